From an optimization exercise on the open Yosys and OpenROAD flow, aimed at small area; shortcuts taken in it are not production practice.
RTL that was checked went through simulation tests only; none was proved equivalent to the original.
Runs are listed by start time; runs that overlapped did not see each other's results, and the first one shown may already differ from the original design.
Not every run is shown, and edits may drop behaviour that the tests do not exercise.
For runs 1 to 4, only the layout was checked, not whether the RTL still works.
The clock cells of runs 9 to 12 come from the design's own scripts or RTL, not from TritonCTS.
The clock input has no modelled driver; a real chip could not lean on it and would need a root buffer or a full tree.
Power and IR drop assume default switching activity.

==> design/flow/design.v <==
module CSRFile (
    input             clk,
    input             rst,
    input      [11:0] csr_addr,        
    input      [11:0] csr_raddr,       
    input      [31:0] csr_wdata,       
    input             csr_write,       
    input      [31:0] csr_set,         
    input             csr_set_valid,   
    input      [31:0] csr_clear,       
    input             csr_clear_valid, 
    output reg [31:0] csr_rdata,       
    output reg [31:0] mstatus,   
    output reg [31:0] mie,       
    output reg [31:0] mtvec,     
    output reg [31:0] mepc,      
    output reg [31:0] mcause,    
    output reg [31:0] mip        
);
    always @(posedge clk or negedge rst) begin
        if (!rst) begin
            mstatus <= 32'h0;
            mie     <= 32'h0;
            mtvec   <= 32'h0;
            mepc    <= 32'h0;
            mcause  <= 32'h0;
            mip     <= 32'h0;
        end else begin
            if (csr_write) begin
                case (csr_addr)
                    12'h300: mstatus <= csr_wdata;
                    12'h304: mie     <= csr_wdata;
                    12'h305: mtvec   <= csr_wdata;
                    12'h341: mepc    <= csr_wdata;
                    12'h342: mcause  <= csr_wdata;
                    12'h344: mip     <= csr_wdata;
                    default: ;
                endcase
            end
            else if (csr_set_valid) begin
                case (csr_addr)
                    12'h300: mstatus <= mstatus | csr_set;
                    12'h304: mie     <= mie     | csr_set;
                    12'h344: mip     <= mip     | csr_set;
                    default: ;
                endcase
            end
            else if (csr_clear_valid) begin
                case (csr_addr)
                    12'h300: mstatus <= mstatus & ~csr_clear;
                    12'h304: mie     <= mie     & ~csr_clear;
                    12'h344: mip     <= mip     & ~csr_clear;
                    default: ;
                endcase
            end
        end
    end
    always @(*) begin
        case (csr_raddr)
            12'h300: csr_rdata = mstatus;
            12'h304: csr_rdata = mie;
            12'h305: csr_rdata = mtvec;
            12'h341: csr_rdata = mepc;
            12'h342: csr_rdata = mcause;
            12'h344: csr_rdata = mip;
            default: csr_rdata = 32'h0;
        endcase
    end
endmodule
module ExceptionHandler
#(  parameter CSR_ADDR_MSTATUS = 12'h300, 
    parameter CSR_ADDR_MIE     = 12'h304, 
    parameter CSR_ADDR_MTVEC   = 12'h305, 
    parameter CSR_ADDR_MEPC    = 12'h341, 
    parameter CSR_ADDR_MCAUSE  = 12'h342, 
    parameter CSR_ADDR_MIP     = 12'h344 )
(
    input  wire        clk,
    input  wire        rst,
    input  wire        exception,         
    input  wire        mret,              
    input  wire [31:0] mcause_in,         
    input  wire [31:0] pc_actual,         
    input  wire        csr_op_valid,      
    input  wire [2:0]  csr_op_type,       
    input  wire [11:0] csr_op_addr,       
    input  wire [31:0] csr_op_wdata,      
    output wire [31:0] csr_op_rdata,      
    output wire        csr_op_done,       
	 output reg [31:0] mtvec_vect_out,   
	 output reg [31:0] mepc_out,          
    output reg         exception_handling_flag  
);
    reg  [11:0] csr_addr;        
    reg  [31:0] csr_wdata;       
    reg         csr_write;       
    reg  [31:0] csr_set;         
    reg         csr_set_valid;   
    reg  [31:0] csr_clear;       
    reg         csr_clear_valid; 
    wire [31:0] csr_rdata;       
    wire [31:0] mstatus, mie, mtvec, mepc, mcause, mip;
    reg [31:0] csr_op_rdata_reg;    
    reg        csr_op_done_reg;
    assign csr_op_rdata = csr_op_rdata_reg;
    assign csr_op_done  = csr_op_done_reg;
    reg [1:0] prep_step;    
    reg       prep_done;    
    CSRFile u_csrfile (
        .clk            (clk),
        .rst            (rst),
        .csr_addr       (csr_addr),
        .csr_raddr      (csr_op_addr),
        .csr_wdata      (csr_wdata),
        .csr_write      (csr_write),
        .csr_set        (csr_set),
        .csr_set_valid  (csr_set_valid),
        .csr_clear      (csr_clear),
        .csr_clear_valid(csr_clear_valid),
        .csr_rdata      (csr_rdata),
        .mstatus        (mstatus),
        .mie            (mie),
        .mtvec          (mtvec),
        .mepc           (mepc),
        .mcause         (mcause),
        .mip            (mip)
    );
    parameter  IDLE       = 3'b000,
               PREPARE    = 3'b001,
               HANDLE     = 3'b010,
               RESTORE    = 3'b011,
               CSR_ACCESS = 3'b100;
    reg [2:0] current_state, next_state;
    always @(posedge clk or negedge rst) begin
        if (!rst) 
            current_state <= IDLE;
        else     
            current_state <= next_state;
    end
    always @(*) begin
        case (current_state)
            IDLE: begin
                if (exception)
                    next_state = PREPARE;
                else if (csr_op_valid)
                    next_state = CSR_ACCESS;
                else
                    next_state = IDLE;
            end
            PREPARE:    next_state = (prep_step == 2'd2) ? HANDLE : PREPARE;
            HANDLE:     next_state = mret ? RESTORE : HANDLE;
            RESTORE:    next_state = IDLE;
            CSR_ACCESS: next_state = IDLE;
            default:    next_state = IDLE;
        endcase
    end
    always @(posedge clk or negedge rst) begin
        if (!rst) begin
            csr_addr         <= 12'h0;
            csr_wdata        <= 32'h0;
            csr_write        <= 1'b0;
            csr_set          <= 32'h0;
            csr_set_valid    <= 1'b0;
            csr_clear        <= 32'h0;
            csr_clear_valid  <= 1'b0;
            csr_op_rdata_reg <= 32'h0;
            csr_op_done_reg  <= 1'b0;
            exception_handling_flag <= 1'b0;
            prep_step        <= 2'd0;
            prep_done        <= 1'b0;
				mtvec_vect_out  <= 32'h0;    
            mepc_out        <= 32'h0;
        end else begin
            csr_addr         <= 12'h0;
            csr_wdata        <= 32'h0;
            csr_write        <= 1'b0;
            csr_set          <= 32'h0;
            csr_set_valid    <= 1'b0;
            csr_clear        <= 32'h0;
            csr_clear_valid  <= 1'b0;
            csr_op_rdata_reg <= 32'h0;   
            csr_op_done_reg  <= 1'b0;
				mtvec_vect_out  <= 32'h0;    
            mepc_out        <= 32'h0;
            prep_done        <= 1'b0;     
            case (current_state)
                PREPARE: begin
                    case (prep_step)
                        2'd0: begin
                            csr_addr  <= CSR_ADDR_MCAUSE;
                            csr_wdata <= mcause_in;
                            csr_write <= 1'b1;
									 mtvec_vect_out <= (mtvec[0])      ?    
                                              ({mtvec[31:2],2'b00} + (mcause_in << 2)) :
                                              {mtvec[31:2],2'b00};   
                            prep_step <= 2'd1;
                        end
                        2'd1: begin
                            csr_addr  <= CSR_ADDR_MEPC;
                            csr_wdata <= pc_actual;
                            csr_write <= 1'b1;
                            prep_step <= 2'd2;
									 mepc_out  <= pc_actual;
                        end
                        2'd2: begin
                            csr_addr  <= CSR_ADDR_MSTATUS;
                            csr_wdata <= { mstatus[31:8],         
                                           mstatus[3],            
                                           mstatus[6:4],          
                                           1'b0,                  
                                           mstatus[2:0] };        
                            csr_write <= 1'b1;
                            prep_step <= 2'd0;    
                            prep_done <= 1'b1;    
                        end
                    endcase
                end
                HANDLE: begin
                    exception_handling_flag <= 1'b1;
                end
                RESTORE: begin
                    exception_handling_flag <= 1'b0;
                    csr_addr  <= CSR_ADDR_MSTATUS;
                    csr_wdata <= { mstatus[31:8],
                                   1'b1,                  
                                   mstatus[6:4],
                                   mstatus[7],            
                                   mstatus[2:0] };
                    csr_write <= 1'b1;
                end
                CSR_ACCESS: begin
                    csr_addr <= csr_op_addr;
                    case (csr_op_type)
                        3'd1: begin                      
                            csr_write <= 1'b1;
                            csr_wdata <= csr_op_wdata;
                        end
                        3'd2: begin                      
                            csr_set_valid <= 1'b1;
                            csr_set       <= csr_op_wdata;
                        end
                        3'd3: begin                      
                            csr_clear_valid <= 1'b1;
                            csr_clear       <= csr_op_wdata;
                        end
                    endcase
                    if (csr_op_type == 3'd0)
                        csr_op_rdata_reg <= csr_rdata;
                    csr_op_done_reg <= 1'b1;  
                end
            endcase
        end
    end
endmodule
==> design/flow/run.sh <==
#!/bin/bash
# synth_recipe.tcl (not shown) runs the flow's synth.tcl, then flattens the netlist and writes it again
# the make line also repeats each setting of config.mk as NAME=value (left out here)
make -C /OpenROAD-flow-scripts/flow DESIGN_CONFIG=/design/flow/config.mk WORK_HOME=/design/flow/orfs CLKGATE_MAP_FILE= SYNTH_SCRIPT=/design/flow/synth_recipe.tcl finish
==> design/flow/config.mk <==
export PLATFORM = sky130hd
export DESIGN_NAME = ExceptionHandler
export DESIGN_NICKNAME = ExceptionHandler
export VERILOG_FILES = /design/flow/design.v
export SDC_FILE = /design/flow/constraint.sdc
export NUM_CORES = 4
export LEC_CHECK = 0
export CAP_MARGIN = 20
export CORE_MARGIN = 2
export CORE_UTILIZATION = 40
export SLEW_MARGIN = 20
==> design/flow/constraint.sdc <==
create_clock -name core_clock -period 10.0 [get_ports {clk}]
set_input_delay 2.0000 -clock core_clock [delete_from_list [all_inputs] [get_ports {clk}]]
set_output_delay 2.0000 -clock core_clock [all_outputs]
set_load 0.01 [all_outputs]
==> results of run 1 <==
## stage by stage
step	instances	cell area, sq um	utilization [%]
3_3_place_gp	2235	20200	46.8
6_report	2308	21600	50.1
2_1_floorplan	1513	17400	-
3_5_place_dp	2235	20200	46.8
4_1_cts	2307	21600	50.1
5_1_grt	2308	21600	50.1
## worst max-delay path, cell delays in order
cell,delay (ps)
clkdlybuf4s50_1,450
ha_1,240
fa_1,430
a211oi_2,310
o21bai_2,140
a31oi_2,280
o2111ai_2,270
a221oi_2,480
o21ai_2,140
a311oi_2,290
xnor2_1,140
mux2i_1,80
nor2_1,100
## worst paths after layout
check	from	endpoint	slack [ps]	depth (start not counted)
worst max-delay path	mcause_in[0]	mtvec_vect_out[30]	5130	13
worst min-delay path	u_csrfile.mepc[22]	u_csrfile.mepc[22]	510	1
worst min register to register	u_csrfile.mepc[22]	u_csrfile.mepc[22]	510	1
worst max register to register	u_csrfile.mtvec[2]	mtvec_vect_out[30]	6570	12
max in group asynchronous	rst	csr_set[23]	7230	2
min in group asynchronous	rst	csr_wdata[4]	1410	1
## power by group
group	switching [uW]	total (uW)	internal [uW]
sequential	202	2070	1870
clock	660	1620	956
combinational	630	969	340
## cell families after synthesis
logic type / synth area share (%)
AO/OA/AOI/OAI: 20.7
XOR/XNOR: 1.31
adder cells (fa/ha/maj): 2.56
buffers and inverters: 2.61
flip-flops: 58.0
multiplexers: 7.48
other: 0.0215
AND/OR/NAND/NOR: 7.33
## cell usage in the layout, fill, tap and decap left out, types with 3 or more instances in the layout
cell type | Yosys | routed
a211oi_1 | 3 | 3
a21o_1 | 15 | 15
a21oi_1 | 65 | 65
a22oi_1 | 188 | 188
a31oi_1 | 34 | 34
and2_1 | 65 | 65
and3_1 | 47 | 46
buf_4 | 2 | 29
bufinv_16 | 0 | 3
clkbuf_1 | 92 | 10
clkbuf_16 | 0 | 45
clkbuf_8 | 0 | 8
clkdlybuf4s50_1 | 0 | 210
clkinv_2 | 0 | 3
dfrtp_1 | 404 | 403
ha_1 | 34 | 33
inv_1 | 13 | 13
mux2_2 | 97 | 97
mux2i_1 | 21 | 21
nand2_1 | 32 | 31
nand2b_1 | 3 | 3
nand3_1 | 12 | 11
nand4_1 | 4 | 4
nor2_1 | 48 | 42
nor2_2 | 0 | 4
nor3_1 | 6 | 4
nor4_1 | 3 | 3
nor4b_2 | 0 | 3
o211ai_1 | 4 | 4
o21ai_0 | 238 | 237
o21bai_1 | 3 | 3
xnor2_1 | 17 | 17
xor2_1 | 9 | 9
## layout make-up
type | count | area [sq um]
Clock buffer | 63 | 1270
Clock inverter | 9 | 130
Fill cell | 3867 | 21500
Inverter | 13 | 48.8
Multi-Input combinational cell | 992 | 6940
Sequential cell | 404 | 10100
Tap cell | 585 | 732
Timing Repair Buffer | 242 | 2360
## routing by layer
layer / GRT usage, % / up-vias / routed length (um)
met5: 0 / - / 0
met4: 8.01 / 0 / 1290
met3: 4.46 / 77 / 3840
met2: 40.4 / 499 / 26500
met1: 34.7 / 6911 / 24100
li1: - / 5954 / -
==> run_results.csv, run 1 <==
group,metric,value,unit
setup_path,start_kind,"input port",
route,drt-pass1-iter-count,5,
clock_tree,clock-root-buffer,"clkbuf_16",
sta,fmax,205,MHz
worst_hold_path,hp-class,"reg2reg",
placed_design,io_buffers,211,
sta,grt_setup_unrepaired,"no",
yosys,yosysMostFrequentCell,"dfrtp_1",
clock_tree,tritoncts,"built",
clock_tree,cts_resized,0,
placed_design,dp_hpwl,33700,um
yosys,yosys_register_bits,404,
sta,max_slew_margin,41.5,%
floorplan,fp.coreArea,43100,sq um
route,drc,0,
yosys,synth.area.top_cells,"dfrtp_1 (58%), a22oi_1 (8.1%), o21ai_0 (6.8%)",
cells_and_area,diodes,0,
power,ir_drop,133,uV
clock_tree,clkLatencyLatePin,580,ps
floorplan,die_h,213,um
grt,grt_pass1_wl,84700,um
clock_tree,cts_sinks,404,
sta,finalWorstSetupSlack,5130,ps
run,maxCapViolCount,0,
run_status,status,"timing/DRC/antenna clean",
sta,hold_violations,0,
grt,grtUsageTotal,25.1,%
yosys,ys_top_cells_by_count,"dfrtp_1 (404), o21ai_0 (238), a22oi_1 (188)",
setup_path,arrival,5370,ps
grt,grt_pass1_vias,13700,
sta,finalSetupTns,0,ps
yosys,async_flop_share,100,%
clock_tree,cts-hold-fix-buffers,0,
yosys,synth_cell_types,63,
yosys,avgSynthCellArea,11.5,sq um
cells_and_area,area_delta_synth_final,23.9,%
route,ant_nets,0,
yosys,synth-seq-area-share,58.0,%
sta,setup_violations,0,
grt,grt-ovfl-total,0,
power,power_density,216,nW/um^2
route,wl_per_cell,24.1,um
setup_path,required,10500,ps
sta,holdWs,507,ps
cells_and_area,layout.nets,1848,
yosys,synth_warnings,2,
yosys,synthFlopType,"dfrtp_1",
clock_tree,clk_pin_slew,60,ps
sta,worst_pin_slew,878,ps
clock_tree,clock_path_buffers,3,
route,via_per_inst,5.82,
cells_and_area,drive_gt1_share,13.0,%
sta,period_needed,4870,ps
floorplan,die_w,213,um
power,power.total,4650,uW
sta,finalClockSkew,19.7,ps
yosys,netlist_instances,1512,
floorplan,die_area,45200,sq um
yosys,synth_area,17400,sq um
setup_path,path_max_fanout,3,
grt,antenna_found_initial,0,
sta,slew_violations,0,
clock_tree,h-tree-depth,2,
route,initialDrtViolationCount,1142,
floorplan,row_count,76,
power,leakage,0.00955,uW
setup_path,endpoint_kind,"flop",
grt,grt_max_degree,81,
clock_tree,post_cts_buffers,0,
yosys,synth-edff-count,0,
clock_tree,cts_buffers,44,
route,routed_wl,55700,um
sta,fin_crit_sh,48.7,%
placed_design,place_ws,4550,ps
yosys,yosysTopAreaCell,"dfrtp_1",
yosys,yosys.area.top_type_share,58.0,%
floorplan,initial_core_util,40.4,%
route,vias,13400,
placed_design,gp_routability_congestion,0.848,
setup_path,crit_type,"in2reg",
floorplan,ios,214,
==> inputs of run 2 (changes only) <==
==> design/flow/design.v (replaced) <==
module CSRFile (
    input             clk,
    input             rst,
    input      [31:0] wdata,
    input             ms_w, ms_s, ms_c,    
    input             ie_w, ie_s, ie_c,    
    input             ip_w, ip_s, ip_c,    
    input             tv_w,                
    input             ep_w,                
    input             ca_w,                
    input             ca_trap,             
    input      [31:0] trap_cause,
    input             ep_trap,             
    input      [31:0] trap_pc,
    input             ms_enter,            
    input             ms_exit,             
    output     [31:0] mstatus,
    output reg [31:0] mie,
    output reg [31:0] mtvec,
    output reg [31:0] mepc,
    output reg [31:0] mcause,
    output reg [31:0] mip,
    output reg        ms_v, ie_v, tv_v, ep_v, ca_v, ip_v
);
    reg [31:0] ms;         
    reg        mie_b, mpie_b;
    assign mstatus = {ms[31:8], mpie_b, ms[6:4], mie_b, ms[2:0]};
    always @(posedge clk or negedge rst) begin
        if (!rst) begin
            ms_v <= 1'b0; ie_v <= 1'b0; ip_v <= 1'b0;
            tv_v <= 1'b0; ep_v <= 1'b0; ca_v <= 1'b0;
            mie_b <= 1'b0; mpie_b <= 1'b0;
        end else begin
            if (ms_w | ms_s) ms_v <= 1'b1;
            if (ie_w | ie_s) ie_v <= 1'b1;
            if (ip_w | ip_s) ip_v <= 1'b1;
            if (tv_w) tv_v <= 1'b1;
            if (ep_w | ep_trap) ep_v <= 1'b1;
            if (ca_w | ca_trap) ca_v <= 1'b1;
            if (ms_w)
                {mpie_b, mie_b} <= {wdata[7], wdata[3]};
            else if (ms_s)
                {mpie_b, mie_b} <= {mpie_b | wdata[7], mie_b | wdata[3]};
            else if (ms_c)
                {mpie_b, mie_b} <= {mpie_b & ~wdata[7], mie_b & ~wdata[3]};
            else if (ms_enter)
                {mpie_b, mie_b} <= {mie_b, 1'b0};
            else if (ms_exit)
                {mpie_b, mie_b} <= {1'b1, mpie_b};
        end
    end
    wire ms_k = ms_w | (ms_s & ~ms_v);
    wire ie_k = ie_w | (ie_s & ~ie_v);
    wire ip_k = ip_w | (ip_s & ~ip_v);
    always @(posedge clk) begin
        ms  <= (wdata & {32{ms_w | ms_s}}) | (ms  & ~{32{ms_k}} & ~(wdata & {32{ms_c}}));
        mie <= (wdata & {32{ie_w | ie_s}}) | (mie & ~{32{ie_k}} & ~(wdata & {32{ie_c}}));
        mip <= (wdata & {32{ip_w | ip_s}}) | (mip & ~{32{ip_k}} & ~(wdata & {32{ip_c}}));
        if (tv_w) mtvec <= wdata;
        if (ep_trap) mepc <= trap_pc;
        else if (ep_w) mepc <= wdata;
        if (ca_trap) mcause <= trap_cause;
        else if (ca_w) mcause <= wdata;
    end
endmodule
module ExceptionHandler (
    input  wire        clk,
    input  wire        rst,
    input  wire        exception,
    input  wire        mret,
    input  wire [31:0] mcause_in,
    input  wire [31:0] pc_actual,
    input  wire        csr_op_valid,
    input  wire [2:0]  csr_op_type,       
    input  wire [11:0] csr_op_addr,
    input  wire [31:0] csr_op_wdata,
    output wire [31:0] csr_op_rdata,
    output wire        csr_op_done,
    output wire [31:0] mtvec_vect_out,
    output wire [31:0] mepc_out,
    output wire        exception_handling_flag
);
    localparam IDLE = 3'd0, CSR = 3'd1, P0 = 3'd2, P1 = 3'd3,
               P2 = 3'd4, H1 = 3'd5, H2 = 3'd6, RST = 3'd7;
    reg [2:0] st;
    reg [2:0] rd;
    wire s_csr = (st == CSR);
    wire a_ms = (csr_op_addr == 12'h300);
    wire a_ie = (csr_op_addr == 12'h304);
    wire a_tv = (csr_op_addr == 12'h305);
    wire a_ep = (csr_op_addr == 12'h341);
    wire a_ca = (csr_op_addr == 12'h342);
    wire a_ip = (csr_op_addr == 12'h344);
    wire t_r = s_csr & (csr_op_type == 3'd0);
    wire t_w = s_csr & (csr_op_type == 3'd1);
    wire t_s = s_csr & (csr_op_type == 3'd2);
    wire t_c = s_csr & (csr_op_type == 3'd3);
    wire [31:0] mstatus, mie, mtvec, mepc, mcause, mip;
    wire ms_v, ie_v, tv_v, ep_v, ca_v, ip_v;
    CSRFile u_csrfile (
        .clk(clk), .rst(rst),
        .wdata(csr_op_wdata),
        .ms_w(t_w & a_ms), .ms_s(t_s & a_ms), .ms_c(t_c & a_ms),
        .ie_w(t_w & a_ie), .ie_s(t_s & a_ie), .ie_c(t_c & a_ie),
        .ip_w(t_w & a_ip), .ip_s(t_s & a_ip), .ip_c(t_c & a_ip),
        .tv_w(t_w & a_tv), .ep_w(t_w & a_ep), .ca_w(t_w & a_ca),
        .ca_trap(st == P0), .trap_cause(mcause_in),
        .ep_trap(st == P1), .trap_pc(pc_actual),
        .ms_enter(st == P2), .ms_exit(st == RST),
        .mstatus(mstatus), .mie(mie), .mtvec(mtvec), .mepc(mepc),
        .mcause(mcause), .mip(mip),
        .ms_v(ms_v), .ie_v(ie_v), .tv_v(tv_v), .ep_v(ep_v), .ca_v(ca_v), .ip_v(ip_v));
    always @(posedge clk or negedge rst) begin
        if (!rst) begin
            st <= IDLE;
            rd <= 3'd0;
        end else begin
            case (st)
                IDLE:    st <= exception ? P0 : csr_op_valid ? CSR : IDLE;
                P0:      st <= P1;
                P1:      st <= P2;
                P2:      st <= H1;
                H1, H2:  st <= mret ? RST : H2;
                default: st <= IDLE;
            endcase
            if (!s_csr)          rd <= 3'd0;
            else if (!t_r)       rd <= 3'd1;
            else if (a_ms)       rd <= 3'd2;
            else if (a_ie)       rd <= ie_v ? 3'd3 : 3'd1;
            else if (a_tv)       rd <= tv_v ? 3'd4 : 3'd1;
            else if (a_ep)       rd <= ep_v ? 3'd5 : 3'd1;
            else if (a_ca)       rd <= ca_v ? 3'd6 : 3'd1;
            else if (a_ip)       rd <= ip_v ? 3'd7 : 3'd1;
            else                 rd <= 3'd1;
        end
    end
    assign csr_op_done = (rd != 3'd0);
    wire [31:0] ms_read = {mstatus[31:8] & {24{ms_v}}, mstatus[7], mstatus[6:4] & {3{ms_v}},
                           mstatus[3], mstatus[2:0] & {3{ms_v}}};
    assign csr_op_rdata = ({32{rd == 3'd2}} & ms_read)
                        | ({32{rd == 3'd3}} & mie)
                        | ({32{rd == 3'd4}} & mtvec)
                        | ({32{rd == 3'd5}} & mepc)
                        | ({32{rd == 3'd6}} & mcause)
                        | ({32{rd == 3'd7}} & mip);
    wire [29:0] vec = mtvec[31:2] + (mcause[29:0] & {30{mtvec[0]}});
    assign mtvec_vect_out = {vec & {30{st == P1 && tv_v}}, 2'b00};
    assign mepc_out = mepc & {32{st == P2}};
    assign exception_handling_flag = (st == H2) | (st == RST);
endmodule
--- a/design/flow/config.mk
+++ b/design/flow/config.mk
@@ -5,6 +5,7 @@
 export SDC_FILE = /design/flow/constraint.sdc
 export NUM_CORES = 4
 export LEC_CHECK = 0
+export ABC_AREA = 1
 export CAP_MARGIN = 20
 export CORE_MARGIN = 2
 export CORE_UTILIZATION = 40
==> run 2 against run 1 <==
Clock power decreased by about 40%. First-iteration DRC count is 10% lower. Combinational power down 23%. Utilization up 1.9 points. Routed wire length down 22%. Setup slack got worse by 1000 ps. Critical endpoint is now mtvec_vect_out[30]. Largest power group unchanged.
==> run_results.csv, run 2 <==
group,metric,value,unit
route,wl_per_cell,19.2,um
setup_path,max_stage_delay,780,ps
clock_tree,cts_sinks,204,
floorplan,ios,214,
setup_path,arrival,3900,ps
yosys,synth_cell_types,46,
cells_and_area,nFillCells,2966,
setup_path,slowest_stage,"edfxtp_1",
setup_path,timing.rr.start,"st[2]",
route,routed_wl,43400,um
placed_design,gp_routability_congestion,0.922,
yosys,synth_warnings,2,
placed_design,dp_hpwl,30100,um
clock_tree,cts-hold-fix-buffers,0,
worst_hold_path,hp-class,"reg2reg",
yosys,synth_area,12100,sq um
run,maxCapViolCount,0,
yosys,yosys.area.top_type_share,23.8,%
route,via_per_inst,5.31,
worst_hold_path,hold_start,"u_csrfile.mie[1]",
placed_design,postPlaceCellArea,14600,sq um
sta,max_slew_margin,21.1,%
cells_and_area,most-common-layout-cells,"nand2_1 (490), inv_1 (214), clkdlybuf4s50_1 (211)",
sta,fmax,169,MHz
cells_and_area,fin_area,15500,sq um
setup_path,endpoint_kind,"output pin",
route,ant_nets,0,
route,drc,0,
sta,period_needed,5900,ps
worst_hold_path,min_path_cells,2,
setup_path,crit_type,"reg2out",
setup_path,r2r_cells,6,
setup_path,critPathLaunch,"u_csrfile.mtvec[0]",
clock_tree,clkLatencyLatePin,540,ps
yosys,avgSynthCellArea,7.32,sq um
yosys,yosysTopAreaCell,"edfxtp_1",
sta,grt_setup_unrepaired,"no",
power,power_density,179,nW/um^2
run_status,status,"timing/DRC/antenna clean",
clock_tree,cts_buffers,25,
floorplan,row_count,63,
grt,antenna_found_initial,3,
clock_tree,h-tree-depth,1,
grt,grt-ovfl-total,0,
floorplan,die_h,178,um
yosys,yosys_register_bits,204,
cells_and_area,layout_commonest_cell,"nand2_1",
sta,hold_violations,0,
setup_path,start_kind,"flop",
sta,slew_violations,0,
route,initialDrtViolationCount,1027,
floorplan,initial_core_util,40.8,%
sta,setup_violations,0,
placed_design,io_buffers,211,
floorplan,die_w,178,um
clock_tree,clk_pin_slew,60,ps
power,leakage,0.00664,uW
floorplan,die_area,31700,sq um
cells_and_area,drive_gt1_share,7.03,%
yosys,synth.area.top_cells,"edfxtp_1 (24%), dfxtp_1 (16%), nand2_1 (15%)",
power,ir_drop,120,uV
grt,grtUsageTotal,27.3,%
sta,fin_crit_sh,59.0,%
clock_tree,cts_resized,0,
grt,grt_pass1_wl,65800,um
clock_tree,tritoncts,"built",
yosys,yosysMostFrequentCell,"nand2_1",
floorplan,fp.coreArea,29700,sq um
route,drt-pass1-iter-count,5,
clock_tree,clock_path_buffers,3,
clock_tree,post_cts_buffers,0,
grt,grt_pass1_vias,11500,
setup_path,path_cells,"buf_4 -> nand2_1 -> inv_1 -> ha_1 -> inv_1 -> fa_1 -> inv_1 -> nand3_1 -> nand3_1 -> nand2_1 -> nand3_1 -> nand2_1 -> nand3_1 -> nand2_1 -> nor2_1 -> clkdlybuf4s50_1",
clock_tree,clock-root-buffer,"clkbuf_16",
setup_path,path_max_fanout,18,
yosys,ys_top_cells_by_count,"nand2_1 (490), inv_1 (214), nor2_1 (168)",
grt,grt_max_degree,67,
cells_and_area,area_delta_synth_final,27.4,%
yosys,synth-seq-area-share,42.2,%
yosys,async_flop_share,6.86,%
sta,worst_pin_slew,1180,ps
yosys,synth-edff-count,96,
yosys,netlist_instances,1657,
sta,finalClockSkew,15.6,ps
route,vias,12000,
yosys,synthFlopType,"edfxtp_1",
cells_and_area,layout.nets,1990,
sta,finalSetupTns,0,ps
setup_path,required,8000,ps
## run 2: cells by family after synthesis
| group | synth area share, % |
|---|---|
| simple gates | 29.4 |
| buf+inv | 10.0 |
| compound gates | 15.1 |
| flops | 42.2 |
| fa+ha+maj | 3.16 |
| xor+xnor | 0.144 |
| other cells | 0.0309 |
## run 2: final cells by class
type	instances	area (sq um)	area share, %
well taps	390	488	3.16
multi-input cells	1164	5890	38.1
repair buffers	227	2250	14.6
clock buffers	27	643	4.16
clock inverters	19	229	1.48
diodes	2	5.00	0.0324
flip-flops and latches	204	5110	33.1
inverters	222	833	5.39
## run 2: final timing paths
kind / to / slack, ps
worst max-delay path: mtvec_vect_out[30] / 4100
worst min-delay path: u_csrfile.mie[1] / 470
worst max register to register: u_csrfile.mcause[31] / 7480
worst min register to register: u_csrfile.mie[1] / 470
max in group asynchronous: u_csrfile.mpie_b / 7660
min in group asynchronous: u_csrfile.ca_v / 1890
## run 2: layer usage
| metal | share of wire (%) | routed length [um] | global-route usage, % | vias up |
|---|---|---|---|---|
| met5 | 0.030 | 13 | 0 | - |
| met4 | 2.2 | 938 | 7.96 | 2 |
| met3 | 7.1 | 3100 | 3.82 | 63 |
| met2 | 45 | 19700 | 43.9 | 477 |
| met1 | 45 | 19700 | 38.1 | 5612 |
| li1 | - | - | - | 5814 |
## run 2: report_power, final
group          switching [uW]  total [uW]  internal, uW  leakage, uW
registers                60.0        1060           997      0.00179
logic                     470         742           272      0.00442
clock network             375         970           595     0.000431
## run 2: critical path: cells and delay by family, from the launching register on
family	cells	cell delay, ps
buf+inv	5	1080
simple gates	9	910
fa+ha+maj	2	590
flops	1	780
## run 2: metrics by stage
stage	total power (uW)	hold WS [ps]	setup slack, ps	utilization, %	std cells
6_report	2770	466	4100	52.0	2255
5_1_grt	2890	482	3780	52.0	2254
4_1_cts	2770	468	4100	52.0	2253
3_5_place_dp	1810	460	4660	49.1	2207
3_3_place_gp	1810	453	4760	49.0	2206
2_1_floorplan	1470	440	4630	-	1658
==> inputs of run 3 (changes only) <==
--- a/design/flow/config.mk
+++ b/design/flow/config.mk
@@ -9,4 +9,5 @@
 export CAP_MARGIN = 20
 export CORE_MARGIN = 2
 export CORE_UTILIZATION = 40
+export CTS_BUF_LIST = sky130_fd_sc_hd__clkbuf_4
 export SLEW_MARGIN = 20
==> run 3 against run 2 <==
Combinational power hardly changed. Clock skew rose by 39 ps. Register-to-register slack worse by 70 ps. Worst hold slack got worse by 0.94 ps. Via count rose by 1.9%. Sequential cell count did not move. Setup slack lost 190 ps. Utilization fell by 0.53 points. Die area unchanged. Synthesized cell count is the same.
==> run_results.csv, run 3 <==
group,metric,value,unit
power,power_density,166,nW/um^2
worst_hold_path,hp-class,"reg2reg",
floorplan,fp.coreArea,29700,sq um
power,ir_drop,118,uV
yosys,synth_warnings,2,
setup_path,reg2reg_setup_slack,7410,ps
sta,finalClockSkew,54.9,ps
route,initialDrtViolationCount,1075,
setup_path,critPathBufInv,5,
placed_design,io_buffers,211,
yosys,yosysMostFrequentCell,"nand2_1",
clock_tree,clk_pin_slew,70,ps
sta,max_slew_margin,22.2,%
clock_tree,cts_sinks,204,
clock_tree,h-tree-depth,2,
setup_path,critPathLaunch,"u_csrfile.mtvec[0]",
setup_path,start_kind,"flop",
cells_and_area,nFillCells,3023,
floorplan,die_h,178,um
sta,setup_violations,0,
sta,slew_violations,0,
floorplan,ios,214,
run,maxCapViolCount,0,
cells_and_area,layout.nets,2019,
setup_path,max_stage_delay,780,ps
yosys,synth.area.top_cells,"edfxtp_1 (24%), dfxtp_1 (16%), nand2_1 (15%)",
cells_and_area,most-common-layout-cells,"nand2_1 (490), inv_1 (214), clkdlybuf4s50_1 (211)",
route,wl_per_cell,18.8,um
sta,period_needed,6090,ps
yosys,synthFlopType,"edfxtp_1",
setup_path,timing.rr.start,"st[2]",
setup_path,path_delay_family,"buffers and inverters",
route,drt-pass1-iter-count,6,
setup_path,required,8000,ps
yosys,synth-seq-area-share,42.2,%
yosys,synth_area,12100,sq um
placed_design,dpl.cell_count,2207,
worst_hold_path,min_path_cells,2,
setup_path,r2r_cells,6,
setup_path,reg2reg_to,"u_csrfile.mcause[20]",
setup_path,arrival,4090,ps
worst_hold_path,hold_start,"u_csrfile.mie[1]",
yosys,synth_cell_types,46,
cells_and_area,drive_gt1_share,9.17,%
setup_path,path_depth,16,
floorplan,die_w,178,um
cells_and_area,final_cells,2311,
clock_tree,cts-hold-fix-buffers,0,
setup_path,path_cells,"buf_4 -> nand2_1 -> inv_1 -> ha_1 -> inv_1 -> fa_1 -> inv_1 -> nand3_1 -> nand3_1 -> nand2_1 -> nand3_1 -> nand2_1 -> nand3_1 -> nand2_1 -> nor2_1 -> clkdlybuf4s50_1",
route,via_per_inst,5.28,
setup_path,slowest_stage,"edfxtp_1",
grt,grt_max_degree,67,
grt,antenna_found_initial,3,
clock_tree,tritoncts,"built",
yosys,yosys.area.top_type_share,23.8,%
route,ant_nets,0,
sta,finalSetupTns,0,ps
cells_and_area,layout_commonest_cell,"nand2_1",
setup_path,path_max_fanout,18,
grt,grt-ovfl-total,0,
yosys,yosysTopAreaCell,"edfxtp_1",
yosys,yosys_register_bits,204,
floorplan,initial_core_util,40.8,%
yosys,async_flop_share,6.86,%
sta,worst_pin_slew,1160,ps
setup_path,endpoint_kind,"output pin",
clock_tree,clkLatencyLatePin,710,ps
setup_path,crit_type,"reg2out",
grt,grt_pass1_wl,66000,um
route,routed_wl,43400,um
route,drc,0,
grt,grt_pass1_vias,11700,
yosys,ys_top_cells_by_count,"nand2_1 (490), inv_1 (214), nor2_1 (168)",
grt,grtUsageTotal,27.4,%
clock_tree,clock-root-buffer,"clkbuf_4",
sta,grt_setup_unrepaired,"no",
floorplan,die_area,31700,sq um
power,leakage,0.00663,uW
sta,fmax,164,MHz
placed_design,gp_routability_congestion,0.922,
clock_tree,post_cts_buffers,0,
yosys,synth-edff-count,96,
sta,hold_violations,0,
yosys,avgSynthCellArea,7.32,sq um
clock_tree,cts_buffers,54,
route,vias,12200,
worst_hold_path,min_to,"u_csrfile.mie[1]",
sta,fin_crit_sh,60.9,%
placed_design,dp_hpwl,30100,um
floorplan,row_count,63,
cells_and_area,area_delta_synth_final,26.1,%
clock_tree,cts_resized,0,
run_status,status,"timing/DRC/antenna clean",
yosys,netlist_instances,1657,
clock_tree,clock_path_buffers,3,
run 3: cell types whose count changed in the layout (fill, tap and decap cells not counted), sizes merged:
cell,delta
clkinv,+9
inv,-3
clkbuf,+55
bufinv,-5
run 3: kinds of logic after synthesis:
group | synth area share, %
flip-flops | 42.2
XOR/XNOR | 0.144
AND/OR/NAND/NOR | 29.4
buffers and inverters | 10.0
adder cells (fa/ha/maj) | 3.16
other | 0.0309
AO/OA/AOI/OAI | 15.1
run 3: worst reg2reg max path, stage by stage (launching register included):
cell,delay (ps)
dfrtp_1,460
inv_2,180
nand2_4,120
nor2_8,230
inv_1,200
o21ai_4,580
buf_4,450
run 3: per-layer routing:
layer / part of all wire (%) / up-vias / track usage [%]
met5: 0.021 / - / 0
met4: 2.6 / 2 / 9.63
met3: 7.6 / 80 / 4.54
met2: 45 / 522 / 43.7
met1: 44 / 5698 / 37.6
li1: - / 5899 / -
run 3: final cells by class:
type	instances	area, sq um	share of cell area [%]
Clock buffer	82	616	4.02
Clock inverter	20	97.6	0.638
Multi-Input combinational cell	1164	5890	38.5
Timing Repair Buffer	227	2250	14.7
Inverter	222	833	5.45
Sequential cell	204	5110	33.4
Tap cell	390	488	3.19
Antenna cell	2	5.00	0.0327
run 3: worst max-delay path by stage:
stage and endpoint:
4_1_cts mtvec_vect_out[30], 5_1_grt mtvec_vect_out[30], 6_report mtvec_vect_out[30], 3_3_place_gp mtvec_vect_out[30], 3_5_place_dp mtvec_vect_out[30], 2_1_floorplan u_csrfile.mcause[0]
run 3: power by group:
group / switching [uW] / internal [uW]
Combinational: 469 / 272
Clock: 365 / 378
Sequential: 60.0 / 996
run 3: per-stage QoR:
stage          power, uW  hold WS, ps  setup slack [ps]  cell area [sq um]  util (%)
3_3_place_gp        1810          453              4760              14500      49.0
3_5_place_dp        1810          460              4660              14600      49.1
2_1_floorplan       1470          440              4630              12100         -
5_1_grt             2680          482              3550              15300      51.5
4_1_cts             2550          469              3880              15300      51.5
6_report            2540          465              3910              15300      51.5
==> inputs of run 4 (changes only) <==
--- a/design/flow/config.mk
+++ b/design/flow/config.mk
@@ -9,5 +9,6 @@
 export CAP_MARGIN = 20
 export CORE_MARGIN = 2
 export CORE_UTILIZATION = 40
-export CTS_BUF_LIST = sky130_fd_sc_hd__clkbuf_4
+export CTS_BUF_LIST = sky130_fd_sc_hd__clkbuf_2
+export CTS_CLUSTER_SIZE = 20
 export SLEW_MARGIN = 20
==> run 4 against run 3 <==
Still clean. Power fell by 6.7%. Global-route usage fell by 0.063 points. Clock power fell by 23%. Final cell count fell by 0.30%. Count of clock-buffer cells in the layout rose by 4. Design area fell by 1.6%. Utilization fell by 0.82 points. Via count barely moved. Non-clock buffer count did not move. Clock skew rose by 25 ps. Critical endpoint unchanged.
==> run_results.csv, run 4 <==
group,metric,value,unit
sta,finalClockSkew,79.9,ps
grt,grt_pass1_vias,11600,
clock_tree,clock-root-buffer,"clkbuf_2",
route,wl_met2,19800,um
setup_path,path_max_fanout,18,
yosys,avgSynthCellArea,7.32,sq um
clock_tree,cts-hold-fix-buffers,0,
placed_design,io_buffers,211,
floorplan,die_h,178,um
route,initialDrtViolationCount,1054,
yosys,yosysMostFrequentCell,"nand2_1",
cells_and_area,drive_gt1_share,9.31,%
yosys,yosys.area.top_type_share,23.8,%
route,wl_met1,19100,um
sta,finalWorstSetupSlack,3760,ps
yosys,synth.area.top_cells,"edfxtp_1 (24%), dfxtp_1 (16%), nand2_1 (15%)",
sta,setup_violations,0,
clock_tree,post_cts_buffers,0,
setup_path,path_cells,"buf_4 -> nand2_1 -> inv_1 -> ha_1 -> inv_1 -> fa_1 -> inv_1 -> nand3_1 -> nand3_1 -> nand2_1 -> nand3_1 -> nand2_1 -> nand3_1 -> nand2_1 -> nor2_1 -> clkdlybuf4s50_1",
sta,holdWs,470,ps
route,drt-pass1-iter-count,7,
yosys,synth_cell_types,46,
setup_path,r2r_cells,6,
setup_path,slowest_stage,"edfxtp_1",
yosys,synth-seq-area-share,42.2,%
worst_hold_path,min_path_cells,2,
yosys,synth-edff-count,96,
yosys,ys_top_cells_by_count,"nand2_1 (490), inv_1 (214), nor2_1 (168)",
yosys,synthFlopType,"edfxtp_1",
grt,grt_pass1_wl,65900,um
run_status,status,"timing/DRC/antenna clean",
floorplan,row_count,63,
route,routed_wl,43500,um
sta,fin_crit_sh,62.4,%
worst_hold_path,hold_start,"u_csrfile.mie[1]",
clock_tree,clock_path_buffers,3,
sta,max_slew_margin,23.5,%
setup_path,endpoint_kind,"output pin",
clock_tree,cts_resized,0,
setup_path,max_stage_delay,800,ps
yosys,yosysTopAreaCell,"edfxtp_1",
worst_hold_path,hp-class,"reg2reg",
floorplan,initial_core_util,40.8,%
clock_tree,h-tree-depth,2,
clock_tree,cts_buffers,53,
floorplan,die_w,178,um
grt,grtUsageTotal,27.3,%
cells_and_area,layout_commonest_cell,"nand2_1",
placed_design,place_ws,4660,ps
clock_tree,clk_pin_slew,100,ps
clock_tree,clkLatencyLatePin,840,ps
route,vias,12200,
setup_path,critPathLaunch,"u_csrfile.mtvec[0]",
power,power.total,2370,uW
yosys,yosys_register_bits,204,
yosys,synth_warnings,2,
grt,grt-ovfl-total,0,
route,top_layer,"met5",
sta,finalSetupTns,0,ps
setup_path,timing.rr.start,"st[1]",
sta,grt_setup_unrepaired,"no",
sta,slew_violations,0,
power,leakage,0.00659,uW
sta,hold_violations,0,
sta,period_needed,6240,ps
route,dr_wl_met3,3700,um
setup_path,crit_type,"reg2out",
cells_and_area,most-common-layout-cells,"nand2_1 (490), inv_1 (214), clkdlybuf4s50_1 (211)",
cells_and_area,layout.nets,2018,
route,ant_nets,0,
clock_tree,tritoncts,"built",
sta,worst_pin_slew,1140,ps
grt,antenna_found_initial,3,
setup_path,reg2reg_setup_slack,7410,ps
grt,grt_max_degree,67,
placed_design,gp_routability_congestion,0.922,
route,wl_per_cell,18.9,um
yosys,synth_area,12100,sq um
route,drc,0,
yosys,netlist_instances,1657,
route,via_per_inst,5.30,
floorplan,die_area,31700,sq um
setup_path,start_kind,"flop",
placed_design,dp_hpwl,30100,um
sta,fmax,160,MHz
power,power_density,157,nW/um^2
run,maxCapViolCount,0,
cells_and_area,nFillCells,3060,
setup_path,arrival,4240,ps
floorplan,fp.coreArea,29700,sq um
floorplan,ios,214,
yosys,async_flop_share,6.86,%
clock_tree,cts_sinks,204,
cells_and_area,area_delta_synth_final,24.1,%
power,ir_drop,126,uV
setup_path,required,8000,ps
-- run 4: cell families after synthesis --
family	Yosys count	synth area share [%]
DFF	204	42.2
other	1	0.0309
xor gates and xnor gates	2	0.144
AOI/OAI and AO/OA	289	15.1
buffers and inverters	290	10.0
and+or+nand+nor	841	29.4
adders and majority gates	30	3.16
-- run 4: power by group --
group	switching, uW	internal (uW)	total (uW)
logic	470	272	742
registers	60.2	995	1060
clock network	348	224	573
-- run 4: metrics by stage --
stage | std cells | area [sq um] | utilization, %
after CTS | 2302 | 15000 | 50.6
after global routing | 2303 | 15000 | 50.6
after global placement | 2206 | 14500 | 49.0
after detailed placement | 2207 | 14600 | 49.1
after floorplan | 1658 | 12100 | -
final | 2304 | 15100 | 50.6
-- run 4: path summary, 6_finish.rpt --
path / to
setup / recovery: mtvec_vect_out[30]
hold / removal: u_csrfile.mie[1]
setup reg to reg: u_csrfile.mcause[16]
hold reg to reg: u_csrfile.mie[1]
max in group asynchronous: rd[0]
min in group asynchronous: st[1]
-- run 4: final cells by class --
type / instances / area, sq um / share of cell area [%]
clock buffer: 86 / 430 / 2.86
multi-input combinational: 1164 / 5890 / 39.1
tap: 390 / 488 / 3.24
antenna: 2 / 5.00 / 0.0333
sequential: 204 / 5110 / 34.0
inverter: 222 / 833 / 5.54
timing repair buffer: 227 / 2250 / 15.0
clock inverter: 9 / 38.8 / 0.258
-- run 4: critical path, delay by kind of cell, from the launching register on --
kind          cells  cell delay (ps)
flops             1              800
buf+inv           5             1080
simple gates      9              930
fa+ha+maj         2              590
-- run 4: per-layer routing --
layer	up-vias	GRT usage (%)
met5	-	0
met2	573	43.9
met3	71	4.71
li1	5889	-
met1	5668	37.6
met4	2	8.37
==> inputs of run 5 (changes only) <==
--- a/design/flow/design.v
+++ b/design/flow/design.v
@@ -49,18 +49,19 @@
                 {mpie_b, mie_b} <= {1'b1, mpie_b};
         end
     end
-    wire ms_k = ms_w | (ms_s & ~ms_v);
-    wire ie_k = ie_w | (ie_s & ~ie_v);
-    wire ip_k = ip_w | (ip_s & ~ip_v);
+    wire ms_set = ms_w | ms_s, ms_keep = ~(ms_w | (ms_s & ~ms_v));
+    wire ie_set = ie_w | ie_s, ie_keep = ~(ie_w | (ie_s & ~ie_v));
+    wire ip_set = ip_w | ip_s, ip_keep = ~(ip_w | (ip_s & ~ip_v));
+    wire tv_keep = ~tv_w;
+    wire ep_keep = ~(ep_w | ep_trap);
+    wire ca_keep = ~(ca_w | ca_trap);
     always @(posedge clk) begin
-        ms  <= (wdata & {32{ms_w | ms_s}}) | (ms  & ~{32{ms_k}} & ~(wdata & {32{ms_c}}));
-        mie <= (wdata & {32{ie_w | ie_s}}) | (mie & ~{32{ie_k}} & ~(wdata & {32{ie_c}}));
-        mip <= (wdata & {32{ip_w | ip_s}}) | (mip & ~{32{ip_k}} & ~(wdata & {32{ip_c}}));
-        if (tv_w) mtvec <= wdata;
-        if (ep_trap) mepc <= trap_pc;
-        else if (ep_w) mepc <= wdata;
-        if (ca_trap) mcause <= trap_cause;
-        else if (ca_w) mcause <= wdata;
+        ms  <= (wdata & {32{ms_set}}) | (ms  & {32{ms_keep}} & ~(wdata & {32{ms_c}}));
+        mie <= (wdata & {32{ie_set}}) | (mie & {32{ie_keep}} & ~(wdata & {32{ie_c}}));
+        mip <= (wdata & {32{ip_set}}) | (mip & {32{ip_keep}} & ~(wdata & {32{ip_c}}));
+        mtvec  <= (wdata & {32{tv_w}}) | (mtvec & {32{tv_keep}});
+        mepc   <= (trap_pc & {32{ep_trap}}) | (wdata & {32{ep_w}}) | (mepc & {32{ep_keep}});
+        mcause <= (trap_cause & {32{ca_trap}}) | (wdata & {32{ca_w}}) | (mcause & {32{ca_keep}});
     end
 endmodule
 module ExceptionHandler (
@@ -143,7 +144,28 @@
                         | ({32{rd == 3'd5}} & mepc)
                         | ({32{rd == 3'd6}} & mcause)
                         | ({32{rd == 3'd7}} & mip);
-    wire [29:0] vec = mtvec[31:2] + (mcause[29:0] & {30{mtvec[0]}});
+    wire [14:0] pa = mtvec[16:2];
+    wire [14:0] pb = mcause_in[14:0] & {15{mtvec[0]}};
+    wire [15:0] pc;
+    assign pc[0] = 1'b0;
+    genvar i;
+    generate for (i = 0; i < 15; i = i + 1) begin : g_pre
+        assign pc[i+1] = (pa[i] & pb[i]) | (pc[i] & (pa[i] | pb[i]));
+    end endgenerate
+    reg c15;
+    always @(posedge clk) c15 <= pc[15];
+    wire [29:0] va = mtvec[31:2];
+    wire [29:0] vb = mcause[29:0] & {30{mtvec[0]}};
+    wire [30:0] vc;
+    assign vc[0] = 1'b0;
+    generate for (i = 0; i < 30; i = i + 1) begin : g_add
+        if (i == 15) begin : g_mid
+            assign vc[i+1] = (va[i] & vb[i]) | (c15 & (va[i] ^ vb[i]));
+        end else begin : g_bit
+            assign vc[i+1] = (va[i] & vb[i]) | (vc[i] & (va[i] ^ vb[i]));
+        end
+    end endgenerate
+    wire [29:0] vec = va ^ vb ^ {vc[29:16], c15, vc[14:0]};
     assign mtvec_vect_out = {vec & {30{st == P1 && tv_v}}, 2'b00};
     assign mepc_out = mepc & {32{st == P2}};
     assign exception_handling_flag = (st == H2) | (st == RST);
--- a/design/flow/config.mk
+++ b/design/flow/config.mk
@@ -9,6 +9,7 @@
 export CAP_MARGIN = 20
 export CORE_MARGIN = 2
 export CORE_UTILIZATION = 40
-export CTS_BUF_LIST = sky130_fd_sc_hd__clkbuf_2
-export CTS_CLUSTER_SIZE = 20
+export CTS_BUF_LIST = sky130_fd_sc_hd__clkbuf_16
+export CTS_CLUSTER_DIAMETER = 80
+export CTS_CLUSTER_SIZE = 25
 export SLEW_MARGIN = 20
==> run 5 against run 4 <==
Still clean on timing, DRC and antenna. Sequential share of layout area rose by 0.80 points. Global-route usage rose by 0.80 points. Fmax fell by 35%. Register-to-register slack got worse by 1300 ps. Design area fell by 14%. Synthesized cell count fell by 24%. Critical path depth rose by 4. Count of clock-buffer cells in the layout fell by 73. Die area fell by 17%. Worst hold slack got worse by 8.3 ps. Clock skew fell by 62 ps. Largest cell class unchanged.
==> run_results.csv, run 5 <==
group,metric,value,unit
run_status,status,"timing/DRC/antenna clean",
yosys,synth_area,10000,sq um
clock_tree,h-tree-depth,1,
yosys,yosys.area.top_type_share,31.7,%
clock_tree,post_cts_buffers,0,
yosys,synth-edff-count,32,
yosys,yosysTopAreaCell,"dfxtp_1",
floorplan,die_w,162,um
route,drt-pass1-iter-count,5,
setup_path,critPathBufInv,3,
power,ir_drop,106,uV
sta,finalWorstSetupSlack,372,ps
placed_design,gp_routability_congestion,0.919,
sta,fin_crit_sh,96.3,%
sta,finalClockSkew,17.7,ps
clock_tree,tritoncts,"built",
yosys,synth-seq-area-share,44.8,%
floorplan,die_h,162,um
sta,worst_pin_slew,1040,ps
yosys,synth_warnings,2,
placed_design,postPlaceCellArea,12500,sq um
setup_path,cp_common_cell,"fa_1",
power,power.total,2440,uW
route,ant_nets,0,
setup_path,path_max_fanout,16,
route,wl_per_cell,21.1,um
clock_tree,cts_sinks,205,
clock_tree,clk_pin_slew,100,ps
setup_path,r2r_cells,9,
yosys,synthFlopType,"dfxtp_1",
floorplan,fp.coreArea,24500,sq um
setup_path,slowest_stage,"clkdlybuf4s50_1",
route,routed_wl,37200,um
sta,period_needed,9630,ps
route,vias,9917,
route,via_per_inst,5.63,
power,p_int,1610,uW
yosys,yosysMostFrequentCell,"nand2_1",
grt,grt_max_degree,35,
yosys,synth_cell_types,35,
yosys,ys_top_cells_by_count,"nand2_1 (230), dfxtp_1 (159), inv_1 (159)",
worst_hold_path,hp-class,"reg2reg",
run,maxCapViolCount,0,
yosys,synth.area.top_cells,"dfxtp_1 (32%), edfxtp_1 (9.6%), nand2_1 (8.6%)",
power,pwr-share-comb,31.7,%
worst_hold_path,min_to,"u_csrfile.ca_v",
cells_and_area,diodes,0,
clock_tree,cts-hold-fix-buffers,0,
cells_and_area,multi_input_area,4680,sq um
cells_and_area,most-common-layout-cells,"nand2_1 (230), clkdlybuf4s50_1 (210), inv_1 (160)",
power,power.net_switching,834,uW
clock_tree,cts_buffers,13,
sta,grt_setup_unrepaired,"no",
grt,grtUsageTotal,28.1,%
yosys,netlist_instances,1259,
clock_tree,clock_path_buffers,3,
setup_path,arrival,7630,ps
power,leakage,0.00501,uW
route,drc,0,
setup_path,reg2reg_to,"u_csrfile.mepc[22]",
clock_tree,clkLatencyLatePin,480,ps
cells_and_area,layout_commonest_cell,"nand2_1",
setup_path,timing.rr.start,"st[2]",
power,pwr-share-seq,43.7,%
floorplan,initial_core_util,41.0,%
worst_hold_path,hold_start,"u_csrfile.ca_v",
power,power_density,189,nW/um^2
sta,finalSetupTns,0,ps
clock_tree,clock-root-buffer,"clkbuf_16",
sta,setup_violations,0,
cells_and_area,fin_area,12900,sq um
sta,hold_violations,0,
cells_and_area,nFillCells,2339,
floorplan,row_count,57,
setup_path,endpoint_kind,"output pin",
setup_path,start_kind,"flop",
route,initialDrtViolationCount,822,
grt,grt-ovfl-total,0,
grt,grt_pass1_wl,57300,um
yosys,yosys_register_bits,205,
grt,grt_pass1_vias,9823,
cells_and_area,regArea,4490,sq um
cells_and_area,layout.nets,1577,
placed_design,place_ws,702,ps
sta,max_slew_margin,30.4,%
setup_path,path_cells,"buf_4 -> nand2_1 -> fa_1 -> fa_1 -> fa_1 -> fa_1 -> fa_1 -> fa_1 -> fa_1 -> fa_1 -> fa_1 -> fa_1 -> fa_1 -> fa_1 -> inv_1 -> fa_1 -> xor2_1 -> o21ai_0 -> a21oi_1 -> clkdlybuf4s50_1",
setup_path,required,8000,ps
setup_path,crit_type,"reg2out",
setup_path,path_delay_family,"adder cells",
cells_and_area,area_delta_synth_final,28.7,%
sta,slew_violations,0,
power,pwr-share-clk,24.7,%
worst_hold_path,min_path_cells,2,
placed_design,dp_hpwl,24400,um
grt,antenna_found_initial,2,
floorplan,die_area,26400,sq um
yosys,avgSynthCellArea,7.97,sq um
power,swShare,34.2,%
setup_path,reg2reg_setup_slack,6090,ps
yosys,async_flop_share,6.83,%
placed_design,io_buffers,211,
floorplan,ios,214,
setup_path,max_stage_delay,550,ps
cells_and_area,drive_gt1_share,4.03,%
sta,fmax,104,MHz
==> run 5: changes by cell type after synthesis, moves of 54 or more <==
| cell | previous run | this run |
|---|---|---|
| inv_1 | 214 | 159 |
| o21ai_0 | 56 | 110 |
| nand2_1 | 490 | 230 |
| edfxtp_1 | 96 | 32 |
| nor2_1 | 168 | 90 |
| o211ai_1 | 4 | 82 |
| dfxtp_1 | 94 | 159 |
==> run 5: how the worst max path moves through the flow <==
stage	from	endpoint	slack, ps	cells after the start
2_1_floorplan	flop	mtvec_vect_out[31]	380	24
3_3_place_gp	flop	mtvec_vect_out[31]	760	21
3_5_place_dp	flop	mtvec_vect_out[31]	700	21
4_1_cts	flop	mtvec_vect_out[31]	210	21
5_1_grt	flop	mtvec_vect_out[16]	70	22
6_report	flop	mtvec_vect_out[16]	370	20
==> run 5: what timing repair did <==
| item | in CTS | in global routing |
|---|---|---|
| endpoints found under the hold margin | 0 | 0 |
| resized for setup | 0 | 1 |
| endpoints found under the setup margin | 0 | 1 |
==> run 5: cells by family (layout without fill, tap and decap cells) <==
logic type,after synthesis,count (layout),share of synthesized area [%]
and+or+nand+nor,439,439,18.2
AOI/OAI and AO/OA,343,343,22.1
buffers and inverters,241,420,9.22
DFF,205,205,44.8
adders and majority gates,28,28,5.51
xor gates and xnor gates,2,2,0.175
other,1,2,0.0374
==> run 5: power by group through the flow <==
stage | combinational, uW | sequential (uW) | clock [uW]
4_1_cts | 776 | 1060 | 607
5_1_grt | 860 | 1080 | 636
6_report | 773 | 1070 | 602
2_1_floorplan | 446 | 1050 | 0
3_5_place_dp | 773 | 1080 | 0
3_3_place_gp | 767 | 1080 | 0
==> run 5: per-layer routing <==
layer,global-route usage [%],routed length (um),vias up
met5,0,13,-
met4,8.69,1010,2
met3,4.00,2800,63
met2,46.9,17500,411
met1,38.0,15900,4772
li1,-,-,4669
==> run 5: layout make-up <==
| class | instances | share of cell area [%] |
|---|---|---|
| multi-input combinational | 814 | 36.2 |
| sequential | 205 | 34.8 |
| timing repair buffer | 234 | 17.7 |
| inverter | 165 | 4.79 |
| tap | 324 | 3.14 |
| clock buffer | 13 | 2.52 |
| clock inverter | 8 | 0.862 |
==> run 5: stage by stage <==
step,cells,utilization [%],hold slack [ps]
3_3_place_gp,1742,51.0,440
3_5_place_dp,1742,51.0,444
5_1_grt,1763,52.8,484
4_1_cts,1763,52.8,466
2_1_floorplan,1260,-,423
6_report,1763,52.8,462
==> run 5: worst reg2reg max path, stage by stage (launching register included) <==
cell	delay [ps]
dfrtp_1	490
inv_2	130
nand2_1	50
nor2_1	110
inv_2	80
nor4_4	380
nand3_2	920
nand2_1	990
buf_4	450
o221ai_1	170
==> inputs of run 6 (changes only) <==
--- a/design/flow/design.v
+++ b/design/flow/design.v
@@ -52,7 +52,7 @@
     wire ms_set = ms_w | ms_s, ms_keep = ~(ms_w | (ms_s & ~ms_v));
     wire ie_set = ie_w | ie_s, ie_keep = ~(ie_w | (ie_s & ~ie_v));
     wire ip_set = ip_w | ip_s, ip_keep = ~(ip_w | (ip_s & ~ip_v));
-    wire tv_keep = ~tv_w;
+    wire tv_keep = ~tv_w & tv_v;      
     wire ep_keep = ~(ep_w | ep_trap);
     wire ca_keep = ~(ca_w | ca_trap);
     always @(posedge clk) begin
==> design/flow/flow/run.sh (new file) <==
#!/bin/bash
# Own layout flow: the standard ORFS flow with three changes:
#  - synthesis is the standard flow's own script (synth_recipe.tcl) with a different ABC
#    script for the combinational logic (area.abc); registers are untouched;
#  - port buffers use the smallest buffer cell;
#  - clock tree with its own clustering and buffer choice, no dummy loads.
# Each tool's output goes to a log in the work folder.
set -euo pipefail
W=$PWD
F=$W/flow
export MY_ABC_SCRIPT=$F/area.abc
RES=$W/orfs/results/sky130hd/ExceptionHandler/base
MK=(make -C "$FLOW_HOME" DESIGN_CONFIG="$W/config.mk" WORK_HOME="$W/orfs" CLKGATE_MAP_FILE=
    SYNTH_SCRIPT="$F/synth.tcl")

"${MK[@]}" synth > "$W/flow_synth.log" 2>&1

"${MK[@]}" "BUFFER_PORTS_ARGS=-buffer_cell sky130_fd_sc_hd__buf_1" \
    "CTS_ARGS=$(cat "$F/cts_args.txt")" finish > "$W/flow_layout.log" 2>&1

: # left out here: write the final layout as DEF
==> design/flow/flow/area.abc (new file) <==
strash
&get -n
&deepsyn -T 30
&put
dch -f
amap
topo
==> design/flow/flow/cts_args.txt (new file) <==
-sink_clustering_enable -repair_clock_nets -sink_clustering_size 25 -sink_clustering_max_diameter 80 -buf_list sky130_fd_sc_hd__clkbuf_16 -dont_use_dummy_load
==> design/flow/flow/synth.tcl (new file) <==
# The standard flow's synthesis script, with ABC run on MY_ABC_SCRIPT instead of ORFS's
# script.  ABC maps only the combinational logic; the registers are as the
# standard synthesis makes them.
proc abc {args} {
  set i [lsearch -exact $args -script]
  if { $i >= 0 } { lset args [expr {$i + 1}] $::env(MY_ABC_SCRIPT) }
  yosys abc {*}$args
}
source [file join [file dirname [file dirname [file normalize [info script]]]] synth_recipe.tcl]
==> design/flow/standard.sh (new file) <==
#!/bin/bash
# synth_recipe.tcl (not shown) runs the flow's synth.tcl, then flattens the netlist and writes it again
# the make line also repeats each setting of config.mk as NAME=value (left out here)
make -C /OpenROAD-flow-scripts/flow DESIGN_CONFIG=/design/flow/config.mk WORK_HOME=/design/flow/orfs CLKGATE_MAP_FILE= SYNTH_SCRIPT=/design/flow/synth_recipe.tcl "${@:-finish}"
--- a/design/flow/config.mk
+++ b/design/flow/config.mk
@@ -9,7 +9,4 @@
 export CAP_MARGIN = 20
 export CORE_MARGIN = 2
 export CORE_UTILIZATION = 40
-export CTS_BUF_LIST = sky130_fd_sc_hd__clkbuf_16
-export CTS_CLUSTER_DIAMETER = 80
-export CTS_CLUSTER_SIZE = 25
 export SLEW_MARGIN = 20
removed: design/flow/run.sh
==> run 6 against run 5 <==
Sequential power about the same. Register-to-register slack improved by 290 ps. Design area decreased by 16%. Critical path depth increased by 1. Count of clock-buffer cells in the layout unchanged. Critical endpoint is now mtvec_vect_out[31].
==> run_results.csv, run 6 <==
group,metric,value,unit
run_status,status,"timing/DRC/antenna clean",
cells_and_area,area_delta_synth_final,19.2,%
grt,grt.busiest_layer,"met2",
grt,grtUsageTotal,27.8,%
yosys,synth_area,9140,sq um
clock_tree,clk_pin_slew,90,ps
sta,slew_violations,0,
grt,antenna_found_initial,0,
floorplan,fp.coreArea,22500,sq um
sta,max_slew_margin,25.9,%
setup_path,required,8000,ps
setup_path,timing.rr.start,"st[1]",
yosys,async_flop_share,6.83,%
worst_hold_path,min_path_cells,1,
clock_tree,h-tree-depth,1,
yosys,synth-seq-area-share,45.7,%
clock_tree,cts_buffers,13,
yosys,ys_top_cells_by_count,"o21ai_0 (195), dfxtp_1 (191), clkinv_1 (165)",
clock_tree,clock_path_buffers,3,
sta,worst_pin_slew,1110,ps
sta,fmax,104,MHz
route,vias,9336,
yosys,synth-edff-count,0,
placed_design,dp_hpwl,21600,um
yosys,yosysMostFrequentCell,"o21ai_0",
clock_tree,tritoncts,"built",
clock_tree,post_cts_buffers,0,
setup_path,start_kind,"flop",
cells_and_area,final_cells,1559,
yosys,avgSynthCellArea,8.89,sq um
route,initialDrtViolationCount,1222,
grt,grt_pass1_vias,8758,
sta,hold_violations,0,
route,routed_wl,34700,um
route,wl_per_cell,22.2,um
cells_and_area,layout.nets,1419,
setup_path,slowest_stage,"fa_1",
power,ir_drop,119,uV
yosys,netlist_instances,1028,
setup_path,max_stage_delay,490,ps
yosys,synth_warnings,2,
floorplan,row_count,55,
floorplan,die_h,155,um
placed_design,gp_routability_congestion,0.869,
cells_and_area,most-common-layout-cells,"buf_1 (211), o21ai_0 (194), dfxtp_1 (190)",
yosys,synth.area.top_cells,"dfxtp_1 (42%), a222oi_1 (13%), o21ai_0 (11%)",
yosys,yosys_register_bits,205,
yosys,yosys.area.top_type_share,41.8,%
grt,use_met1,38.5,%
grt,met2_usage,46.0,%
setup_path,arrival,7630,ps
setup_path,crit_type,"reg2out",
clock_tree,cts-hold-fix-buffers,0,
placed_design,io_buffers,211,
floorplan,die_w,155,um
route,drt-pass1-iter-count,7,
setup_path,cp_common_cell,"fa_1",
route,via_per_inst,5.99,
setup_path,path_max_fanout,11,
floorplan,die_area,24100,sq um
grt,grt_pass1_wl,51700,um
setup_path,r2r_cells,13,
power,leakage,0.00354,uW
grt,grt_max_degree,35,
route,ant_nets,0,
clock_tree,cts_sinks,205,
yosys,synthFlopType,"dfxtp_1",
floorplan,initial_core_util,40.6,%
setup_path,endpoint_kind,"output pin",
yosys,synth_cell_types,40,
placed_design,dpl.cell_count,1544,
sta,grt_setup_unrepaired,"no",
route,drc,0,
worst_hold_path,hp-class,"reg2reg",
grt,grtUsageMet3,3.59,%
sta,fin_crit_sh,96.3,%
clock_tree,clock-root-buffer,"clkbuf_16",
clock_tree,clkLatencyLatePin,490,ps
run,maxCapViolCount,0,
cells_and_area,drive_gt1_share,4.01,%
worst_hold_path,hold_start,"u_csrfile.ep_v",
sta,finalClockSkew,35.2,ps
power,power_density,199,nW/um^2
cells_and_area,layout_commonest_cell,"buf_1",
setup_path,path_cells,"nand2_1 -> fa_1 -> fa_1 -> fa_1 -> fa_1 -> fa_1 -> fa_1 -> fa_1 -> fa_1 -> fa_1 -> fa_1 -> fa_1 -> fa_1 -> clkinv_1 -> fa_1 -> clkinv_1 -> fa_1 -> a21oi_1 -> o21ai_0 -> a21oi_1 -> buf_1",
sta,period_needed,9630,ps
sta,finalSetupTns,0,ps
yosys,yosysTopAreaCell,"dfxtp_1",
grt,grt-ovfl-total,0,
sta,setup_violations,0,
floorplan,ios,214,
setup_path,critPathLaunch,"u_csrfile.mtvec[0]",
run 6: cell count changes in the layout (fill, tap and decap cells not counted), sizes merged, moves of 116 or more:
| cell | change |
|---|---|
| nand2 | -158 |
| a222oi | +116 |
| inv | -166 |
| clkinv | +160 |
| buf | +210 |
| clkdlybuf4s50 | -210 |
run 6: power breakdown:
| group | internal [uW] | leakage [uW] | switching [uW] |
|---|---|---|---|
| clock | 233 | 0.000160 | 279 |
| sequential | 960 | 0.00171 | 119 |
| combinational | 232 | 0.00167 | 346 |
| total | 1430 | 0.00354 | 744 |
run 6: cell families after synthesis:
logic type                 share of synthesized area (%)
and+or+nand+nor                                     11.1
adders and majority gates                           6.05
DFF                                                 45.7
buffers and inverters                               6.94
AOI/OAI and AO/OA                                   30.2
other                                             0.0410
run 6: through the flow:
stage	instance area [sq um]	setup WS (ps)	hold slack (ps)	util (%)	total power, uW
finish	10900	374	467	48.4	2170
global route	10900	22.4	493	48.4	2290
CTS	10900	188	473	48.3	2170
detailed placement	10500	730	452	46.8	1660
global placement	10500	808	447	46.8	1660
floorplan	9140	855	424	-	1430
run 6: final timing paths:
kind                                         to  slack (ps)
min                              u_csrfile.ep_v         470
min in group asynchronous        u_csrfile.tv_v        1590
max reg2reg                u_csrfile.mcause[18]        6380
max                          mtvec_vect_out[31]         370
min reg2reg                      u_csrfile.ep_v         470
max in group asynchronous        u_csrfile.ms_v        7880
run 6: layer usage:
metal | part of all wire [%] | up-vias
li1 | - | 4336
met1 | 42 | 4406
met5 | 0 | -
met4 | 2.1 | 0
met2 | 46 | 541
met3 | 9.8 | 53
run 6: area by class of cell:
| type | count | area, sq um |
|---|---|---|
| multi-input combinational | 657 | 4430 |
| antenna | 1 | 2.50 |
| inverter | 165 | 619 |
| clock buffer | 13 | 325 |
| timing repair buffer | 233 | 977 |
| fill | 2261 | 11600 |
| sequential | 205 | 4180 |
| tap | 285 | 357 |
run 6: repair_timing:
action | in CTS | in global routing
setup endpoints to repair | 0 | 2
gates resized for setup | 0 | 1
endpoints found under the hold margin | 0 | 0
run 6: critical path: cells and delay by family, from the launching register on:
family,cells,cell delay [ps]
AOI/OAI and AO/OA,3,410
adders and majority gates,14,5840
buffers and inverters,3,340
and+or+nand+nor,1,100
DFF,1,460
==> inputs of run 7 (changes only) <==
==> design/flow/design.v (replaced) <==
module CSRFile (
    input             clk,
    input             live,
    input      [31:0] wdata,
    input             ms_w, ms_s, ms_c,    
    input             ie_w, ie_s, ie_c,    
    input             ip_w, ip_s, ip_c,    
    input             tv_w,                
    input             ep_w,                
    input             ca_w,                
    input             ca_trap,             
    input      [31:0] trap_cause,
    input             ep_trap,             
    input      [31:0] trap_pc,
    input             ms_enter,            
    input             ms_exit,             
    output reg [31:0] mstatus,
    output reg [31:0] mie,
    output reg [31:0] mtvec,
    output reg [31:0] mepc,
    output reg [31:0] mcause,
    output reg [31:0] mip
);
    wire ms_set = ms_w | ms_s, ms_keep = ~ms_w & live;
    wire ie_set = ie_w | ie_s, ie_keep = ~ie_w & live;
    wire ip_set = ip_w | ip_s, ip_keep = ~ip_w & live;
    wire tv_keep = ~tv_w & live;
    wire ep_keep = ~(ep_w | ep_trap) & live;
    wire ca_keep = ~(ca_w | ca_trap) & live;
    wire [31:0] ms_next = (wdata & {32{ms_set}}) | (mstatus & {32{ms_keep}} & ~(wdata & {32{ms_c}}));
    always @(posedge clk) begin
        mstatus <= {ms_next[31:8],
                    ms_enter ? mstatus[3] : (ms_exit | ms_next[7]),
                    ms_next[6:4],
                    ~ms_enter & (ms_exit ? mstatus[7] : ms_next[3]),
                    ms_next[2:0]};
        mie    <= (wdata & {32{ie_set}}) | (mie & {32{ie_keep}} & ~(wdata & {32{ie_c}}));
        mip    <= (wdata & {32{ip_set}}) | (mip & {32{ip_keep}} & ~(wdata & {32{ip_c}}));
        mtvec  <= (wdata & {32{tv_w}}) | (mtvec & {32{tv_keep}});
        mepc   <= (trap_pc & {32{ep_trap}}) | (wdata & {32{ep_w}}) | (mepc & {32{ep_keep}});
        mcause <= (trap_cause & {32{ca_trap}}) | (wdata & {32{ca_w}}) | (mcause & {32{ca_keep}});
    end
endmodule
module ExceptionHandler (
    input  wire        clk,
    input  wire        rst,
    input  wire        exception,
    input  wire        mret,
    input  wire [31:0] mcause_in,
    input  wire [31:0] pc_actual,
    input  wire        csr_op_valid,
    input  wire [2:0]  csr_op_type,       
    input  wire [11:0] csr_op_addr,
    input  wire [31:0] csr_op_wdata,
    output wire [31:0] csr_op_rdata,
    output wire        csr_op_done,
    output wire [31:0] mtvec_vect_out,
    output wire [31:0] mepc_out,
    output wire        exception_handling_flag
);
    localparam IDLE = 3'd0, CSR = 3'd1, P0 = 3'd2, P1 = 3'd3,
               P2 = 3'd4, H1 = 3'd5, H2 = 3'd6, RST = 3'd7;
    reg [2:0] st;
    reg [2:0] rd;
    reg       live;
    wire s_csr = (st == CSR);
    wire a_ms = (csr_op_addr == 12'h300);
    wire a_ie = (csr_op_addr == 12'h304);
    wire a_tv = (csr_op_addr == 12'h305);
    wire a_ep = (csr_op_addr == 12'h341);
    wire a_ca = (csr_op_addr == 12'h342);
    wire a_ip = (csr_op_addr == 12'h344);
    wire t_r = s_csr & (csr_op_type == 3'd0);
    wire t_w = s_csr & (csr_op_type == 3'd1);
    wire t_s = s_csr & (csr_op_type == 3'd2);
    wire t_c = s_csr & (csr_op_type == 3'd3);
    wire [31:0] mstatus, mie, mtvec, mepc, mcause, mip;
    CSRFile u_csrfile (
        .clk(clk), .live(live),
        .wdata(csr_op_wdata),
        .ms_w(t_w & a_ms), .ms_s(t_s & a_ms), .ms_c(t_c & a_ms),
        .ie_w(t_w & a_ie), .ie_s(t_s & a_ie), .ie_c(t_c & a_ie),
        .ip_w(t_w & a_ip), .ip_s(t_s & a_ip), .ip_c(t_c & a_ip),
        .tv_w(t_w & a_tv), .ep_w(t_w & a_ep), .ca_w(t_w & a_ca),
        .ca_trap(st == P0), .trap_cause(mcause_in),
        .ep_trap(st == P1), .trap_pc(pc_actual),
        .ms_enter(st == P2), .ms_exit(st == RST),
        .mstatus(mstatus), .mie(mie), .mtvec(mtvec), .mepc(mepc),
        .mcause(mcause), .mip(mip));
    always @(posedge clk or negedge rst) begin
        if (!rst) begin
            st <= IDLE;
            rd <= 3'd0;
            live <= 1'b0;
        end else begin
            live <= 1'b1;
            case (st)
                IDLE:    st <= exception ? P0 : csr_op_valid ? CSR : IDLE;
                P0:      st <= P1;
                P1:      st <= P2;
                P2:      st <= H1;
                H1, H2:  st <= mret ? RST : H2;
                default: st <= IDLE;
            endcase
            if (!s_csr)          rd <= 3'd0;
            else if (!t_r)       rd <= 3'd1;
            else if (a_ms)       rd <= 3'd2;
            else if (a_ie)       rd <= 3'd3;
            else if (a_tv)       rd <= 3'd4;
            else if (a_ep)       rd <= 3'd5;
            else if (a_ca)       rd <= 3'd6;
            else if (a_ip)       rd <= 3'd7;
            else                 rd <= 3'd1;
        end
    end
    assign csr_op_done = (rd != 3'd0);
    assign csr_op_rdata = ({32{rd == 3'd2}} & mstatus)
                        | ({32{rd == 3'd3}} & mie)
                        | ({32{rd == 3'd4}} & mtvec)
                        | ({32{rd == 3'd5}} & mepc)
                        | ({32{rd == 3'd6}} & mcause)
                        | ({32{rd == 3'd7}} & mip);
    wire [14:0] pa = mtvec[16:2];
    wire [14:0] pb = mcause_in[14:0] & {15{mtvec[0]}};
    wire [15:0] pc;
    assign pc[0] = 1'b0;
    genvar i;
    generate for (i = 0; i < 15; i = i + 1) begin : g_pre
        assign pc[i+1] = (pa[i] & pb[i]) | (pc[i] & (pa[i] | pb[i]));
    end endgenerate
    reg c15;
    always @(posedge clk) c15 <= pc[15];
    wire [29:0] va = mtvec[31:2];
    wire [29:0] vb = mcause[29:0] & {30{mtvec[0]}};
    wire [30:0] vc;
    assign vc[0] = 1'b0;
    generate for (i = 0; i < 30; i = i + 1) begin : g_add
        if (i == 15) begin : g_mid
            assign vc[i+1] = (va[i] & vb[i]) | (c15 & (va[i] ^ vb[i]));
        end else begin : g_bit
            assign vc[i+1] = (va[i] & vb[i]) | (vc[i] & (va[i] ^ vb[i]));
        end
    end endgenerate
    wire [29:0] vec = va ^ vb ^ {vc[29:16], c15, vc[14:0]};
    assign mtvec_vect_out = {vec & {30{st == P1}}, 2'b00};
    assign mepc_out = mepc & {32{st == P2}};
    assign exception_handling_flag = (st == H2) | (st == RST);
endmodule
--- a/design/flow/flow/run.sh
+++ b/design/flow/flow/run.sh
@@ -1,7 +1,8 @@
 #!/bin/bash
 # Own layout flow: the standard ORFS flow with three changes:
 #  - synthesis is the standard flow's own script (synth_recipe.tcl) with a different ABC
-#    script for the combinational logic (area.abc); registers are untouched;
+#    script for the combinational logic (area.abc), run with several seeds,
+#    keeping the smallest mapping (synth.tcl); registers are untouched;
 #  - port buffers use the smallest buffer cell;
 #  - clock tree with its own clustering and buffer choice, no dummy loads.
 # Each tool's output goes to a log in the work folder.
@@ -9,6 +10,7 @@
 W=$PWD
 F=$W/flow
 export MY_ABC_SCRIPT=$F/area.abc
+export MY_ABC_SEEDS="1 2 3 4 5 6 7 8 9 10"
 RES=$W/orfs/results/sky130hd/ExceptionHandler/base
 MK=(make -C "$FLOW_HOME" DESIGN_CONFIG="$W/config.mk" WORK_HOME="$W/orfs" CLKGATE_MAP_FILE=
     SYNTH_SCRIPT="$F/synth.tcl")
==> design/flow/flow/area.abc (replaced) <==
strash
&get -n
&deepsyn -T 30 -S @SEED@
&put
dch -f
amap
topo
==> design/flow/flow/synth.tcl (replaced) <==
# The standard flow's synthesis script, with ABC run on the script in MY_ABC_SCRIPT
# instead of ORFS's.  ABC maps only the combinational logic; the registers are
# as the standard synthesis makes them.  The script's @SEED@ is replaced by
# each seed in MY_ABC_SEEDS in turn, and the mapping with the smallest cell
# area is kept.
proc abc {args} {
  set i [lsearch -exact $args -script]
  set lib [lindex $args [expr {[lsearch -exact $args -liberty] + 1}]]
  set fh [open $::env(MY_ABC_SCRIPT) r]
  set text [read $fh]
  close $fh
  yosys design -save my_pre_abc
  set best_area 1e30
  set best_seed ""
  foreach seed $::env(MY_ABC_SEEDS) {
    yosys design -load my_pre_abc
    set script $::env(OBJECTS_DIR)/abc_seed_$seed.script
    set fh [open $script w]
    puts -nonewline $fh [string map [list @SEED@ $seed] $text]
    close $fh
    lset args [expr {$i + 1}] $script
    yosys abc {*}$args
    set report [tee -q -s result.string stat -liberty $lib]
    regexp {Chip area for module [^:]*: ([0-9.]+)} $report -> area
    puts "ABC seed $seed: cell area $area"
    if { $area < $best_area } {
      set best_area $area
      set best_seed $seed
      yosys design -save my_best_abc
    }
  }
  puts "ABC: keeping seed $best_seed, cell area $best_area"
  yosys design -load my_best_abc
}
source [file join [file dirname [file dirname [file normalize [info script]]]] synth_recipe.tcl]
==> run 7 against run 6 <==
Still clean. Synthesized cell count rose by 1.6%. Clock skew decreased by 5.0 ps. Power is 0.82% higher. Register-to-register slack improved by 190 ps. Count of clock-buffer cells in the layout increased by 4. Non-clock buffer count decreased by 4. First-iteration DRC count rose by 9.4%. Sequential cell count down 5. Synthesized area fell by 1.4%. Sequential power is essentially flat. Critical endpoint unchanged.
==> run_results.csv, run 7 <==
group,metric,value,unit
run_status,status,"timing/DRC/antenna clean",
setup_path,arrival,7520,ps
floorplan,die_area,23700,sq um
clock_tree,clk_pin_slew,60,ps
power,leakage,0.00350,uW
sta,fin_crit_sh,95.2,%
grt,grtUsageTotal,29.9,%
placed_design,io_buffers,211,
yosys,synth_area,9010,sq um
route,vias,9662,
route,via_per_inst,6.16,
run,maxCapViolCount,0,
cells_and_area,final_cells,1569,
yosys,ys_top_cells_by_count,"o21ai_0 (205), dfxtp_1 (193), clkinv_1 (160)",
cells_and_area,nFillCells,2200,
setup_path,endpoint_kind,"output pin",
clock_tree,h-tree-depth,4,
cells_and_area,regArea,4040,sq um
cells_and_area,layout_commonest_cell,"buf_1",
sta,setup_violations,0,
yosys,yosysTopAreaCell,"dfxtp_1",
sta,slew_violations,0,
route,initialDrtViolationCount,1337,
clock_tree,cts_sinks,200,
yosys,netlist_instances,1044,
sta,hold_violations,0,
grt,grt_pass1_vias,9018,
sta,finalClockSkew,30.2,ps
cells_and_area,drive_gt1_share,3.88,%
yosys,synth_warnings,2,
floorplan,row_count,54,
sta,period_needed,9520,ps
worst_hold_path,hp-class,"reg2reg",
route,drc,0,
clock_tree,clock_path_buffers,2,
cells_and_area,layout.nets,1435,
cells_and_area,diodes,0,
route,drt-pass1-iter-count,9,
cells_and_area,multi_input_area,4420,sq um
sta,fmax,105,MHz
placed_design,place_ws,859,ps
sta,finalSetupTns,0,ps
yosys,synth-seq-area-share,44.8,%
sta,finalWorstSetupSlack,480,ps
yosys,yosys.area.top_type_share,42.9,%
route,routed_wl,36300,um
floorplan,die_w,154,um
yosys,synthFlopType,"dfxtp_1",
placed_design,gp_routability_congestion,0.864,
sta,max_slew_margin,29.0,%
clock_tree,tritoncts,"built",
yosys,async_flop_share,3.50,%
floorplan,ios,214,
setup_path,max_stage_delay,470,ps
setup_path,start_kind,"flop",
route,ant_nets,0,
yosys,synth_cell_types,38,
yosys,yosys_register_bits,200,
placed_design,dpl.cell_count,1552,
yosys,avgSynthCellArea,8.63,sq um
setup_path,critPathBufInv,4,
setup_path,path_cells,"buf_6 -> nand2_1 -> fa_1 -> fa_1 -> fa_1 -> fa_1 -> fa_1 -> fa_1 -> fa_1 -> fa_1 -> fa_1 -> fa_1 -> fa_1 -> fa_1 -> clkinv_1 -> fa_1 -> clkinv_1 -> fa_1 -> o21ai_0 -> a21oi_1 -> buf_1",
clock_tree,clock-root-buffer,"clkbuf_16",
floorplan,initial_core_util,41.0,%
placed_design,dp_hpwl,22800,um
setup_path,crit_type,"reg2out",
clock_tree,clkLatencyLatePin,440,ps
clock_tree,cts_buffers,17,
setup_path,cp_common_cell,"fa_1",
grt,grt_max_degree,35,
sta,grt_setup_unrepaired,"no",
setup_path,slowest_stage,"fa_1",
grt,grt_pass1_wl,54200,um
setup_path,required,8000,ps
sta,worst_pin_slew,1060,ps
setup_path,path_delay_family,"adder cells",
power,power_density,203,nW/um^2
grt,grt-ovfl-total,0,
route,wl_per_cell,23.1,um
clock_tree,post_cts_buffers,0,
power,ir_drop,107,uV
floorplan,die_h,154,um
yosys,yosysMostFrequentCell,"o21ai_0",
setup_path,path_max_fanout,29,
grt,antenna_found_initial,0,
floorplan,fp.coreArea,22000,sq um
cells_and_area,area_delta_synth_final,19.6,%
yosys,synth-edff-count,0,
clock_tree,cts-hold-fix-buffers,0,
cells_and_area,most-common-layout-cells,"buf_1 (211), o21ai_0 (205), dfxtp_1 (193)",
yosys,synth.area.top_cells,"dfxtp_1 (43%), o21ai_0 (11%), a222oi_1 (9.0%)",
[run 7: changes by cell type in the layout (fill, tap and decap cells not counted), sizes merged, moves of 7 or more]
cell,previous run,this run
nor3,11,22
o21ai,195,205
dfrtp,14,7
a21oi,14,4
a222oi,116,81
nor2,85,119
a221o,1,17
nand2,72,60
o22ai,33,52
[run 7: final cells by class]
type	count	share of cell area [%]
multi-input combinational	683	41.1
sequential	200	37.5
timing repair buffer	229	8.64
inverter	160	5.58
clock buffer	17	3.95
tap	280	3.25
[run 7: timing repair]
item / CTS / global route
resized for setup: 0 / 1
endpoints found under the setup margin: 0 / 1
endpoints found under the hold margin: 0 / 0
[run 7: through the flow]
stage	total power, uW	util, %	area [sq um]	hold slack, ps
6_report	2190	49.0	10800	466
5_1_grt	2290	49.0	10800	488
4_1_cts	2180	49.0	10800	469
3_5_place_dp	1620	47.1	10300	449
3_3_place_gp	1620	47.1	10300	450
2_1_floorplan	1360	-	9010	426
[run 7: kinds of logic (layout without fill, tap and decap cells)]
family	Yosys count	count (layout)	synth area share, %
buffers and inverters	162	406	6.84
AO/OA/AOI/OAI	400	400	29.8
flip-flops	200	200	44.8
other	2	3	0.0834
AND/OR/NAND/NOR	252	252	12.3
adder cells (fa/ha/maj)	28	28	6.14
[run 7: power breakdown]
part	leakage [uW]	switching, uW	internal, uW
combinational	0.00163	369	187
sequential	0.00166	125	935
clock	0.000209	275	296
[run 7: per-layer routing]
| metal | global-route usage, % | wire length, um |
|---|---|---|
| met3 | 6.03 | 3930 |
| met5 | 0 | 0 |
| met4 | 8.99 | 706 |
| met1 | 40.4 | 14900 |
| met2 | 48.4 | 16700 |
[run 7: worst paths after layout]
| kind | to | cells after the start | slack [ps] | startpoint |
|---|---|---|---|---|
| max reg2reg | u_csrfile.mtvec[4] | 7 | 6570 | st[2] |
| min in group asynchronous | st[0] | 1 | 1450 | rst |
| min reg2reg | u_csrfile.mepc[17] | 2 | 470 | u_csrfile.mepc[17] |
| max in group asynchronous | rd[2] | 1 | 8240 | rst |
| min | u_csrfile.mepc[17] | 2 | 470 | u_csrfile.mepc[17] |
| max | mtvec_vect_out[31] | 21 | 480 | u_csrfile.mtvec[0] |
[run 7: worst min-delay path, stage by stage, from the launching register on]
cell	delay, ps
dfxtp_1	330
a222oi_1	70
clkinv_1	50
==> inputs of run 8 (changes only) <==
--- a/design/flow/design.v
+++ b/design/flow/design.v
@@ -12,6 +12,8 @@
     input      [31:0] trap_cause,
     input             ep_trap,             
     input      [31:0] trap_pc,
+    input             ep_scratch,          
+    input      [31:0] scratch,
     input             ms_enter,            
     input             ms_exit,             
     output reg [31:0] mstatus,
@@ -25,7 +27,7 @@
     wire ie_set = ie_w | ie_s, ie_keep = ~ie_w & live;
     wire ip_set = ip_w | ip_s, ip_keep = ~ip_w & live;
     wire tv_keep = ~tv_w & live;
-    wire ep_keep = ~(ep_w | ep_trap) & live;
+    wire ep_keep = ~(ep_w | ep_trap | ep_scratch) & live;
     wire ca_keep = ~(ca_w | ca_trap) & live;
     wire [31:0] ms_next = (wdata & {32{ms_set}}) | (mstatus & {32{ms_keep}} & ~(wdata & {32{ms_c}}));
     always @(posedge clk) begin
@@ -37,7 +39,8 @@
         mie    <= (wdata & {32{ie_set}}) | (mie & {32{ie_keep}} & ~(wdata & {32{ie_c}}));
         mip    <= (wdata & {32{ip_set}}) | (mip & {32{ip_keep}} & ~(wdata & {32{ip_c}}));
         mtvec  <= (wdata & {32{tv_w}}) | (mtvec & {32{tv_keep}});
-        mepc   <= (trap_pc & {32{ep_trap}}) | (wdata & {32{ep_w}}) | (mepc & {32{ep_keep}});
+        mepc   <= (scratch & {32{ep_scratch}}) | (trap_pc & {32{ep_trap}}) | (wdata & {32{ep_w}})
+                | (mepc & {32{ep_keep}});
         mcause <= (trap_cause & {32{ca_trap}}) | (wdata & {32{ca_w}}) | (mcause & {32{ca_keep}});
     end
 endmodule
@@ -75,6 +78,7 @@
     wire t_s = s_csr & (csr_op_type == 3'd2);
     wire t_c = s_csr & (csr_op_type == 3'd3);
     wire [31:0] mstatus, mie, mtvec, mepc, mcause, mip;
+    wire [31:0] scratch;
     CSRFile u_csrfile (
         .clk(clk), .live(live),
         .wdata(csr_op_wdata),
@@ -84,6 +88,7 @@
         .tv_w(t_w & a_tv), .ep_w(t_w & a_ep), .ca_w(t_w & a_ca),
         .ca_trap(st == P0), .trap_cause(mcause_in),
         .ep_trap(st == P1), .trap_pc(pc_actual),
+        .ep_scratch(st == P0), .scratch(scratch),
         .ms_enter(st == P2), .ms_exit(st == RST),
         .mstatus(mstatus), .mie(mie), .mtvec(mtvec), .mepc(mepc),
         .mcause(mcause), .mip(mip));
@@ -120,28 +125,24 @@
                         | ({32{rd == 3'd5}} & mepc)
                         | ({32{rd == 3'd6}} & mcause)
                         | ({32{rd == 3'd7}} & mip);
-    wire [14:0] pa = mtvec[16:2];
-    wire [14:0] pb = mcause_in[14:0] & {15{mtvec[0]}};
-    wire [15:0] pc;
-    assign pc[0] = 1'b0;
+    wire        mode = mtvec[0];
+    wire [14:0] la = mtvec[16:2];
+    wire [14:0] lb = mcause_in[14:0] & {15{mode}};
+    wire [15:0] lc;
+    assign lc[0] = 1'b0;
     genvar i;
-    generate for (i = 0; i < 15; i = i + 1) begin : g_pre
-        assign pc[i+1] = (pa[i] & pb[i]) | (pc[i] & (pa[i] | pb[i]));
+    generate for (i = 0; i < 15; i = i + 1) begin : g_lo
+        assign lc[i+1] = (la[i] & lb[i]) | (lc[i] & (la[i] ^ lb[i]));
     end endgenerate
-    reg c15;
-    always @(posedge clk) c15 <= pc[15];
-    wire [29:0] va = mtvec[31:2];
-    wire [29:0] vb = mcause[29:0] & {30{mtvec[0]}};
-    wire [30:0] vc;
-    assign vc[0] = 1'b0;
-    generate for (i = 0; i < 30; i = i + 1) begin : g_add
-        if (i == 15) begin : g_mid
-            assign vc[i+1] = (va[i] & vb[i]) | (c15 & (va[i] ^ vb[i]));
-        end else begin : g_bit
-            assign vc[i+1] = (va[i] & vb[i]) | (vc[i] & (va[i] ^ vb[i]));
-        end
+    assign scratch = {15'd0, la ^ lb ^ lc[14:0], 1'b0, lc[15]};
+    wire [14:0] ha = mtvec[31:17];
+    wire [14:0] hb = mcause[29:15] & {15{mode}};
+    wire [15:0] hc;
+    assign hc[0] = mepc[0];
+    generate for (i = 0; i < 15; i = i + 1) begin : g_hi
+        assign hc[i+1] = (ha[i] & hb[i]) | (hc[i] & (ha[i] ^ hb[i]));
     end endgenerate
-    wire [29:0] vec = va ^ vb ^ {vc[29:16], c15, vc[14:0]};
+    wire [29:0] vec = {ha ^ hb ^ hc[14:0], mepc[16:2]};
     assign mtvec_vect_out = {vec & {30{st == P1}}, 2'b00};
     assign mepc_out = mepc & {32{st == P2}};
     assign exception_handling_flag = (st == H2) | (st == RST);
==> run 8 against run 7 <==
Still clean on timing, DRC and antenna. Global-route usage shrank 1.2 points. Utilization hardly changed. Register-to-register slack got worse by 4500 ps. First-iteration DRC count decreased by 31%. Design area down 0.56%. Routed wire length fell by 6.8%. Fmax rose by 0.28%. Critical path type unchanged. Largest power group unchanged.
==> run_results.csv, run 8 <==
group,metric,value,unit
yosys,synth_area,8880,sq um
floorplan,die_h,153,um
yosys,synth-edff-count,0,
floorplan,die_area,23400,sq um
power,ir_drop,101,uV
cells_and_area,nFillCells,2188,
setup_path,critPathBufInv,4,
route,via_per_inst,5.84,
yosys,async_flop_share,3.52,%
clock_tree,clock_path_buffers,2,
setup_path,cp_common_cell,"fa_1",
yosys,netlist_instances,1046,
cells_and_area,area_delta_synth_final,20.6,%
route,drt-pass1-iter-count,8,
power,swShare,33.3,%
yosys,yosysTopAreaCell,"dfxtp_1",
yosys,synth_warnings,2,
setup_path,reg2reg_to,"u_csrfile.mepc[16]",
clock_tree,cts_buffers,17,
floorplan,fp.coreArea,21800,sq um
sta,grt_setup_unrepaired,"no",
yosys,yosys.area.top_type_share,43.3,%
power,leakage,0.00333,uW
power,power_density,188,nW/um^2
setup_path,r2r_cells,22,
yosys,synth_cell_types,34,
grt,grtUsageTotal,28.6,%
setup_path,start_kind,"flop",
cells_and_area,diodes,0,
setup_path,path_delay_family,"adder cells",
yosys,synth.area.top_cells,"dfxtp_1 (43%), o21ai_0 (11%), fa_1 (6.3%)",
placed_design,io_buffers,211,
sta,fmax,105,MHz
clock_tree,clkLatencyLatePin,440,ps
floorplan,ios,214,
placed_design,dp_hpwl,21200,um
setup_path,endpoint,"mtvec_vect_out[31]",
cells_and_area,most-common-layout-cells,"buf_1 (211), o21ai_0 (203), dfxtp_1 (192)",
clock_tree,cts_sinks,199,
cells_and_area,regArea,4020,sq um
yosys,yosys_register_bits,199,
route,initialDrtViolationCount,928,
clock_tree,clock-root-buffer,"clkbuf_16",
grt,grt_max_degree,37,
route,ant_nets,0,
run_status,status,"timing/DRC/antenna clean",
setup_path,endpoint_kind,"output pin",
floorplan,die_w,153,um
route,vias,9201,
yosys,synthFlopType,"dfxtp_1",
setup_path,path_cells,"clkinv_1 -> fa_1 -> fa_1 -> fa_1 -> fa_1 -> fa_1 -> fa_1 -> fa_1 -> fa_1 -> fa_1 -> fa_1 -> fa_1 -> fa_1 -> clkinv_1 -> fa_1 -> clkinv_1 -> fa_1 -> nor2_1 -> a21oi_1 -> o21a_1 -> nor3_1 -> buf_1",
yosys,ys_top_cells_by_count,"o21ai_0 (203), dfxtp_1 (192), clkinv_1 (146)",
grt,grt_pass1_vias,8884,
setup_path,critPathLaunch,"u_csrfile.mepc[0]",
cells_and_area,layout.nets,1442,
setup_path,timing.rr.start,"u_csrfile.mtvec[0]",
clock_tree,cts_resized,0,
grt,grt-ovfl-total,0,
cells_and_area,drive_gt1_share,3.86,%
setup_path,path_depth,22,
floorplan,initial_core_util,40.7,%
sta,period_needed,9490,ps
sta,fin_crit_sh,94.9,%
clock_tree,post_cts_buffers,0,
placed_design,gp_routability_congestion,0.809,
route,routed_wl,33800,um
sta,finalSetupTns,0,ps
setup_path,reg2reg_setup_slack,2120,ps
clock_tree,h-tree-depth,4,
worst_hold_path,hp-class,"reg2reg",
clock_tree,clk_pin_slew,70,ps
sta,setup_violations,0,
sta,worst_pin_slew,1040,ps
cells_and_area,multi_input_area,4380,sq um
power,power.net_switching,669,uW
setup_path,max_stage_delay,460,ps
power,pwr-share-clk,28.4,%
clock_tree,tritoncts,"built",
route,drc,0,
sta,holdWs,471,ps
power,p_int,1340,uW
power,pwr-share-comb,23.2,%
yosys,yosysMostFrequentCell,"o21ai_0",
setup_path,arrival,7490,ps
yosys,synth-seq-area-share,45.2,%
clock_tree,cts-hold-fix-buffers,0,
sta,max_slew_margin,30.0,%
sta,slew_violations,0,
grt,grt_pass1_wl,52100,um
floorplan,row_count,54,
setup_path,crit_type,"reg2out",
sta,finalClockSkew,20.1,ps
power,pwr-share-seq,48.3,%
run,maxCapViolCount,0,
setup_path,path_max_fanout,4,
sta,hold_violations,0,
setup_path,slowest_stage,"fa_1",
yosys,avgSynthCellArea,8.49,sq um
grt,antenna_found_initial,0,
setup_path,required,8000,ps
cells_and_area,layout_commonest_cell,"buf_1",
route,wl_per_cell,21.5,um
run 8: changes by cell type after synthesis, sizes merged, moves of 13 or more:
cell    previous run  this run
a21oi              4        20
a221o             17         0
a221oi             1        25
a222oi            81        32
clkinv           160       146
nand2             60        87
nor2b             30         5
nor3              22         9
o211ai             3        17
o221ai             8        38
o22ai             52        37
run 8: metal layers:
| metal | vias up | GRT usage (%) | part of all wire [%] |
|---|---|---|---|
| met3 | 49 | 5.64 | 9.6 |
| met2 | 462 | 45.5 | 45 |
| met4 | 0 | 7.89 | 1.8 |
| met1 | 4384 | 39.9 | 43 |
| met5 | - | 0 | 0 |
| li1 | 4306 | - | - |
run 8: worst reg2reg max path: stages (launching register included):
cell,delay [ps]
dfxtp_1,320
buf_4,340
clkinv_1,450
nor2b_1,250
ha_1,180
clkinv_1,80
fa_1,420
fa_1,450
fa_1,430
fa_1,440
fa_1,420
fa_1,440
fa_1,440
fa_1,440
fa_1,440
fa_1,430
fa_1,430
fa_1,410
clkinv_1,70
fa_1,180
clkinv_1,90
fa_1,510
o221ai_1,110
run 8: how the worst min path moves through the flow:
stage,to,slack [ps],from,depth (start not counted)
after floorplan,u_csrfile.mtvec[1],450,u_csrfile.mtvec[1],2
after global placement,u_csrfile.mtvec[1],460,u_csrfile.mtvec[1],2
after detailed placement,u_csrfile.mtvec[1],470,u_csrfile.mtvec[1],2
after CTS,u_csrfile.mtvec[1],480,u_csrfile.mtvec[1],2
after global routing,u_csrfile.mstatus[7],500,u_csrfile.mstatus[3],1
final,u_csrfile.mtvec[1],470,u_csrfile.mtvec[1],2
run 8: stage by stage:
step                worst slack [ps]  total power, uW  cell area, sq um  instances  utilization [%]
floorplan                        954             1240              8890       1047                -
global placement                 953             1440             10200       1556             46.9
detailed placement               893             1450             10300       1557             47.0
CTS                              444             2010             10700       1574             49.0
global route                     112             2100             10700       1575             49.1
finish                           507             2010             10700       1575             49.1
run 8: cell type report:
class / instances / area share [%]
Multi-Input combinational cell: 700 / 40.9
Sequential cell: 199 / 37.5
Timing Repair Buffer: 233 / 9.24
Inverter: 146 / 5.12
Clock buffer: 17 / 3.97
Tap cell: 280 / 3.27
run 8: power by group through the flow:
stage | registers (uW) | logic [uW] | clock network, uW
floorplan | 967 | 273 | 0
global placement | 986 | 454 | 0
detailed placement | 987 | 460 | 0
CTS | 969 | 464 | 579
global route | 983 | 511 | 607
finish | 971 | 466 | 571
run 8: cells by family (layout without fill, tap and decap cells):
logic type	Yosys count	after routing	share of synthesized area [%]
AO/OA/AOI/OAI	411	411	30.0
AND/OR/NAND/NOR	257	257	11.9
flip-flops	199	199	45.2
buffers and inverters	148	396	6.34
adder cells (fa/ha/maj)	29	29	6.45
other	2	3	0.0846
==> inputs of run 9 (changes only) <==
==> design/flow/flow/run.sh (replaced) <==
#!/bin/bash
# Own layout flow: the standard ORFS flow with three changes:
#  - synthesis is the standard flow's own script (synth_recipe.tcl) with a different ABC
#    script for the combinational logic (area.abc), run with several seeds,
#    keeping the smallest mapping (synth.tcl); registers are untouched;
#  - port buffers use the smallest buffer cell;
#  - a two-level clock tree of its own (cts.tcl, in place of TritonCTS).
# Each tool's output goes to a log in the work folder.
set -euo pipefail
W=$PWD
F=$W/flow
export MY_ABC_SCRIPT=$F/area.abc
export MY_ABC_SEEDS="1 2 3 4 5 6 7 8 9 10"
export MY_CTS_LEAF_BUF=sky130_fd_sc_hd__clkbuf_16 MY_CTS_ROOT_BUF=sky130_fd_sc_hd__clkbuf_16
export MY_CTS_CLOCK_PORT=clk MY_CTS_FANOUT=27
RES=$W/orfs/results/sky130hd/ExceptionHandler/base
MK=(make -C "$FLOW_HOME" DESIGN_CONFIG="$W/config.mk" WORK_HOME="$W/orfs" CLKGATE_MAP_FILE=
    SYNTH_SCRIPT="$F/synth.tcl")

"${MK[@]}" synth > "$W/flow_synth.log" 2>&1

"${MK[@]}" "BUFFER_PORTS_ARGS=-buffer_cell sky130_fd_sc_hd__buf_1" \
    "PRE_CTS_TCL=$F/cts.tcl" finish > "$W/flow_layout.log" 2>&1

: # left out here: write the final layout as DEF
==> design/flow/flow/cts.tcl (new file) <==
# Sourced by ORFS's CTS step (PRE_CTS_TCL): replaces clock_tree_synthesis with
# a two-level clock tree.  The flip-flops are split by recursive bisection of
# their positions into clusters of at most MY_CTS_FANOUT; each cluster gets a
# leaf buffer at its centre, and one root buffer, fed by the clock port,
# drives the leaf buffers.  All leaves see the same number of buffers and
# about the same load, so the tree is balanced.
proc my_cts_split {items parts} {
  # items: list of {iterm x y}; returns parts clusters of near-equal size,
  # cut across the longer side of the region, recursively
  if {$parts <= 1} { return [list $items] }
  set xs [lmap it $items {lindex $it 1}]
  set ys [lmap it $items {lindex $it 2}]
  set dx [expr {[tcl::mathfunc::max {*}$xs] - [tcl::mathfunc::min {*}$xs]}]
  set dy [expr {[tcl::mathfunc::max {*}$ys] - [tcl::mathfunc::min {*}$ys]}]
  set k [expr {$dx >= $dy ? 1 : 2}]
  set sorted [lsort -integer -index $k $items]
  set lo [expr {$parts / 2}]
  set cut [expr {int(round([llength $sorted] * double($lo) / $parts))}]
  return [concat [my_cts_split [lrange $sorted 0 [expr {$cut - 1}]] $lo] \
                 [my_cts_split [lrange $sorted $cut end] [expr {$parts - $lo}]]]
}

proc clock_tree_synthesis {args} {
  set block [ord::get_db_block]
  set db [ord::get_db]
  set leaf_master [$db findMaster $::env(MY_CTS_LEAF_BUF)]
  set root_master [$db findMaster $::env(MY_CTS_ROOT_BUF)]
  set clk_net [[$block findBTerm $::env(MY_CTS_CLOCK_PORT)] getNet]
  set items {}
  foreach it [$clk_net getITerms] {
    set bb [[$it getInst] getBBox]
    lappend items [list $it [expr {([$bb xMin] + [$bb xMax]) / 2}] [expr {([$bb yMin] + [$bb yMax]) / 2}]]
  }
  set parts [expr {int(ceil([llength $items] / double($::env(MY_CTS_FANOUT))))}]
  set clusters [my_cts_split $items $parts]
  set root_net [odb::dbNet_create $block clknet_root]
  $root_net setSigType CLOCK
  set sx 0; set sy 0; set n 0
  set k 0
  foreach cl $clusters {
    set cx 0; set cy 0
    foreach it $cl { set cx [expr {$cx + [lindex $it 1]}]; set cy [expr {$cy + [lindex $it 2]}] }
    set cx [expr {$cx / [llength $cl]}]; set cy [expr {$cy / [llength $cl]}]
    set net [odb::dbNet_create $block clknet_leaf_$k]
    $net setSigType CLOCK
    set buf [odb::dbInst_create $block $leaf_master clkbuf_leaf_$k]
    $buf setLocation $cx $cy
    $buf setPlacementStatus PLACED
    foreach it $cl {
      set iterm [lindex $it 0]
      $iterm disconnect
      $iterm connect $net
    }
    [$buf findITerm X] connect $net
    [$buf findITerm A] connect $root_net
    puts "clock tree: leaf $k, [llength $cl] flip-flops"
    set sx [expr {$sx + $cx}]; set sy [expr {$sy + $cy}]; incr n
    incr k
  }
  set root [odb::dbInst_create $block $root_master clkbuf_root]
  $root setLocation [expr {$sx / $n}] [expr {$sy / $n}]
  $root setPlacementStatus PLACED
  [$root findITerm A] connect $clk_net
  [$root findITerm X] connect $root_net
  puts "clock tree: 1 root buffer, $n leaf buffers"
  set_propagated_clock [all_clocks]
}
removed: design/flow/flow/cts_args.txt
==> run 9 against run 8 <==
Critical path depth unchanged. Via count down 0.12%. Clock skew fell by 7.9 ps. Die area stayed put. Critical path type unchanged. Critical endpoint unchanged. Highest routed layer unchanged.
==> run_results.csv, run 9 <==
group,metric,value,unit
run_status,status,"timing/DRC/antenna clean",
route,vias,9190,
sta,finalSetupTns,0,ps
yosys,yosysTopAreaCell,"dfxtp_1",
sta,fin_crit_sh,94.8,%
setup_path,arrival,7480,ps
placed_design,dp_hpwl,21200,um
placed_design,gp_routability_congestion,0.809,
clock_tree,cts-hold-fix-buffers,0,
sta,finalClockSkew,12.2,ps
cells_and_area,fin_area,10500,sq um
power,ir_drop,105,uV
yosys,ys_top_cells_by_count,"o21ai_0 (203), dfxtp_1 (192), clkinv_1 (146)",
yosys,synth_cell_types,34,
floorplan,row_count,54,
cells_and_area,nFillCells,2221,
floorplan,fp.coreArea,21800,sq um
worst_hold_path,hp-class,"reg2reg",
yosys,yosys_register_bits,199,
clock_tree,clkLatencyLatePin,400,ps
route,wl_per_cell,21.5,um
route,initialDrtViolationCount,817,
sta,worst_pin_slew,1040,ps
clock_tree,post_cts_buffers,0,
grt,antenna_found_initial,1,
setup_path,max_stage_delay,460,ps
power,leakage,0.00323,uW
route,drc,0,
route,drt-pass1-iter-count,7,
yosys,yosysMostFrequentCell,"o21ai_0",
setup_path,crit_type,"reg2out",
floorplan,ios,214,
route,routed_wl,33700,um
grt,grt_max_degree,37,
setup_path,path_max_fanout,4,
cells_and_area,area_delta_synth_final,18.4,%
yosys,synth_area,8880,sq um
grt,grtUsageTotal,27.8,%
setup_path,start_kind,"flop",
placed_design,io_buffers,211,
sta,fmax,105,MHz
sta,setup_violations,0,
yosys,synth.area.top_cells,"dfxtp_1 (43%), o21ai_0 (11%), fa_1 (6.3%)",
yosys,avgSynthCellArea,8.49,sq um
sta,max_slew_margin,30.6,%
yosys,netlist_instances,1046,
cells_and_area,most-common-layout-cells,"buf_1 (211), o21ai_0 (203), dfxtp_1 (192)",
clock_tree,cts_resized,0,
yosys,yosys.area.top_type_share,43.3,%
grt,grt_pass1_wl,51700,um
clock_tree,clk_pin_slew,110,ps
setup_path,required,8000,ps
cells_and_area,layout_commonest_cell,"buf_1",
placed_design,postPlaceCellArea,10300,sq um
route,via_per_inst,5.86,
run,maxCapViolCount,0,
floorplan,die_h,153,um
cells_and_area,layout.nets,1434,
cells_and_area,drive_gt1_share,3.26,%
cells_and_area,regArea,4020,sq um
floorplan,die_w,153,um
power,power_density,176,nW/um^2
route,ant_nets,0,
yosys,synth-seq-area-share,45.2,%
grt,grt_pass1_vias,8793,
floorplan,initial_core_util,40.7,%
cells_and_area,multi_input_area,4380,sq um
yosys,synthFlopType,"dfxtp_1",
yosys,synth_warnings,2,
yosys,synth-edff-count,0,
sta,grt_setup_unrepaired,"no",
setup_path,path_cells,"clkinv_1 -> fa_1 -> fa_1 -> fa_1 -> fa_1 -> fa_1 -> fa_1 -> fa_1 -> fa_1 -> fa_1 -> fa_1 -> fa_1 -> fa_1 -> clkinv_1 -> fa_1 -> clkinv_1 -> fa_1 -> nor2_1 -> a21oi_1 -> o21a_1 -> nor3_1 -> buf_1",
setup_path,endpoint_kind,"output pin",
yosys,async_flop_share,3.52,%
sta,hold_violations,0,
sta,slew_violations,0,
grt,grt-ovfl-total,0,
setup_path,cp_common_cell,"fa_1",
sta,period_needed,9480,ps
setup_path,slowest_stage,"fa_1",
floorplan,die_area,23400,sq um
## run 9: final cells by class
cell class	instances	area share, %
timing repair buffer	233	9.41
buffer	9	2.14
antenna	1	0.0238
multi-input combinational	700	41.6
inverter	146	5.21
sequential	199	38.2
tap	280	3.33
## run 9: logic make-up after synthesis
| logic type | after synthesis | synth area share, % |
|---|---|---|
| other cells | 2 | 0.0846 |
| flops | 199 | 45.2 |
| simple gates | 257 | 11.9 |
| fa+ha+maj | 29 | 6.45 |
| compound gates | 411 | 30.0 |
| buf+inv | 148 | 6.34 |
## run 9: stage by stage
stage                     util (%)  setup WS (ps)  cells  hold WS, ps  total power (uW)
after floorplan                  -            954   1047          447              1240
after global placement        46.9            953   1556          458              1440
after detailed placement      47.0            893   1557          466              1450
after CTS                     48.0            458   1566          480              1850
after global routing          48.2            117   1568          509              1940
final                         48.2            521   1568          478              1850
## run 9: routing by layer
metal  vias to the layer above  global-route usage (%)  wire length, um
met5                         -                       0                0
met4                         0                    6.70              787
met3                        48                    3.32             3210
met2                       465                    44.9            15200
met1                      4403                    40.0            14500
li1                       4274                       -                -
## run 9: critical path, delay by kind of cell (launching register included)
kind                       cells  cell delay, ps
and+or+nand+nor                2             260
adders and majority gates     14            5850
DFF                            1             330
AOI/OAI and AO/OA              2             170
buffers and inverters          4             480
## run 9: power breakdown
part,total (uW),internal [uW],switching (uW)
combinational,466,138,328
clock,414,163,251
sequential,970,904,65.6
## run 9: final timing paths
check | start | slack [ps] | endpoint | depth (start not counted)
worst max-delay path | u_csrfile.mepc[0] | 520 | mtvec_vect_out[31] | 22
worst min-delay path | u_csrfile.mtvec[1] | 480 | u_csrfile.mtvec[1] | 2
worst max register to register | u_csrfile.mtvec[0] | 2150 | u_csrfile.mepc[16] | 22
worst min register to register | u_csrfile.mtvec[1] | 480 | u_csrfile.mtvec[1] | 2
max in group asynchronous | rst | 8250 | live | 1
min in group asynchronous | rst | 1480 | st[0] | 1
==> inputs of run 10 (changes only) <==
--- a/design/flow/design.v
+++ b/design/flow/design.v
@@ -61,10 +61,9 @@
     output wire [31:0] mepc_out,
     output wire        exception_handling_flag
 );
-    localparam IDLE = 3'd0, CSR = 3'd1, P0 = 3'd2, P1 = 3'd3,
-               P2 = 3'd4, H1 = 3'd5, H2 = 3'd6, RST = 3'd7;
-    reg [2:0] st;
-    reg [2:0] rd;
+    localparam IDLE = 4'd0, CSR = 4'd9, P0 = 4'd10, P1 = 4'd11,
+               P2 = 4'd12, H1 = 4'd13, H2 = 4'd14, RST = 4'd15;
+    reg [3:0] st;
     reg       live;
     wire s_csr = (st == CSR);
     wire a_ms = (csr_op_addr == 12'h300);
@@ -95,36 +94,29 @@
     always @(posedge clk or negedge rst) begin
         if (!rst) begin
             st <= IDLE;
-            rd <= 3'd0;
             live <= 1'b0;
         end else begin
             live <= 1'b1;
-            case (st)
-                IDLE:    st <= exception ? P0 : csr_op_valid ? CSR : IDLE;
+            if (!st[3])
+                st <= exception ? P0 : csr_op_valid ? CSR : IDLE;
+            else case (st)
+                CSR:     st <= !t_r ? 4'd1 : a_ms ? 4'd2 : a_ie ? 4'd3 : a_tv ? 4'd4 :
+                               a_ep ? 4'd5 : a_ca ? 4'd6 : a_ip ? 4'd7 : 4'd1;
                 P0:      st <= P1;
                 P1:      st <= P2;
                 P2:      st <= H1;
                 H1, H2:  st <= mret ? RST : H2;
                 default: st <= IDLE;
             endcase
-            if (!s_csr)          rd <= 3'd0;
-            else if (!t_r)       rd <= 3'd1;
-            else if (a_ms)       rd <= 3'd2;
-            else if (a_ie)       rd <= 3'd3;
-            else if (a_tv)       rd <= 3'd4;
-            else if (a_ep)       rd <= 3'd5;
-            else if (a_ca)       rd <= 3'd6;
-            else if (a_ip)       rd <= 3'd7;
-            else                 rd <= 3'd1;
         end
     end
-    assign csr_op_done = (rd != 3'd0);
-    assign csr_op_rdata = ({32{rd == 3'd2}} & mstatus)
-                        | ({32{rd == 3'd3}} & mie)
-                        | ({32{rd == 3'd4}} & mtvec)
-                        | ({32{rd == 3'd5}} & mepc)
-                        | ({32{rd == 3'd6}} & mcause)
-                        | ({32{rd == 3'd7}} & mip);
+    assign csr_op_done = ~st[3] & (st[2:0] != 3'd0);
+    assign csr_op_rdata = ({32{st == 4'd2}} & mstatus)
+                        | ({32{st == 4'd3}} & mie)
+                        | ({32{st == 4'd4}} & mtvec)
+                        | ({32{st == 4'd5}} & mepc)
+                        | ({32{st == 4'd6}} & mcause)
+                        | ({32{st == 4'd7}} & mip);
     wire        mode = mtvec[0];
     wire [14:0] la = mtvec[16:2];
     wire [14:0] lb = mcause_in[14:0] & {15{mode}};
--- a/design/flow/flow/run.sh
+++ b/design/flow/flow/run.sh
@@ -10,7 +10,7 @@
 W=$PWD
 F=$W/flow
 export MY_ABC_SCRIPT=$F/area.abc
-export MY_ABC_SEEDS="1 2 3 4 5 6 7 8 9 10"
+export MY_ABC_SEEDS="1 2 3 4 5 6 7 8 9 10 11 12 13 14 15 16"
 export MY_CTS_LEAF_BUF=sky130_fd_sc_hd__clkbuf_16 MY_CTS_ROOT_BUF=sky130_fd_sc_hd__clkbuf_16
 export MY_CTS_CLOCK_PORT=clk MY_CTS_FANOUT=27
 RES=$W/orfs/results/sky130hd/ExceptionHandler/base
==> run 10 against run 9 <==
Utilization down 0.32 points. Clock power is essentially flat. Sequential share of layout area decreased by 0.10 points. Still clean. Critical path depth decreased by 1. Design area shrank 0.98%. Via count rose by 1.6%. Worst hold slack worse by 7.7 ps. Global-route usage up 0.19 points. Synthesized cell count is 0.48% lower. Critical endpoint unchanged.
==> run_results.csv, run 10 <==
group,metric,value,unit
run_status,status,"timing/DRC/antenna clean",
cells_and_area,final_cells,1564,
yosys,synth_cell_types,35,
setup_path,required,8000,ps
cells_and_area,fin_area,10400,sq um
sta,worst_pin_slew,1050,ps
placed_design,gp_routability_congestion,0.847,
power,power_density,184,nW/um^2
yosys,yosysMostFrequentCell,"o21ai_0",
yosys,synth-seq-area-share,45.0,%
setup_path,path_cells,"clkinv_1 -> fa_1 -> fa_1 -> fa_1 -> fa_1 -> fa_1 -> fa_1 -> fa_1 -> fa_1 -> fa_1 -> fa_1 -> fa_1 -> fa_1 -> clkinv_1 -> fa_1 -> clkinv_1 -> fa_1 -> o21ai_0 -> nor3_1 -> nor3_1 -> buf_1",
route,initialDrtViolationCount,947,
route,ant_nets,0,
yosys,synth-edff-count,0,
yosys,synth.area.top_cells,"dfxtp_1 (44%), o21ai_0 (11%), clkinv_1 (6.4%)",
yosys,avgSynthCellArea,8.48,sq um
worst_hold_path,min_to,"u_csrfile.mcause[13]",
yosys,synth_warnings,2,
cells_and_area,multi_input_area,4330,sq um
clock_tree,cts-hold-fix-buffers,0,
yosys,synth-xor-area-share,0,%
cells_and_area,nFillCells,2256,
cells_and_area,diodes,0,
grt,grt-ovfl-total,0,
floorplan,die_area,23300,sq um
floorplan,die_h,153,um
floorplan,fp.coreArea,21800,sq um
yosys,yosys_register_bits,197,
setup_path,critPathBufInv,4,
sta,finalSetupTns,0,ps
setup_path,reg2reg_to,"u_csrfile.mepc[16]",
sta,period_needed,9500,ps
cells_and_area,area_delta_synth_final,18.0,%
setup_path,reg2reg_setup_slack,2050,ps
setup_path,crit_type,"reg2out",
yosys,synthMuxAreaShare,0,%
setup_path,r2r_cells,24,
cells_and_area,regArea,3970,sq um
power,leakage,0.00319,uW
grt,antenna_found_initial,1,
route,drc,0,
run,maxCapViolCount,0,
floorplan,die_w,153,um
setup_path,arrival,7500,ps
sta,slew_violations,0,
route,via_per_inst,5.97,
yosys,synth_fa_ha_area_share,6.49,%
worst_hold_path,hp-class,"reg2reg",
setup_path,timing.rr.start,"u_csrfile.mtvec[0]",
grt,grt_max_degree,36,
sta,max_slew_margin,29.5,%
placed_design,dp_hpwl,20700,um
clock_tree,cts_resized,0,
setup_path,max_stage_delay,470,ps
yosys,synth_compound_area_share,30.2,%
yosys,synthFlopType,"dfxtp_1",
clock_tree,post_cts_buffers,0,
setup_path,start_kind,"flop",
yosys,async_flop_share,2.54,%
yosys,netlist_instances,1041,
setup_path,path_delay_family,"adder cells",
worst_hold_path,min_path_cells,2,
yosys,synth_area,8820,sq um
floorplan,initial_core_util,40.6,%
sta,fmax,105,MHz
route,wl_per_cell,21.7,um
floorplan,row_count,54,
grt,grt_pass1_wl,51900,um
yosys,yosys.area.top_type_share,43.6,%
grt,grtUsageTotal,28.0,%
cells_and_area,layout.nets,1431,
setup_path,endpoint_kind,"output pin",
route,routed_wl,33900,um
clock_tree,clk_pin_slew,100,ps
floorplan,ios,214,
sta,holdWs,470,ps
sta,hold_violations,0,
yosys,yosys.area_share.simple,11.7,%
clock_tree,clkLatencyLatePin,390,ps
power,ir_drop,114,uV
cells_and_area,drive_gt1_share,3.35,%
grt,grt_pass1_vias,8944,
placed_design,io_buffers,211,
setup_path,path_max_fanout,4,
yosys,synth_top_family_by_area,"compound AO/OA/AOI/OAI gates",
route,drt-pass1-iter-count,6,
sta,fin_crit_sh,95.0,%
yosys,yosysTopAreaCell,"dfxtp_1",
placed_design,dpl.cell_count,1555,
sta,setup_violations,0,
worst_hold_path,hold_start,"u_csrfile.mcause[13]",
setup_path,slowest_stage,"fa_1",
sta,grt_setup_unrepaired,"no",
cells_and_area,layout_commonest_cell,"buf_1",
sta,finalClockSkew,9.91,ps
setup_path,cp_common_cell,"fa_1",
cells_and_area,most-common-layout-cells,"buf_1 (211), o21ai_0 (202), dfxtp_1 (192)",
placed_design,postPlaceCellArea,10200,sq um
yosys,ys_top_cells_by_count,"o21ai_0 (202), dfxtp_1 (192), clkinv_1 (151)",
route,vias,9339,
-- run 10: cell types whose count changed in the layout (fill, tap and decap cells not counted), sizes merged, moves of 7 or more --
cell | previous run | this run
a222oi | 32 | 39
a22oi | 13 | 21
nand4 | 0 | 7
nor2 | 130 | 120
o22ai | 37 | 48
-- run 10: where the power goes --
part / switching, uW / internal, uW
Clock: 248 / 163
Sequential: 69.8 / 892
Combinational: 397 / 147
-- run 10: how the worst max path moves through the flow --
stage / from / endpoint / depth (start not counted)
after floorplan: u_csrfile.mtvec[0] / mtvec_vect_out[31] / 20
after global placement: u_csrfile.mepc[0] / mtvec_vect_out[31] / 21
after detailed placement: u_csrfile.mepc[0] / mtvec_vect_out[31] / 21
after CTS: u_csrfile.mepc[0] / mtvec_vect_out[31] / 21
after global routing: u_csrfile.mepc[0] / mtvec_vect_out[31] / 21
final: u_csrfile.mepc[0] / mtvec_vect_out[31] / 21
-- run 10: final cells by class --
type	instances	area share, %
plain buffers	9	2.16
inverters	151	5.44
multi-input cells	692	41.6
flip-flops and latches	197	38.1
well taps	280	3.37
repair buffers	235	9.34
-- run 10: cell families after synthesis --
logic type,after synthesis
flops,197
compound gates,411
simple gates,249
buf+inv,153
fa+ha+maj,29
other cells,2
-- run 10: per-layer routing --
| metal | vias to the layer above | share of wire [%] | GRT usage (%) |
|---|---|---|---|
| met5 | - | 0.032 | 0 |
| met4 | 2 | 1.8 | 5.38 |
| met3 | 43 | 11 | 5.77 |
| met2 | 515 | 44 | 44.0 |
| met1 | 4481 | 43 | 40.4 |
| li1 | 4298 | - | - |
-- run 10: metrics by stage --
step,setup slack [ps],utilization (%),power (uW)
3_5_place_dp,908,46.8,1510
2_1_floorplan,934,-,1260
3_3_place_gp,922,46.8,1500
5_1_grt,200,47.8,2010
6_report,501,47.8,1920
4_1_cts,462,47.8,1910
-- run 10: worst reg2reg max path, cell delays in order (launching register included) --
cell and delay (ps):
dfxtp_1 350, buf_4 350, clkinv_1 330, nor2b_1 190
ha_1 160, clkinv_1 80, fa_1 470, fa_1 450
fa_1 430, fa_1 420, fa_1 440, fa_1 450
fa_1 430, fa_1 420, fa_1 430, fa_1 420
fa_1 430, fa_1 410, clkinv_1 90, fa_1 170
clkinv_1 80, fa_1 500, nor2_1 40, a21oi_1 140
o221ai_1 110
==> inputs of run 11 (changes only) <==
--- a/design/flow/flow/run.sh
+++ b/design/flow/flow/run.sh
@@ -10,9 +10,9 @@
 W=$PWD
 F=$W/flow
 export MY_ABC_SCRIPT=$F/area.abc
-export MY_ABC_SEEDS="1 2 3 4 5 6 7 8 9 10 11 12 13 14 15 16"
-export MY_CTS_LEAF_BUF=sky130_fd_sc_hd__clkbuf_16 MY_CTS_ROOT_BUF=sky130_fd_sc_hd__clkbuf_16
-export MY_CTS_CLOCK_PORT=clk MY_CTS_FANOUT=27
+export MY_ABC_SEEDS="1 2 3 4 5 6 7 8 9 10 11 12 13 14 15 16 17 18 19 20"
+export MY_CTS_LEAF_BUF=sky130_fd_sc_hd__clkbuf_8 MY_CTS_ROOT_BUF=sky130_fd_sc_hd__clkbuf_16
+export MY_CTS_CLOCK_PORT=clk MY_CTS_FANOUT=16
 RES=$W/orfs/results/sky130hd/ExceptionHandler/base
 MK=(make -C "$FLOW_HOME" DESIGN_CONFIG="$W/config.mk" WORK_HOME="$W/orfs" CLKGATE_MAP_FILE=
     SYNTH_SCRIPT="$F/synth.tcl")
==> run 11 against run 10 <==
Critical path depth stayed put. Sequential share of layout area up 0.078 points. Final cell count is 0.32% higher. Critical endpoint unchanged. Still clean on timing, DRC and antenna.
==> run_results.csv, run 11 <==
group,metric,value,unit
yosys,synth-seq-area-share,45.0,%
sta,finalSetupTns,0,ps
sta,fmax,105,MHz
sta,finalClockSkew,10.6,ps
sta,fin_crit_sh,95.3,%
setup_path,max_stage_delay,470,ps
yosys,async_flop_share,2.54,%
route,via_per_inst,5.96,
yosys,synthFlopType,"dfxtp_1",
power,pwr-share-comb,28.5,%
cells_and_area,area_delta_synth_final,17.7,%
cells_and_area,diodes,0,
setup_path,endpoint_kind,"output pin",
setup_path,critPathBufInv,4,
yosys,synth-edff-count,0,
floorplan,die_area,23300,sq um
sta,grt_setup_unrepaired,"no",
cells_and_area,drive_gt1_share,3.72,%
grt,antenna_found_initial,1,
power,power_density,182,nW/um^2
route,initialDrtViolationCount,1014,
cells_and_area,nFillCells,2265,
grt,grtUsageTotal,28.2,%
setup_path,start_kind,"flop",
cells_and_area,most-common-layout-cells,"buf_1 (211), o21ai_0 (202), dfxtp_1 (192)",
clock_tree,post_cts_buffers,0,
grt,grt-ovfl-total,0,
floorplan,row_count,54,
placed_design,io_buffers,211,
power,pwr-share-clk,20.7,%
yosys,netlist_instances,1041,
setup_path,crit_type,"reg2out",
route,drc,0,
placed_design,gp_routability_congestion,0.847,
setup_path,path_cells,"clkinv_1 -> fa_1 -> fa_1 -> fa_1 -> fa_1 -> fa_1 -> fa_1 -> fa_1 -> fa_1 -> fa_1 -> fa_1 -> fa_1 -> fa_1 -> clkinv_1 -> fa_1 -> clkinv_1 -> fa_1 -> o21ai_0 -> nor3_1 -> nor3_1 -> buf_1",
floorplan,die_h,153,um
grt,grt_pass1_wl,52100,um
route,wl_per_cell,21.6,um
route,vias,9345,
sta,max_slew_margin,28.7,%
cells_and_area,regArea,3970,sq um
sta,slew_violations,0,
floorplan,initial_core_util,40.6,%
yosys,synth_area,8820,sq um
setup_path,path_delay_family,"adder cells",
yosys,synth.area.top_cells,"dfxtp_1 (44%), o21ai_0 (11%), clkinv_1 (6.4%)",
floorplan,die_w,153,um
yosys,yosys_register_bits,197,
power,power.net_switching,719,uW
clock_tree,cts_resized,0,
power,ir_drop,113,uV
placed_design,postPlaceCellArea,10200,sq um
clock_tree,clkLatencyLatePin,410,ps
cells_and_area,layout_commonest_cell,"buf_1",
cells_and_area,layout.nets,1436,
sta,period_needed,9530,ps
yosys,synth_warnings,2,
route,ant_nets,0,
route,routed_wl,34000,um
yosys,yosysTopAreaCell,"dfxtp_1",
floorplan,fp.coreArea,21800,sq um
placed_design,dp_hpwl,20700,um
sta,worst_pin_slew,1060,ps
run,maxCapViolCount,0,
power,swShare,38.0,%
grt,grt_pass1_vias,8967,
route,drt-pass1-iter-count,6,
yosys,avgSynthCellArea,8.48,sq um
grt,grt_max_degree,36,
clock_tree,clk_pin_slew,100,ps
yosys,yosys.area.top_type_share,43.6,%
yosys,ys_top_cells_by_count,"o21ai_0 (202), dfxtp_1 (192), clkinv_1 (151)",
sta,hold_violations,0,
setup_path,arrival,7530,ps
cells_and_area,fin_area,10400,sq um
yosys,yosysMostFrequentCell,"o21ai_0",
setup_path,cp_common_cell,"fa_1",
sta,setup_violations,0,
power,pwr-share-seq,50.7,%
setup_path,path_max_fanout,4,
clock_tree,cts-hold-fix-buffers,0,
cells_and_area,final_util,47.8,%
run_status,status,"timing/DRC/antenna clean",
setup_path,slowest_stage,"fa_1",
floorplan,ios,214,
yosys,synth_cell_types,35,
setup_path,required,8000,ps
cells_and_area,multi_input_area,4330,sq um
power,p_int,1180,uW
worst_hold_path,hp-class,"reg2reg",
power,leakage,0.00318,uW
[run 11: cell type report]
cell class	count	share of cell area (%)
Buffer	14	1.96
Inverter	151	5.46
Multi-Input combinational cell	692	41.6
Sequential cell	197	38.2
Tap cell	280	3.37
Timing Repair Buffer	235	9.36
[run 11: worst paths after layout]
check / start / endpoint / slack, ps / cells past startpoint
worst min-delay path: u_csrfile.mcause[13] / u_csrfile.mcause[13] / 470 / 2
worst max-delay path: u_csrfile.mepc[0] / mtvec_vect_out[31] / 470 / 21
max in group asynchronous: rst / st[1] / 8340 / 1
worst max register to register: u_csrfile.mtvec[0] / u_csrfile.mepc[16] / 2090 / 24
worst min register to register: u_csrfile.mcause[13] / u_csrfile.mcause[13] / 470 / 2
min in group asynchronous: rst / live / 1440 / 1
[run 11: cell families (layout without fill, tap and decap cells)]
| group | after synthesis | in the layout | synth area share, % |
|---|---|---|---|
| other | 2 | 3 | 0.0851 |
| AO/OA/AOI/OAI | 411 | 411 | 30.2 |
| flip-flops | 197 | 197 | 45.0 |
| buffers and inverters | 153 | 400 | 6.59 |
| adder cells (fa/ha/maj) | 29 | 29 | 6.49 |
| AND/OR/NAND/NOR | 249 | 249 | 11.7 |
[run 11: power groups by stage]
stage	Sequential, uW	Combinational [uW]	Clock, uW
detailed placement	977	530	0
floorplan	958	304	0
global route	975	592	423
global placement	978	526	0
CTS	960	532	398
finish	961	541	393
[run 11: per-layer routing]
metal | global-route usage [%] | share of wire, % | vias up
li1 | - | - | 4306
met1 | 40.4 | 44 | 4491
met2 | 44.7 | 45 | 503
met3 | 5.94 | 10 | 43
met4 | 4.59 | 1.4 | 2
met5 | 0 | 0.032 | -
[run 11: metrics by stage]
stage                     total power (uW)  setup WS [ps]  instances  hold slack (ps)
after CTS                             1890            439       1569              471
after floorplan                       1260            934       1042              431
final                                 1890            472       1569              472
after global routing                  1990            173       1569              499
after detailed placement              1510            908       1555              447
after global placement                1500            922       1555              449
[run 11: worst min-delay path, cell delays in order (launching register included)]
cell and delay, ps:
dfxtp_1 340, a222oi_1 60, clkinv_1 50
==> inputs of run 12 (changes only) <==
--- a/design/flow/flow/run.sh
+++ b/design/flow/flow/run.sh
@@ -10,7 +10,7 @@
 W=$PWD
 F=$W/flow
 export MY_ABC_SCRIPT=$F/area.abc
-export MY_ABC_SEEDS="1 2 3 4 5 6 7 8 9 10 11 12 13 14 15 16 17 18 19 20"
+export MY_ABC_SEEDS="1 2 3 4 5 6 7 8 9 10 11 12 13 14 15 16 17 18 19 20 21 22 23 24 25 26 27 28 29 30 31 32"
 export MY_CTS_LEAF_BUF=sky130_fd_sc_hd__clkbuf_8 MY_CTS_ROOT_BUF=sky130_fd_sc_hd__clkbuf_16
 export MY_CTS_CLOCK_PORT=clk MY_CTS_FANOUT=16
 RES=$W/orfs/results/sky130hd/ExceptionHandler/base
==> run 12 against run 11 <==
Power decreased by 0.85%. Highest routed layer is now met4. Setup slack improved by 280 ps. Design area about the same. Critical path type unchanged. Clock skew about the same. Largest cell class unchanged. Routed wire length decreased by 1.2%. Via count decreased by 2.1%. Critical path depth decreased by 1. Die area decreased by 0.55%.
==> run_results.csv, run 12 <==
group,metric,value,unit
run_status,status,"timing/DRC/antenna clean",
grt,grtUsageTotal,27.7,%
placed_design,dp_hpwl,21300,um
sta,finalClockSkew,10.7,ps
route,routed_wl,33500,um
placed_design,io_buffers,211,
setup_path,arrival,7250,ps
yosys,avgSynthCellArea,8.58,sq um
yosys,synth-seq-area-share,45.2,%
floorplan,initial_core_util,40.5,%
run,maxCapViolCount,0,
cells_and_area,layout_commonest_cell,"buf_1",
sta,grt_setup_unrepaired,"no",
clock_tree,clk_pin_slew,100,ps
setup_path,required,8000,ps
grt,grt_max_degree,36,
yosys,ys_top_cells_by_count,"dfxtp_1 (192), o21ai_0 (191), clkinv_1 (146)",
sta,setup_violations,0,
power,pwr-share-seq,51.2,%
yosys,synth_warnings,2,
grt,grt-ovfl-total,0,
route,initialDrtViolationCount,1023,
route,wl_per_cell,21.6,um
route,via_per_inst,5.90,
power,p_int,1170,uW
worst_hold_path,hp-class,"reg2reg",
yosys,yosysMostFrequentCell,"dfxtp_1",
floorplan,die_h,152,um
sta,finalSetupTns,0,ps
setup_path,crit_type,"reg2out",
yosys,yosysTopAreaCell,"dfxtp_1",
sta,slew_violations,0,
cells_and_area,drive_gt1_share,4.09,%
yosys,synthMuxAreaShare,0,%
sta,fin_crit_sh,92.5,%
floorplan,die_area,23100,sq um
grt,grt_pass1_wl,51100,um
cells_and_area,area_delta_synth_final,18.3,%
yosys,yosys.area_share.simple,11.6,%
power,ir_drop,130,uV
power,swShare,37.6,%
yosys,synth_fa_ha_area_share,6.53,%
sta,worst_pin_slew,988,ps
yosys,synth_area,8770,sq um
clock_tree,clkLatencyLatePin,410,ps
yosys,netlist_instances,1023,
yosys,synth_top_family_by_area,"compound AO/OA/AOI/OAI gates",
setup_path,endpoint_kind,"output pin",
yosys,synth_compound_area_share,30.1,%
power,power.net_switching,706,uW
floorplan,row_count,54,
power,pwr-share-comb,28.1,%
clock_tree,post_cts_buffers,0,
power,power_density,181,nW/um^2
cells_and_area,layout.nets,1419,
sta,period_needed,9250,ps
yosys,async_flop_share,2.54,%
yosys,synthFlopType,"dfxtp_1",
floorplan,ios,214,
power,leakage,0.00314,uW
yosys,synth.area.top_cells,"dfxtp_1 (44%), o21ai_0 (11%), a222oi_1 (7.0%)",
route,drt-pass1-iter-count,9,
grt,grt_pass1_vias,8811,
setup_path,path_max_fanout,4,
clock_tree,cts-hold-fix-buffers,0,
floorplan,fp.coreArea,21700,sq um
sta,hold_violations,0,
yosys,yosys.area.top_type_share,43.8,%
cells_and_area,diodes,0,
setup_path,start_kind,"flop",
power,pwr-share-clk,20.7,%
sta,max_slew_margin,34.0,%
route,vias,9150,
yosys,synth-edff-count,0,
floorplan,die_w,152,um
yosys,synth_cell_types,33,
placed_design,gp_routability_congestion,0.822,
yosys,yosys_register_bits,197,
yosys,synth-xor-area-share,0,%
sta,fmax,108,MHz
route,drc,0,
cells_and_area,most-common-layout-cells,"buf_1 (211), dfxtp_1 (192), o21ai_0 (191)",
grt,antenna_found_initial,0,
sta,holdWs,479,ps
route,ant_nets,0,
clock_tree,cts_resized,0,
-- run 12: cell count changes in the layout (fill, tap and decap cells not counted), sizes merged, moves of 3 or more --
cell,before,now
o221ai,35,32
o22ai,48,38
nand4,7,4
o211ai,13,7
o2111ai,2,21
nand2,88,93
nor2b,4,8
a222oi,39,61
o21ai,202,191
a221oi,22,2
a22o,4,0
clkinv,151,146
-- run 12: final timing paths --
kind | endpoint | start | slack (ps) | cells after the start
max | mtvec_vect_out[31] | u_csrfile.mepc[0] | 750 | 20
max reg2reg | u_csrfile.mepc[16] | u_csrfile.mtvec[0] | 2200 | 22
min | u_csrfile.mtvec[1] | u_csrfile.mtvec[1] | 480 | 2
min reg2reg | u_csrfile.mtvec[1] | u_csrfile.mtvec[1] | 480 | 2
min in group asynchronous | live | rst | 1430 | 1
max in group asynchronous | st[1] | rst | 8340 | 1
-- run 12: cell type report --
type,instances,area [sq um]
timing repair buffer,236,983
inverter,146,548
multi-input combinational,679,4330
sequential,197,3970
buffer,14,204
tap,280,350
fill,2238,11300
-- run 12: power by group through the flow --
| stage | clock (uW) | combinational [uW] | sequential [uW] |
|---|---|---|---|
| after floorplan | 0 | 296 | 956 |
| after global placement | 0 | 514 | 976 |
| after detailed placement | 0 | 520 | 977 |
| after CTS | 394 | 522 | 959 |
| after global routing | 420 | 567 | 974 |
| final | 389 | 528 | 961 |
-- run 12: worst max-delay path, cell delays in order (launching register included) --
cell and delay (ps):
dfxtp_1 320, clkinv_1 160, fa_1 480, fa_1 430, fa_1 450, fa_1 440, fa_1 420, fa_1 430
fa_1 430, fa_1 440, fa_1 430, fa_1 420, fa_1 440, fa_1 410, clkinv_1 70, fa_1 160
clkinv_1 80, fa_1 430, o21ai_0 180, a21oi_1 80, buf_1 140
-- run 12: cells by family (layout without fill, tap and decap cells) --
| family | count (synthesis) | count (layout) |
|---|---|---|
| other | 2 | 3 |
| flip-flops | 197 | 197 |
| buffers and inverters | 148 | 396 |
| AO/OA/AOI/OAI | 397 | 397 |
| AND/OR/NAND/NOR | 250 | 250 |
| adder cells (fa/ha/maj) | 29 | 29 |
-- run 12: routing by layer --
metal  GRT usage, %  vias up  part of all wire [%]
met3           3.02       52                   8.3
met1           39.7     4367                    44
met4           6.99        0                   2.6
met5              0        -                     0
li1               -     4274                     -
met2           44.7      457                    45
-- run 12: metrics by stage --
stage / cell area (sq um) / setup WS, ps / total power (uW) / util (%) / std cells
6_report: 10400 / 748 / 1880 / 47.9 / 1552
5_1_grt: 10400 / 407 / 1960 / 47.9 / 1552
4_1_cts: 10400 / 676 / 1880 / 47.9 / 1552
3_5_place_dp: 10200 / 994 / 1500 / 46.9 / 1538
3_3_place_gp: 10200 / 1030 / 1490 / 46.9 / 1537
2_1_floorplan: 8780 / 1240 / 1250 / - / 1024

## static timing again, ports no longer ideal
The results above use ideal ports. As a check the final layouts listed here were re-extracted and re-timed, cells and wires unchanged.
Step 1 (the two cells are an assumption about what drives the block):
set clk [get_ports {clk}]
set_driving_cell -lib_cell sky130_fd_sc_hd__clkbuf_16 $clk
set_driving_cell -lib_cell sky130_fd_sc_hd__buf_2 [delete_from_list [all_inputs] $clk]
Step 2 adds t to the input delays and takes it off the output delays; t is the mean of the earliest and latest rising clock arrival at the registers after step 1. Input paths then give back, and output paths get back, about the clock's delay inside the block.
Three values: ideal ports, drivers, drivers and shift; two values: the first two.
run | t (ns) | setup WS [ns] | worst setup path after step 2 | worst data-port slew with drivers (ns) | pins driven straight from the clock port
run 1 | 0.622 | 5.131 / 5.159 / 4.537 | input to register | 0.06 | 1
run 2 | 0.579 | 4.097 / 4.048 / 4.627 | register to output | 0.10 | 1
run 3 | 0.734 | 3.907 / 3.864 / 4.597 | register to output | 0.10 | 1
run 4 | 0.842 | 3.758 / 3.716 / 4.558 | register to output | 0.10 | 1
run 5 | 0.517 | 0.372 / 0.323 / 0.840 | register to output | 0.08 | 1
run 6 | 0.517 | 0.374 / 0.327 / 0.844 | register to output | 0.07 | 1
run 7 | 0.476 | 0.480 / 0.432 / 0.908 | register to output | 0.05 | 1
run 8 | 0.477 | 0.507 / 0.460 / 0.936 | register to output | 0.07 | 1
run 9 | 0.435 | 0.521 / 0.478 / 0.913 | register to output | 0.08 | 1
run 10 | 0.433 | 0.501 / 0.457 / 0.890 | register to output | 0.07 | 1
run 11 | 0.448 | 0.472 / 0.428 / 0.875 | register to output | 0.08 | 1
run 12 | 0.448 | 0.748 / 0.701 / 1.030 | input to register | 0.07 | 1
After both steps setup and hold are still met in every run listed. For run 1, which loses most, drivers alone change the setup slack by +0.028 ns; drivers and shift together by -0.594 ns.
